This design comes from an exercise in tuning for small area and a short achievable clock period on the open sky130 flow, not from production work. RTL that was checked went through simulation tests only; none was proved equivalent to the original. Order is by start time. A run may have started before the one above it ended, and the first run may already hold edits. The series may have gaps, and a smaller design here may also do less where the tests do not look. The RTL of run 1 was laid out without a check of its function.

==> design/flow/design.v <==
module flow_meter_counter #(
    parameter CLOCK_FREQ = 1000,
    parameter PULSES_PER_LITER = 450,
    parameter DEBOUNCE_CYCLES = 50,
    parameter RATE_SAMPLE_PERIOD_MS = 1000,
    parameter VOLUME_WIDTH = 32,
    parameter RATE_WIDTH = 16
)(
    input wire clk,
    input wire rst_n,
    input wire flow_pulse,
    input wire sensor_enable,
    input wire clear_volume,
    input wire clear_statistics,
    input wire start_measurement,
    input wire stop_measurement,
    input wire [15:0] calibration_factor,
    input wire use_custom_calibration,
    input wire [RATE_WIDTH-1:0] max_flow_rate,
    input wire [RATE_WIDTH-1:0] min_flow_rate,
    input wire enable_flow_monitoring,
    output reg [VOLUME_WIDTH-1:0] total_volume_ml,
    output reg [RATE_WIDTH-1:0] flow_rate_ml_per_sec,
    output reg [RATE_WIDTH-1:0] flow_rate_l_per_min,
    output reg [31:0] pulse_count,
    output reg measurement_active,
    output reg [RATE_WIDTH-1:0] min_flow_rate_measured,
    output reg [RATE_WIDTH-1:0] max_flow_rate_measured,
    output reg [RATE_WIDTH-1:0] avg_flow_rate,
    output reg flow_detected,
    output reg no_flow_timeout,
    output reg over_flow_detected,
    output reg under_flow_detected,
    output reg sensor_error,
    output reg [7:0] error_code
);
    localparam RATE_SAMPLE_CYCLES = (CLOCK_FREQ / 1000) * RATE_SAMPLE_PERIOD_MS;
    localparam NO_FLOW_TIMEOUT_CYCLES = CLOCK_FREQ * 5;
    localparam ML_PER_LITER = 1000;
    localparam SECONDS_PER_MINUTE = 60;
    reg [DEBOUNCE_CYCLES-1:0] pulse_filter;
    wire pulse_filtered;
    reg pulse_prev;
    wire pulse_rising_edge;
    reg [15:0] pulses_per_liter_active;
    reg [31:0] rate_timer;
    reg [31:0] pulses_in_period;
    reg [31:0] last_pulse_time;
    reg [63:0] volume_accumulator;
    reg [31:0] rate_sample_count;
    reg [47:0] flow_rate_sum;
    reg [31:0] no_flow_timer;
    always @(posedge clk or negedge rst_n) begin
        if (!rst_n) begin
            pulse_filter <= {DEBOUNCE_CYCLES{1'b0}};
        end else if (sensor_enable && measurement_active) begin
            pulse_filter <= {pulse_filter[DEBOUNCE_CYCLES-2:0], flow_pulse};
        end else begin
            pulse_filter <= {DEBOUNCE_CYCLES{1'b0}};
        end
    end
    assign pulse_filtered = (pulse_filter == {DEBOUNCE_CYCLES{1'b1}});
    always @(posedge clk or negedge rst_n) begin
        if (!rst_n) begin
            pulse_prev <= 1'b0;
        end else begin
            pulse_prev <= pulse_filtered;
        end
    end
    assign pulse_rising_edge = pulse_filtered & ~pulse_prev;
    always @(posedge clk or negedge rst_n) begin
        if (!rst_n) begin
            pulses_per_liter_active <= PULSES_PER_LITER;
        end else begin
            if (use_custom_calibration && (calibration_factor != 16'd0)) begin
                pulses_per_liter_active <= calibration_factor;
            end else begin
                pulses_per_liter_active <= PULSES_PER_LITER;
            end
        end
    end
    always @(posedge clk or negedge rst_n) begin
        if (!rst_n) begin
            measurement_active <= 1'b0;
        end else if (start_measurement) begin
            measurement_active <= 1'b1;
        end else if (stop_measurement) begin
            measurement_active <= 1'b0;
        end
    end
    always @(posedge clk or negedge rst_n) begin
        if (!rst_n) begin
            pulse_count <= 32'd0;
            last_pulse_time <= 32'd0;
            flow_detected <= 1'b0;
        end else if (clear_volume) begin
            pulse_count <= 32'd0;
        end else if (sensor_enable && measurement_active) begin
            if (pulse_rising_edge) begin
                pulse_count <= pulse_count + 1'b1;
                last_pulse_time <= rate_timer;
                flow_detected <= 1'b1;
            end
        end else begin
            flow_detected <= 1'b0;
        end
    end
    always @(posedge clk or negedge rst_n) begin
        if (!rst_n) begin
            pulses_in_period <= 32'd0;
        end else if (!clear_statistics && sensor_enable && measurement_active &&
                     rate_timer >= RATE_SAMPLE_CYCLES) begin
            pulses_in_period <= 32'd0;
        end else if (clear_volume) begin
            pulses_in_period <= 32'd0;
        end else if (sensor_enable && measurement_active && pulse_rising_edge) begin
            pulses_in_period <= pulses_in_period + 1'b1;
        end
    end
    always @(posedge clk or negedge rst_n) begin
        if (!rst_n) begin
            total_volume_ml <= {VOLUME_WIDTH{1'b0}};
            volume_accumulator <= 64'd0;
        end else if (clear_volume) begin
            total_volume_ml <= {VOLUME_WIDTH{1'b0}};
            volume_accumulator <= 64'd0;
        end else if (sensor_enable && measurement_active && pulse_rising_edge) begin
            volume_accumulator <= volume_accumulator + ML_PER_LITER;
            if (volume_accumulator >= pulses_per_liter_active) begin
                total_volume_ml <= total_volume_ml + (volume_accumulator / pulses_per_liter_active);
                volume_accumulator <= volume_accumulator % pulses_per_liter_active;
            end
        end
    end
    always @(posedge clk or negedge rst_n) begin
        if (!rst_n) begin
            rate_timer <= 32'd0;
            flow_rate_ml_per_sec <= {RATE_WIDTH{1'b0}};
            flow_rate_l_per_min <= {RATE_WIDTH{1'b0}};
        end else if (clear_statistics) begin
            rate_timer <= 32'd0;
            flow_rate_ml_per_sec <= {RATE_WIDTH{1'b0}};
            flow_rate_l_per_min <= {RATE_WIDTH{1'b0}};
        end else if (sensor_enable && measurement_active) begin
            if (rate_timer >= RATE_SAMPLE_CYCLES) begin
                if (pulses_in_period > 0) begin
                    flow_rate_ml_per_sec <= (pulses_in_period * ML_PER_LITER) / 
                                          (pulses_per_liter_active * (RATE_SAMPLE_PERIOD_MS / 1000));
                    flow_rate_l_per_min <= (flow_rate_ml_per_sec * SECONDS_PER_MINUTE) / ML_PER_LITER;
                end else begin
                    flow_rate_ml_per_sec <= {RATE_WIDTH{1'b0}};
                    flow_rate_l_per_min <= {RATE_WIDTH{1'b0}};
                end
                rate_timer <= 32'd0;
            end else begin
                rate_timer <= rate_timer + 1'b1;
            end
        end
    end
    always @(posedge clk or negedge rst_n) begin
        if (!rst_n) begin
            min_flow_rate_measured <= {RATE_WIDTH{1'b1}};
            max_flow_rate_measured <= {RATE_WIDTH{1'b0}};
            avg_flow_rate <= {RATE_WIDTH{1'b0}};
            rate_sample_count <= 32'd0;
            flow_rate_sum <= 48'd0;
        end else if (clear_statistics) begin
            min_flow_rate_measured <= {RATE_WIDTH{1'b1}};
            max_flow_rate_measured <= {RATE_WIDTH{1'b0}};
            avg_flow_rate <= {RATE_WIDTH{1'b0}};
            rate_sample_count <= 32'd0;
            flow_rate_sum <= 48'd0;
        end else if (sensor_enable && measurement_active && rate_timer == RATE_SAMPLE_CYCLES) begin
            if (flow_rate_ml_per_sec < min_flow_rate_measured && flow_rate_ml_per_sec > 0) begin
                min_flow_rate_measured <= flow_rate_ml_per_sec;
            end
            if (flow_rate_ml_per_sec > max_flow_rate_measured) begin
                max_flow_rate_measured <= flow_rate_ml_per_sec;
            end
            if (flow_rate_ml_per_sec > 0) begin
                rate_sample_count <= rate_sample_count + 1'b1;
                flow_rate_sum <= flow_rate_sum + flow_rate_ml_per_sec;
                if (rate_sample_count > 0) begin
                    avg_flow_rate <= flow_rate_sum / rate_sample_count;
                end
            end
        end
    end
    always @(posedge clk or negedge rst_n) begin
        if (!rst_n) begin
            no_flow_timer <= 32'd0;
            no_flow_timeout <= 1'b0;
            over_flow_detected <= 1'b0;
            under_flow_detected <= 1'b0;
            sensor_error <= 1'b0;
            error_code <= 8'd0;
        end else if (clear_statistics) begin
            no_flow_timer <= 32'd0;
            no_flow_timeout <= 1'b0;
            over_flow_detected <= 1'b0;
            under_flow_detected <= 1'b0;
            sensor_error <= 1'b0;
            error_code <= 8'd0;
        end else if (sensor_enable && measurement_active && enable_flow_monitoring) begin
            if (pulse_rising_edge) begin
                no_flow_timer <= 32'd0;
                no_flow_timeout <= 1'b0;
            end else if (no_flow_timer >= NO_FLOW_TIMEOUT_CYCLES) begin
                no_flow_timeout <= 1'b1;
                error_code <= 8'h01;
            end else begin
                no_flow_timer <= no_flow_timer + 1'b1;
            end
            if (flow_rate_ml_per_sec > max_flow_rate) begin
                over_flow_detected <= 1'b1;
                error_code <= 8'h02;
            end else begin
                over_flow_detected <= 1'b0;
            end
            if (flow_rate_ml_per_sec > 0 && flow_rate_ml_per_sec < min_flow_rate) begin
                under_flow_detected <= 1'b1;
                error_code <= 8'h03;
            end else begin
                under_flow_detected <= 1'b0;
            end
            sensor_error <= no_flow_timeout || over_flow_detected || under_flow_detected;
        end
    end
endmodule
==> design/flow/run.sh <==
#!/bin/bash
# synth_recipe.tcl (not shown) runs the flow's synth.tcl, then flattens the netlist and writes it again
# the make line also repeats each setting of config.mk as NAME=value (left out here)
make -C /OpenROAD-flow-scripts/flow DESIGN_CONFIG=/design/flow/config.mk WORK_HOME=/design/flow/orfs CLKGATE_MAP_FILE= SYNTH_SCRIPT=/design/flow/synth_recipe.tcl finish
==> design/flow/config.mk <==
export PLATFORM = sky130hd
export DESIGN_NAME = flow_meter_counter
export DESIGN_NICKNAME = flow_meter_counter
export VERILOG_FILES = /design/flow/design.v
export SDC_FILE = /design/flow/constraint.sdc
export NUM_CORES = 4
export LEC_CHECK = 0
export CAP_MARGIN = 20
export CORE_MARGIN = 2
export CORE_UTILIZATION = 40
export SLEW_MARGIN = 20
==> design/flow/constraint.sdc <==
create_clock -name core_clock -period 330.0 [get_ports {clk}]
set_input_delay 66.0000 -clock core_clock [delete_from_list [all_inputs] [get_ports {clk}]]
set_output_delay 66.0000 -clock core_clock [all_outputs]
set_load 0.01 [all_outputs]
==> run summary, run 1 <==
- The run finished with no timing, DRC or antenna violations.
- The wire length per cell after detailed routing is 20.0 µm.
- The max-slew violation total from the final report is 0.
- The die outline width is 677 µm.
- CTS placed an instance of sky130_fd_sc_hd__clkbuf_16 at the clock tree root.
- For this run, the leading register cell type out of synthesis is sky130_fd_sc_hd__dfrtp_1.
- The clock latency of the later-clocked register in the worst-skew pair is 0.86 ns.
- Synthesis instantiated 220 different standard cells from the library.
- The post-route clock skew is 0.109 ns.
- The kind of cell with the highest combined delay along the critical path is compound AO/OA/AOI/OAI gates.
- The max-cap check violation count is 0.
- Setup total negative slack on the finished layout was measured at 0 ns.
- The worst reg2reg path endpoint is total_volume_ml[31].
- After Yosys synthesis, XOR and XNOR cells account for 8.81% of the synthesized area.
- Before antenna repair, the detailed router went through 8 iterations.
- The beginning of the worst hold path is avg_flow_rate[6].
- The number of antenna violations at the first check in global routing came to 13.
- The number of vias per cell after detailed routing is 6.18.
- Setup repair after global routing left no endpoint under its margin.
- The instance count on the critical path is 723.
- The weighted congestion at the end of routability-driven global placement is 0.961.
- Summing the sequential cell areas from Yosys gives 6.30% of the chip area.
- The number of buffers added to fix hold violations after cts is 0.
- For this design the top-level I/O count stands at 216.
- The number of instances in the synthesized netlist is 24.8k.
- The number of fillers in the final layout is 46.6k.
- The register-to-register path setup slack is 28.31 ns.
- Setup violations remaining at the end of the flow were counted as 0.
- For this run the aggregate overflow at the end of global routing stands at 0.
- After floorplanning, the core was divided into 247 placement rows.
- The share of the synthesized area in compound gates (AO/OA/AOI/OAI) is 29.4%.
- The synthesized area per cell is 7.32 µm².
- Counting flops with a built-in enable in the synthesized netlist gives 0.
- The first global-routing pass estimated 968,000 µm of wire.
- The maximum achievable frequency is 0.00331 GHz.
- The combinational family with the most area after synthesis is compound AO/OA/AOI/OAI gates.
- The number of warnings reported in the yosys synthesis log is 1.
- Entering global routing, the biggest net connects 85 pins.
- The cell type of the slowest stage on the worst timing path is sky130_fd_sc_hd__a2111oi_0.
- The simple-gate area share of the yosys netlist is 29.0%.
- The number of sinks driven by the clock tree is 456.
- The placed wire-length estimate is 487,000 µm.
- The level count of the clock H-tree is 3.
- The total length of routed wires is 610,000 µm.
- The final-report hold violation count is 0.
- The region available for standard cell placement spans 452,000 µm².
- In this run the critical register-to-register path is launched from volume_accumulator[4].
- Counting along the longest clock path gives a buffer depth of 4.
- For this run, design rule violations remaining after detail routing come to 0.
- Headroom to the max-slew limit came out at 23.4%.
- For the worst setup path, the data required time is 330.70 ns.
- Counting both buffers and inverters, the worst setup path holds a total of 55.
- The critical path launch point type is a register.
- In the final layout, the share of cells above drive strength 1 is 8.78%.
- The path class of the tightest hold or removal check is register to register.
- In this run, synthesis produced a sequential element count of 456.
- The worst hold path terminates at avg_flow_rate[6].
- Detailed routing inserted a total of 188k vias.
- The via count of the first global-routing pass came to 176k.
- The number of nets in the layout is 27.2k.
- Measured along the y axis, the die boundary spans 677 µm.
- The starting utilization of the core area is 40.1%.
- Clock-pin slew was measured on the worst setup and hold paths at 0.05 ns.
- The shortest clock period the worst path allows after layout is 301.69 ns.
- The number of nets still failing antenna checks after routing is 0.
- Global routing used 25.3% of the available tracks across all layers.
- The number of CTS-inserted buffers is 74.
- The worst setup path is of the register to register kind.
- The final clock period utilization by the worst path is 91.4%.
- The area growth from synthesis to layout is 5.06%.
- For the worst flop-to-flop path, the logic depth is 1,454.
- The share of synthesized cell area in full adder, half adder and majority cells is 19.2%.
- The worst hold path depth is 2.
- The overall die area is 459,000 µm².
- For the pin with the worst max-slew slack, the measured transition is 1.12 ns.
- The share of synthesized area spent on multiplexers is 2.51%.
- Of all nets on the critical path, the largest fanout is 49.
- In the synthesized netlist the async set-or-reset flop fraction comes to 100%.
- The count of buffers added on input and output ports is 206.
- The delay of the slowest critical-path stage is 0.68 ns.
- The mapped netlist covers 181,000 µm².
- The critical path ends at total_volume_ml[31].
- TritonCTS built the clock tree.
- STA puts the critical path data arrival time at 302.39 ns.
- The worst setup path is captured at a register.
- The most critical setup path has its startpoint at volume_accumulator[4].
- The first routing iteration left 14.1k violations.
- The most repeated library cell on the critical path is sky130_fd_sc_hd__o21a_1.
[logic make-up (layout without fill, tap and decap cells)]
| group | Yosys count | in the layout |
|---|---|---|
| AO/OA/AOI/OAI | 7577 | 7577 |
| XOR/XNOR | 1756 | 1756 |
| AND/OR/NAND/NOR | 10100 | 10100 |
| multiplexers | 418 | 418 |
| adder cells (fa/ha/maj) | 2716 | 2716 |
| other | 1 | 10 |
| flip-flops | 456 | 456 |
| buffers and inverters | 1743 | 1440 |
[registers in the layout, summed over array words and instances (netlist names), 16 cells and up]
| register | flops |
|---|---|
| min_flow_rate_measured | 16 |
| pulses_per_liter_active | 16 |
| avg_flow_rate | 16 |
| max_flow_rate_measured | 16 |
| flow_rate_ml_per_sec | 16 |
| volume_accumulator | 64 |
| flow_rate_sum | 48 |
| total_volume_ml | 32 |
| no_flow_timer | 32 |
| rate_sample_count | 32 |
| pulses_in_period | 32 |
| rate_timer | 32 |
| pulse_filter | 50 |
| pulse_count | 32 |
[timing repair]
| item | CTS | global route |
|---|---|---|
| resized for setup | 0 | 12 |
| setup buffers | 0 | 0 |
| setup endpoints to repair | 0 | 16 |
[metrics by stage]
stage	instances	hold slack, ns	instance area (µm²)	setup WS, ns	utilization (%)
floorplan	24800	0.454	181000	45.35	-
global placement	30300	0.464	188000	38.03	41.6
detailed placement	30400	0.472	188000	30.64	41.6
CTS	30500	0.484	191000	29.01	42.1
global route	30500	0.515	191000	0.00270	42.2
finish	30500	0.476	191000	28.31	42.2
[routing by layer]
metal | vias up | track usage, % | wire length, µm
li1 | 93000 | - | -
met1 | 89100 | 33.5 | 276000
met2 | 5133 | 43.2 | 282000
met3 | 968 | 2.15 | 31200
met4 | 4 | 7.95 | 20900
met5 | - | 0 | 32
[cells in the final DEF, fill, tap and decap left out, types with 76 or more instances in the layout]
cell type and instances:
sky130_fd_sc_hd__nor4_1 266, sky130_fd_sc_hd__mux2_2 248, sky130_fd_sc_hd__mux2i_1 148, sky130_fd_sc_hd__xnor2_1 1007, sky130_fd_sc_hd__a21o_1 321, sky130_fd_sc_hd__inv_1 740
sky130_fd_sc_hd__dfrtp_1 435, sky130_fd_sc_hd__o31ai_1 1189, sky130_fd_sc_hd__clkdlybuf4s50_1 202, sky130_fd_sc_hd__nand2b_1 197, sky130_fd_sc_hd__and2_1 166, sky130_fd_sc_hd__nand3_1 471
sky130_fd_sc_hd__or2_2 306, sky130_fd_sc_hd__o21ai_0 755, sky130_fd_sc_hd__a311oi_1 76, sky130_fd_sc_hd__and3_1 246, sky130_fd_sc_hd__or4_1 102, sky130_fd_sc_hd__ha_1 2572
sky130_fd_sc_hd__a211oi_1 122, sky130_fd_sc_hd__nor3_1 2010, sky130_fd_sc_hd__a31oi_1 196, sky130_fd_sc_hd__o211ai_1 135, sky130_fd_sc_hd__o21a_1 1730, sky130_fd_sc_hd__nand2_1 2354
sky130_fd_sc_hd__nor2b_1 223, sky130_fd_sc_hd__nand4_1 394, sky130_fd_sc_hd__xor2_1 699, sky130_fd_sc_hd__clkbuf_16 76, sky130_fd_sc_hd__a21oi_1 1589, sky130_fd_sc_hd__o21ai_1 133
sky130_fd_sc_hd__or3_1 213, sky130_fd_sc_hd__buf_4 303, sky130_fd_sc_hd__o21bai_1 111, sky130_fd_sc_hd__o2111ai_1 80, sky130_fd_sc_hd__fa_1 124, sky130_fd_sc_hd__nor4b_1 83
sky130_fd_sc_hd__and4_1 77, sky130_fd_sc_hd__nor2_1 2100
[area by class of cell]
type                    count  area [µm²]  share of cell area [%]
multi-input cells       22600      162000                    84.8
flip-flops and latches    456       11400                    6.00
well taps                5976        7480                    3.92
repair buffers            508        4320                    2.27
inverters                 805        3110                    1.63
clock buffers              91        2060                    1.08
clock inverters            36         484                   0.254
diodes                      1        2.50                 0.00131
[cells in the mapped netlist, types with 306 or more instances]
cell	n	area share, %
sky130_fd_sc_hd__ha_1	2572	18
sky130_fd_sc_hd__nand2_1	2354	4.9
sky130_fd_sc_hd__nor2_1	2115	4.4
sky130_fd_sc_hd__nor3_1	2015	5.6
sky130_fd_sc_hd__o21a_1	1730	7.2
sky130_fd_sc_hd__a21oi_1	1595	4.4
sky130_fd_sc_hd__o31ai_1	1193	4.9
sky130_fd_sc_hd__xnor2_1	1007	4.9
sky130_fd_sc_hd__inv_1	775	1.6
sky130_fd_sc_hd__o21ai_0	763	2.1
sky130_fd_sc_hd__xor2_1	699	3.4
sky130_fd_sc_hd__clkbuf_1	514	1.1
sky130_fd_sc_hd__nand3_1	472	1.3
sky130_fd_sc_hd__dfrtp_1	436	6.0
sky130_fd_sc_hd__nand4_1	394	1.4
sky130_fd_sc_hd__a21o_1	321	1.3
sky130_fd_sc_hd__or2_2	306	1.1
Power of run 1 is not shown: the default activity estimate is doubtful for this run.
==> inputs of run 2 (changes only) <==
==> design/flow/design.v (replaced) <==
module flow_meter_counter #(
    parameter CLOCK_FREQ = 1000,
    parameter PULSES_PER_LITER = 450,
    parameter DEBOUNCE_CYCLES = 50,
    parameter RATE_SAMPLE_PERIOD_MS = 1000,
    parameter VOLUME_WIDTH = 32,
    parameter RATE_WIDTH = 16
)(
    input wire clk,
    input wire rst_n,
    input wire flow_pulse,
    input wire sensor_enable,
    input wire clear_volume,
    input wire clear_statistics,
    input wire start_measurement,
    input wire stop_measurement,
    input wire [15:0] calibration_factor,
    input wire use_custom_calibration,
    input wire [RATE_WIDTH-1:0] max_flow_rate,
    input wire [RATE_WIDTH-1:0] min_flow_rate,
    input wire enable_flow_monitoring,
    output reg [VOLUME_WIDTH-1:0] total_volume_ml,
    output reg [RATE_WIDTH-1:0] flow_rate_ml_per_sec,
    output wire [RATE_WIDTH-1:0] flow_rate_l_per_min,
    output reg [31:0] pulse_count,
    output reg measurement_active,
    output reg [RATE_WIDTH-1:0] min_flow_rate_measured,
    output reg [RATE_WIDTH-1:0] max_flow_rate_measured,
    output reg [RATE_WIDTH-1:0] avg_flow_rate,
    output reg flow_detected,
    output reg no_flow_timeout,
    output reg over_flow_detected,
    output reg under_flow_detected,
    output reg sensor_error,
    output wire [7:0] error_code
);
    integer i;
    wire en = sensor_enable & measurement_active;
    reg [5:0] db_cnt;
    reg pulse_prev;
    wire pulse_filtered = (db_cnt == 6'd50);
    wire edge_p = pulse_filtered & ~pulse_prev;
    wire pe = en & edge_p;
    always @(posedge clk or negedge rst_n) begin
        if (!rst_n) db_cnt <= 6'd0;
        else if (en & flow_pulse) db_cnt <= pulse_filtered ? db_cnt : db_cnt + 6'd1;
        else db_cnt <= 6'd0;
    end
    always @(posedge clk or negedge rst_n) begin
        if (!rst_n) pulse_prev <= 1'b0;
        else pulse_prev <= pulse_filtered;
    end
    reg [15:0] ppl;
    wire [15:0] ppl_n = (use_custom_calibration && (calibration_factor != 16'd0)) ?
                        calibration_factor : 16'd450;
    always @(posedge clk or negedge rst_n) begin
        if (!rst_n) ppl <= 16'd450;
        else ppl <= ppl_n;
    end
    always @(posedge clk or negedge rst_n) begin
        if (!rst_n) measurement_active <= 1'b0;
        else if (start_measurement) measurement_active <= 1'b1;
        else if (stop_measurement) measurement_active <= 1'b0;
    end
    always @(posedge clk or negedge rst_n) begin
        if (!rst_n) begin
            pulse_count <= 32'd0;
            flow_detected <= 1'b0;
        end else if (clear_volume) begin
            pulse_count <= 32'd0;
        end else if (en) begin
            if (edge_p) begin
                pulse_count <= pulse_count + 32'd1;
                flow_detected <= 1'b1;
            end
        end else begin
            flow_detected <= 1'b0;
        end
    end
    reg [9:0] rate_timer;
    wire win_end = rate_timer[9] & rate_timer[8] & rate_timer[7] & rate_timer[6] &
                   rate_timer[5] & rate_timer[3];    
    wire close = en & win_end;
    reg [28:0] win_e;
    reg win_nz;
    wire win_clr = (!clear_statistics && close) || clear_volume;
    wire [28:0] win_e_n = win_clr ? 29'd0 : pe ? win_e + 29'd125 : win_e;
    always @(posedge clk or negedge rst_n) begin
        if (!rst_n) begin
            win_e <= 29'd0;
            win_nz <= 1'b0;
        end else begin
            win_e <= win_e_n;
            if (win_clr) win_nz <= 1'b0;
            else if (pe) win_nz <= 1'b1;
        end
    end
    localparam RK = 13;
    wire [31:0] rn_n = {win_e_n, 3'b000};
    wire [31:0] rn = {win_e, 3'b000};
    reg [15:0] rr, rrem, rr_n;
    reg [16:0] rt;
    reg [17:0] rd;
    reg [15:0] rq, rq_hi, rq_hi_n;
    always @* begin
        rr_n = 16'd0;
        rq_hi_n = 16'd0;
        for (i = 31; i >= 32 - RK; i = i - 1) begin
            rt = {rr_n, rn_n[i]};
            rd = {1'b0, rt} - {2'b00, ppl_n};
            if (!rd[17]) begin
                rr_n = rd[15:0];
                if (i < 16) rq_hi_n[i] = 1'b1;
            end else begin
                rr_n = rt[15:0];
            end
        end
        rr = rrem;
        rq = rq_hi;
        for (i = 31 - RK; i >= 0; i = i - 1) begin
            rt = {rr, rn[i]};
            rd = {1'b0, rt} - {2'b00, ppl};
            if (!rd[17]) begin
                rr = rd[15:0];
                if (i < 16) rq[i] = 1'b1;
            end else begin
                rr = rt[15:0];
            end
        end
    end
    always @(posedge clk or negedge rst_n) begin
        if (!rst_n) begin
            rrem <= 16'd0;
            rq_hi <= 16'd0;
        end else begin
            rrem <= rr_n;
            rq_hi <= rq_hi_n;
        end
    end
    localparam VK = 8;
    reg [16:0] acc;
    wire [16:0] acc_n = clear_volume ? 17'd0 : acc;
    reg [15:0] vr, vrem, vr_n;
    reg [16:0] vt;
    reg [17:0] vd;
    reg [16:0] vq, vq_hi, vq_hi_n;
    always @* begin
        vr_n = 16'd0;
        vq_hi_n = 17'd0;
        for (i = 16; i >= 17 - VK; i = i - 1) begin
            vt = {vr_n, acc_n[i]};
            vd = {1'b0, vt} - {2'b00, ppl_n};
            if (!vd[17]) begin
                vr_n = vd[15:0];
                vq_hi_n[i] = 1'b1;
            end else begin
                vr_n = vt[15:0];
            end
        end
        vr = vrem;
        vq = vq_hi;
        for (i = 16 - VK; i >= 0; i = i - 1) begin
            vt = {vr, acc[i]};
            vd = {1'b0, vt} - {2'b00, ppl};
            if (!vd[17]) begin
                vr = vd[15:0];
                vq[i] = 1'b1;
            end else begin
                vr = vt[15:0];
            end
        end
    end
    always @(posedge clk or negedge rst_n) begin
        if (!rst_n) begin
            vrem <= 16'd0;
            vq_hi <= 17'd0;
        end else begin
            vrem <= vr_n;
            vq_hi <= vq_hi_n;
        end
    end
    always @(posedge clk or negedge rst_n) begin
        if (!rst_n) begin
            total_volume_ml <= 32'd0;
            acc <= 17'd0;
        end else if (clear_volume) begin
            total_volume_ml <= 32'd0;
            acc <= 17'd0;
        end else if (pe) begin
            total_volume_ml <= total_volume_ml + {15'd0, vq};
            acc <= (|vq) ? {1'b0, vr} : acc + 17'd1000;
        end
    end
    reg [11:0] lpm;
    wire [11:0] lpm_val;
    assign flow_rate_l_per_min = {4'd0, lpm};
    always @(posedge clk or negedge rst_n) begin
        if (!rst_n) begin
            rate_timer <= 10'd0;
            flow_rate_ml_per_sec <= 16'd0;
            lpm <= 12'd0;
        end else if (clear_statistics) begin
            rate_timer <= 10'd0;
            flow_rate_ml_per_sec <= 16'd0;
            lpm <= 12'd0;
        end else if (en) begin
            if (win_end) begin
                flow_rate_ml_per_sec <= win_nz ? rq : 16'd0;
                lpm <= win_nz ? lpm_val : 12'd0;
                rate_timer <= 10'd0;
            end else begin
                rate_timer <= rate_timer + 10'd1;
            end
        end
    end
    wire [31:0] fr60 = flow_rate_ml_per_sec * 32'd60;
    wire [31:0] lpm_full = fr60 / 32'd1000;
    assign lpm_val = lpm_full[11:0];
    reg [31:0] sample_cnt;
    reg [47:0] rate_sum;
    reg [31:0] arem;
    reg [15:0] aq;
    reg [5:0] astep;
    wire fr_nz = |flow_rate_ml_per_sec;
    wire [32:0] at = {arem, rate_sum[47]};
    wire [33:0] ad = {1'b0, at} - {2'b00, sample_cnt};
    wire abit = ~ad[33];
    always @(posedge clk or negedge rst_n) begin
        if (!rst_n) begin
            min_flow_rate_measured <= 16'hFFFF;
            max_flow_rate_measured <= 16'd0;
            avg_flow_rate <= 16'd0;
            sample_cnt <= 32'd0;
            rate_sum <= 48'd0;
            arem <= 32'd0;
            aq <= 16'd0;
            astep <= 6'd0;
        end else if (clear_statistics) begin
            min_flow_rate_measured <= 16'hFFFF;
            max_flow_rate_measured <= 16'd0;
            avg_flow_rate <= 16'd0;
            sample_cnt <= 32'd0;
            rate_sum <= 48'd0;
            arem <= 32'd0;
            aq <= 16'd0;
            astep <= 6'd0;
        end else if (close) begin
            if (flow_rate_ml_per_sec < min_flow_rate_measured && fr_nz)
                min_flow_rate_measured <= flow_rate_ml_per_sec;
            if (flow_rate_ml_per_sec > max_flow_rate_measured)
                max_flow_rate_measured <= flow_rate_ml_per_sec;
            if (fr_nz) begin
                sample_cnt <= sample_cnt + 32'd1;
                rate_sum <= rate_sum + {32'd0, flow_rate_ml_per_sec};
                if (sample_cnt != 32'd0) avg_flow_rate <= aq;
            end
            arem <= 32'd0;
            astep <= 6'd48;
        end else if (astep != 6'd0) begin
            arem <= abit ? ad[31:0] : at[31:0];
            aq <= {aq[14:0], abit};
            rate_sum <= {rate_sum[46:0], rate_sum[47]};
            astep <= astep - 6'd1;
        end
    end
    reg [12:0] nf_timer;
    reg [1:0] ec;
    assign error_code = {6'd0, ec};
    wire nf_end = nf_timer[12] & nf_timer[9] & nf_timer[8] & nf_timer[7] & nf_timer[3];
    wire over_c = flow_rate_ml_per_sec > max_flow_rate;
    wire under_c = fr_nz && (flow_rate_ml_per_sec < min_flow_rate);
    always @(posedge clk or negedge rst_n) begin
        if (!rst_n) begin
            nf_timer <= 13'd0;
            no_flow_timeout <= 1'b0;
            over_flow_detected <= 1'b0;
            under_flow_detected <= 1'b0;
            sensor_error <= 1'b0;
            ec <= 2'd0;
        end else if (clear_statistics) begin
            nf_timer <= 13'd0;
            no_flow_timeout <= 1'b0;
            over_flow_detected <= 1'b0;
            under_flow_detected <= 1'b0;
            sensor_error <= 1'b0;
            ec <= 2'd0;
        end else if (en && enable_flow_monitoring) begin
            if (edge_p) begin
                nf_timer <= 13'd0;
                no_flow_timeout <= 1'b0;
            end else if (nf_end) begin
                no_flow_timeout <= 1'b1;
            end else begin
                nf_timer <= nf_timer + 13'd1;
            end
            over_flow_detected <= over_c;
            under_flow_detected <= under_c;
            if (under_c) ec <= 2'd3;
            else if (over_c) ec <= 2'd2;
            else if (!edge_p && nf_end) ec <= 2'd1;
            sensor_error <= no_flow_timeout | over_flow_detected | under_flow_detected;
        end
    end
endmodule
==> run 2 against run 1 <==
  * Clock skew down 0.037 ns
  * Final area down 64%
  * Still clean on timing, DRC and antenna
  * First-iteration DRC count down 81%
  * Global-route usage down 4.9 points
  * Register-to-register slack better by 230 ns
==> run summary, run 2 <==
- The run finished with no timing, DRC or antenna violations.
- The count of flip-flops with a built-in enable after synthesis is 0.
- The sequential element share of the synthesized area is 16.7%.
- Row generation in the floorplan step produced 144 rows.
- Of the post-synthesis cell area, the dominant cell type holds 18.5%.
- The maximum achievable frequency is 0.00878 GHz.
- The tightest slew margin relative to the limit is 27.9%.
- Pin placement for this block handled 216 I/O pins.
- The number of antenna diodes in the final layout is 0.
- Gates resized during post-CTS repair numbered 0.
- The cell count after synthesis came out at 8,002.
- After clock tree synthesis, the setup repair step added 0 buffers.
- The total area inside the core boundary comes to 154,000 µm².
- Among all cell types in the netlist, the one instantiated most often is sky130_fd_sc_hd__ha_1.
- The number of buffers added to fix hold violations after cts is 0.
- The shortest clock period the worst path allows after layout is 113.93 ns.
- For this design, the sink count on the clock tree is 415.
- Synthesis inferred 415 register bits.
- The buffer cell driving the clock tree root is sky130_fd_sc_hd__clkbuf_16.
- The slew at the pin with the worst max-slew slack is 1.08 ns.
- The delay of the slowest critical-path stage is 0.58 ns.
- The die is 399 µm wide.
- The max-cap check violation count is 0.
- After detailed routing, the number of remaining DRC violations is 0.
- The total overflow reported by the global router is 0.
- Of all nets on the critical path, the largest fanout is 28.
- Data on the critical path is required at its endpoint by 330.50 ns.
- The number of warnings reported in the yosys synthesis log is 1.
- The max-slew violation total from the final report was 0.
- The commonest cells after synthesis are sky130_fd_sc_hd__ha_1, sky130_fd_sc_hd__nor2_1, sky130_fd_sc_hd__a21oi_1.
- Ranked by flip-flop count, first place goes to rate_sum.
- The cell type contributing the most total cell area after synthesis is sky130_fd_sc_hd__ha_1.
- The die height is 399 µm.
- The flip-flop count of the largest register after layout is 48.
- Leaving out fill and tap cells, the most frequent cell in the layout is sky130_fd_sc_hd__ha_1.
- The total global routing track utilization is 20.4%.
- The share of cells above drive strength 1 is 7.72%.
- The number of nets still failing antenna checks after routing is 0.
- Summing every instance area after synthesis gives 62,400 µm².
- The clock latency of the later-clocked register in the worst-skew pair is 0.68 ns.
- In the routed layout, each cell is associated on average with a via count of 5.45.
- The number of fillers in the final layout is 15.2k.
- In the layout the commonest cells are sky130_fd_sc_hd__ha_1, sky130_fd_sc_hd__a21oi_1, sky130_fd_sc_hd__nor2_1.
- A synthesized cell averages 7.79 µm².
- The final count of negative-setup-slack endpoints is 0.
- For this block, the via count after detailed routing is 56.0k.
- The total negative setup slack is 0 ns.
- Counting the buffers created by CTS gives 52.
- For the worst setup path, the data arrival time is 114.43 ns.
- Including well taps, the total number of placed cells is 10.2k.
- The worst setup path is launched from an input pin.
- The buffering stage count on the worst path with inverters included is 18.
- Summed over all layers, the routed wires come to 167,000 µm.
- The placed wire-length estimate is 125,000 µm.
- The kind of cell with the highest combined delay along the critical path is compound AO/OA/AOI/OAI gates.
- The wire length per cell after detailed routing is 16.3 µm.
- Entering global routing, the biggest net connects 140 pins.
- The die covers 159,000 µm².
- The number of antenna violations at the first check in global routing is 0.
- Relative to the synthesized area, the layout overhead comes to 10.6%.
- The min-delay analysis places its worst path in the category register to register.
- The number of nets in the layout is 9,231.
- The via count of the first global-routing pass is 53.7k.
- By area the synthesized netlist is led by sky130_fd_sc_hd__ha_1, sky130_fd_sc_hd__dfrtp_1, sky130_fd_sc_hd__a21oi_1.
- The global-route wire length before repair is 272,000 µm.
- The number of cells in the finished layout apart from fillers is 10.3k.
- The critical path is of the input pin to register type.
- The starting utilization of the core area is 40.4%.
- The longest clock path from root to sink contains 3 buffers.
- Yosys mapped the design onto 121 distinct sky130hd cell types.
- The largest individual stage delay along the critical path comes from the cell sky130_fd_sc_hd__nand3_1.
- The worst slack on hold paths is 0.476 ns.
- The worst path uses 34.5% of the clock period.
- Clock-pin slew was measured on the worst setup and hold paths at 0.06 ns.
- The most numerous cell type found on the critical path is sky130_fd_sc_hd__o21ai_0.
- On the final layout, the worst clock skew is 0.0719 ns.
- STA classifies the critical path endpoint as a register.
- The prevailing post-synth register cell is sky130_fd_sc_hd__dfrtp_1.
- Setup repair after global routing left no endpoint under its margin.
- Buffers placed on the I/O ports in this run total 205.
- At the end of routability-driven placement, the weighted congestion stood at 0.858.
- The final-report hold violation count is 0.
- The async set-reset flop share out of synthesis is 100%.
- The level count of the clock H-tree is 2.
- The clock tree from TritonCTS is built.
- After the first detailed-routing iteration, the DRC count stood at 2,702.
- The length of the first detailed-routing pass in iterations is 5.
==> run 2: through the flow <==
step	worst slack [ns]	instance area (µm²)	utilization [%]
after detailed placement	216.01	67100	43.4
after floorplan	220.29	62400	-
after global routing	210.34	69000	44.7
after global placement	216.74	67100	43.4
final	216.07	69000	44.7
after CTS	216.32	69000	44.7
==> run 2: final cells by class <==
type                    instances  area [µm²]  area share [%]
inverters                     680        2550            3.70
multi-input cells            6708       48700            70.5
repair buffers                317        2910            4.21
clock inverters                31         458           0.664
flip-flops and latches        415       10400            15.1
well taps                    2044        2560            3.71
clock buffers                  65        1440            2.09
==> run 2: worst reg2reg max path, delay by kind of cell (launching register included) <==
family                     cells  cell delay, ns
AOI/OAI and AO/OA            228           46.60
DFF                            1            0.65
buffers and inverters         30            4.88
muxes                          3            1.02
and+or+nand+nor               72            9.08
adders and majority gates     19            5.21
==> run 2: worst paths after layout <==
path | from | end | slack (ns) | cells past startpoint
worst min register to register | lpm[7] | lpm[7] | 0.48 | 2
worst max register to register | ppl[1] | flow_rate_ml_per_sec[0] | 262.40 | 352
worst min-delay path | lpm[7] | lpm[7] | 0.48 | 2
min in group asynchronous | rst_n | lpm[9] | 65.31 | 1
worst max-delay path | sensor_enable | rrem[1] | 216.07 | 243
max in group asynchronous | rst_n | avg_flow_rate[9] | 262.68 | 3
==> run 2: kinds of logic (layout without fill, tap and decap cells) <==
logic type                 Yosys count  after routing  share of synthesized area, %
xor gates and xnor gates           667            667                          9.39
muxes                              391            391                          6.84
buffers and inverters              902           1093                          5.55
adders and majority gates         1000           1000                          21.0
and+or+nand+nor                   2216           2216                          16.7
other                                1             24                       0.00601
DFF                                415            415                          16.7
AOI/OAI and AO/OA                 2410           2410                          23.9
==> run 2: metal layers <==
| layer | track usage, % | routed length [µm] | vias up |
|---|---|---|---|
| li1 | - | - | 28600 |
| met1 | 26.0 | 76300 | 26300 |
| met2 | 36.6 | 81400 | 786 |
| met3 | 1.71 | 4760 | 205 |
| met4 | 5.34 | 4260 | 0 |
| met5 | 0 | 0 | - |
Power of run 2 is not shown: default switching activity piles up to over one toggle a cycle in this logic, so the estimate is an artifact.
==> inputs of run 3 (changes only) <==
--- a/design/flow/design.v
+++ b/design/flow/design.v
@@ -96,5 +96,5 @@
         end
     end
-    localparam RK = 13;
+    localparam RK = 7;
     wire [31:0] rn_n = {win_e_n, 3'b000};
     wire [31:0] rn = {win_e, 3'b000};
@@ -129,36 +129,17 @@
         end
     end
-    always @(posedge clk or negedge rst_n) begin
-        if (!rst_n) begin
-            rrem <= 16'd0;
-            rq_hi <= 16'd0;
-        end else begin
-            rrem <= rr_n;
-            rq_hi <= rq_hi_n;
-        end
-    end
-    localparam VK = 8;
+    always @(posedge clk) begin
+        rrem <= rr_n;
+        rq_hi <= rq_hi_n;
+    end
     reg [16:0] acc;
-    wire [16:0] acc_n = clear_volume ? 17'd0 : acc;
-    reg [15:0] vr, vrem, vr_n;
+    reg [15:0] vr;
     reg [16:0] vt;
     reg [17:0] vd;
-    reg [16:0] vq, vq_hi, vq_hi_n;
+    reg [16:0] vq;
     always @* begin
-        vr_n = 16'd0;
-        vq_hi_n = 17'd0;
-        for (i = 16; i >= 17 - VK; i = i - 1) begin
-            vt = {vr_n, acc_n[i]};
-            vd = {1'b0, vt} - {2'b00, ppl_n};
-            if (!vd[17]) begin
-                vr_n = vd[15:0];
-                vq_hi_n[i] = 1'b1;
-            end else begin
-                vr_n = vt[15:0];
-            end
-        end
-        vr = vrem;
-        vq = vq_hi;
-        for (i = 16 - VK; i >= 0; i = i - 1) begin
+        vr = 16'd0;
+        vq = 17'd0;
+        for (i = 16; i >= 0; i = i - 1) begin
             vt = {vr, acc[i]};
             vd = {1'b0, vt} - {2'b00, ppl};
@@ -169,13 +150,4 @@
                 vr = vt[15:0];
             end
-        end
-    end
-    always @(posedge clk or negedge rst_n) begin
-        if (!rst_n) begin
-            vrem <= 16'd0;
-            vq_hi <= 17'd0;
-        end else begin
-            vrem <= vr_n;
-            vq_hi <= vq_hi_n;
         end
     end
@@ -214,7 +186,4 @@
         end
     end
-    wire [31:0] fr60 = flow_rate_ml_per_sec * 32'd60;
-    wire [31:0] lpm_full = fr60 / 32'd1000;
-    assign lpm_val = lpm_full[11:0];
     reg [31:0] sample_cnt;
     reg [47:0] rate_sum;
@@ -222,8 +191,40 @@
     reg [15:0] aq;
     reg [5:0] astep;
+    reg [10:0] lu;
+    reg [5:0] lr;
     wire fr_nz = |flow_rate_ml_per_sec;
     wire [32:0] at = {arem, rate_sum[47]};
     wire [33:0] ad = {1'b0, at} - {2'b00, sample_cnt};
     wire abit = ~ad[33];
+    wire lrun = (astep <= 6'd16) && (astep != 6'd0);
+    wire [5:0] lidx6 = astep - 6'd1;
+    wire [3:0] lidx = lidx6[3:0];
+    wire [6:0] lt = {lr, flow_rate_ml_per_sec[lidx]};
+    wire lbit = (lt >= 7'd50);
+    wire [1:0] lc = (lr >= 6'd34) ? 2'd2 : (lr >= 6'd17) ? 2'd1 : 2'd0;
+    assign lpm_val = {1'b0, lu} + {lu, 1'b0} + {10'd0, lc};
+    always @(posedge clk or negedge rst_n) begin
+        if (!rst_n) begin
+            astep <= 6'd48;
+        end else if (clear_statistics || close) begin
+            astep <= 6'd48;
+        end else if (astep != 6'd0) begin
+            astep <= astep - 6'd1;
+        end
+    end
+    always @(posedge clk) begin
+        if (clear_statistics || close) begin
+            arem <= 32'd0;
+        end else if (astep != 6'd0) begin
+            arem <= abit ? ad[31:0] : at[31:0];
+            aq <= {aq[14:0], abit};
+        end
+        if (astep == 6'd48) begin
+            lr <= 6'd0;
+        end else if (lrun) begin
+            lr <= lbit ? lt[5:0] - 6'd50 : lt[5:0];
+            lu <= {lu[9:0], lbit};
+        end
+    end
     always @(posedge clk or negedge rst_n) begin
         if (!rst_n) begin
@@ -233,7 +234,4 @@
             sample_cnt <= 32'd0;
             rate_sum <= 48'd0;
-            arem <= 32'd0;
-            aq <= 16'd0;
-            astep <= 6'd0;
         end else if (clear_statistics) begin
             min_flow_rate_measured <= 16'hFFFF;
@@ -242,7 +240,4 @@
             sample_cnt <= 32'd0;
             rate_sum <= 48'd0;
-            arem <= 32'd0;
-            aq <= 16'd0;
-            astep <= 6'd0;
         end else if (close) begin
             if (flow_rate_ml_per_sec < min_flow_rate_measured && fr_nz)
@@ -255,11 +250,6 @@
                 if (sample_cnt != 32'd0) avg_flow_rate <= aq;
             end
-            arem <= 32'd0;
-            astep <= 6'd48;
         end else if (astep != 6'd0) begin
-            arem <= abit ? ad[31:0] : at[31:0];
-            aq <= {aq[14:0], abit};
             rate_sum <= {rate_sum[46:0], rate_sum[47]};
-            astep <= astep - 6'd1;
         end
     end
==> run 3 against run 2 <==
  * Cell count decreased by 0.39%
  * Clock skew decreased by 0.039 ns
  * Global-route usage increased by 1.6 points
  * Worst setup slack improved by 21 ns
  * Register-to-register slack got worse by 25 ns
  * Critical path type unchanged
  * Largest cell class unchanged
==> run summary, run 3 <==
- The data arrival time of the critical path is 93.67 ns.
- The most repeated library cell on the critical path is sky130_fd_sc_hd__o21ai_0.
- The boundary pin count is 216.
- Derived from the worst setup path, the maximum achievable clock frequency is 0.0107 GHz.
- The overall die area is 159,000 µm².
- The number of gates resized after CTS was 0.
- The floorplan row count is 144.
- In this run the worst path has a maximum fanout of 31.
- The number of nets still failing antenna checks after routing is 0.
- STA puts the critical path data required time at 330.50 ns.
- The final count of negative-setup-slack endpoints is 0.
- The unique cell type count in the Yosys netlist is 117.
- The path type of the worst min-delay path is register to register.
- In the post-synthesis netlist, the cell with the most instances is sky130_fd_sc_hd__ha_1.
- Synthesis produced a netlist whose cell count is 7,947.
- By area the synthesized netlist is led by sky130_fd_sc_hd__ha_1, sky130_fd_sc_hd__dfrtp_1, sky130_fd_sc_hd__mux2_2.
- Counting instances in the post-synthesis netlist gives the leading cell types as sky130_fd_sc_hd__ha_1, sky130_fd_sc_hd__nor2_1, sky130_fd_sc_hd__nand2_1.
- The synthesized netlist occupies a cell area of 62,400 µm².
- The total length of routed wires is 180,000 µm.
- The register clock-pin slew on the reported worst setup and hold paths is 0.06 ns.
- The final-report hold violation count is 0.
- The tool flagged a number of max-cap violations equal to 0.
- The first global-routing pass estimated 292,000 µm of wire.
- The number of buffers added to fix hold violations after cts is 0.
- STA classifies the critical path startpoint as an input pin.
- On the critical path, the stage with the largest delay is an instance of sky130_fd_sc_hd__or4_1.
- The count of flip-flops with a built-in enable after synthesis is 27.
- For the worst-skew pair, the clock arrives at the later sink with an insertion delay of 0.63 ns.
- The first detailed-routing pass took 6 iterations.
- The share of cells above drive strength 1 is 7.93%.
- After detailed routing, the average wire length per cell comes to 17.6 µm.
- The via count of the first global-routing pass came to 55.7k.
- For this configuration, the core starts out at a cell density of 40.4%.
- The largest net degree at the start of global routing is 83.
- The number of warnings reported in the yosys synthesis log is 1.
- The prevailing post-synth register cell is sky130_fd_sc_hd__dfrtp_1.
- The tightest slew margin relative to the limit is 34.0%.
- sky130_fd_sc_hd__ha_1 takes more of the synthesized area than any other cell.
- The buffer cell driving the clock tree root is sky130_fd_sc_hd__clkbuf_16.
- The number of sinks driven by the clock tree is 408.
- The placed wire-length estimate is 139,000 µm.
- The area growth from synthesis to layout is 10.1%.
- In the global route stage, overall resource usage came out at 22.0%.
- The vias after detailed routing is 57.7k.
- The area fraction of the dominant cell type after synthesis is 18.3%.
- The max-slew violation total from the final report is 0.
- The final clock period utilization by the worst path is 28.2%.
- After global routing the overflow that remains totals 0.
- The largest buffer count on any clock path is 3.
- The standard cell core area is 155,000 µm².
- The first-iteration detailed-routing DRC count is 3,311.
- The flip-flop count of the largest register after layout is 48.
- More flip-flops sit in one register than any other, and that register is rate_sum.
- The number of fillers in the final layout is 15.5k.
- The worst setup path is captured at a register.
- The post-route clock skew is 0.0325 ns.
- For this run, the register share of the synthesized area comes to 16.2%.
- Leaving out fill and tap cells, the most frequent cell in the layout is sky130_fd_sc_hd__ha_1.
- In the routed layout, each cell is associated on average with a via count of 5.64.
- The worst path needs 93.17 ns of the cycle, external delays included.
- The post-CTS setup buffer count is 0.
- The floorplan step set the die width to 399 µm.
- The slew at the pin with the worst max-slew slack is 0.982 ns.
- In the layout the commonest cells are sky130_fd_sc_hd__ha_1, sky130_fd_sc_hd__nor2_1, sky130_fd_sc_hd__nand2_1.
- The flow ran to the end and the layout has no timing, DRC or antenna violations.
- Buffers placed on the I/O ports in this run total 205.
- After synthesis the netlist holds a flip-flop and latch count of 408.
- The level count of the clock H-tree is 2.
- In this run, CTS created clock tree buffers numbering 47.
- Counting flops with an async set or reset pin after synthesis yields a share of 80.1%.
- The die height is 399 µm.
- The DRC violation count after routing is 0.
- For the final routed database, the setup TNS stands at 0 ns.
- The type of the worst setup path is input pin to register.
- The number of antenna violations at the first check in global routing is 4.
- The delay of the slowest critical-path stage is 0.65 ns.
- Setup repair after global routing left no endpoint under its margin.
- TritonCTS built the clock tree.
- The weighted congestion at the end of routability-driven global placement is 0.880.
- Dividing the synthesized area by the synthesized cell count gives 7.86 µm².
- The number of nets in the layout is 9,158.
run 3: changes by cell type in the layout (fill, tap and decap cells not counted), sizes merged, moves of 65 or more:
cell   before  now
a21o      323  428
a21oi     792  549
dfrtp     395  305
inv       681  604
nand2     553  707
nor2      793  728
nor3       77  152
xnor2     434  322
xor2      233  304
run 3: area by class of cell:
type | count | area (µm²) | share of cell area [%]
Multi-Input combinational cell | 6766 | 49400 | 71.9
Sequential cell | 408 | 10100 | 14.7
Timing Repair Buffer | 310 | 2840 | 4.13
Tap cell | 2044 | 2560 | 3.72
Inverter | 603 | 2260 | 3.29
Clock buffer | 66 | 1320 | 1.92
Clock inverter | 22 | 226 | 0.330
Antenna cell | 1 | 2.50 | 0.00364
run 3: cell families after synthesis:
| logic type | after synthesis | synth area share (%) |
|---|---|---|
| other | 1 | 0.00601 |
| XOR/XNOR | 626 | 8.78 |
| multiplexers | 474 | 8.35 |
| AO/OA/AOI/OAI | 2350 | 24.6 |
| buffers and inverters | 796 | 4.98 |
| flip-flops | 408 | 16.2 |
| AND/OR/NAND/NOR | 2328 | 17.2 |
| adder cells (fa/ha/maj) | 964 | 19.9 |
run 3: metrics by stage:
stage	setup WS [ns]	hold WS [ns]	std cells	util (%)	area, µm²
after global placement	236.96	0.432	10100	43.4	67100
after global routing	229.94	0.460	10200	44.4	68700
after detailed placement	236.54	0.436	10100	43.4	67200
after CTS	237.03	0.458	10200	44.4	68700
after floorplan	239.97	0.426	7970	-	62500
final	236.83	0.451	10200	44.4	68700
run 3: path summary, 6_finish.rpt:
path / startpoint / end / slack (ns) / cells past startpoint
max in group asynchronous: rst_n / acc[10] / 262.39 / 3
setup / recovery: sensor_enable / rrem[1] / 236.83 / 144
hold / removal: aq[0] / aq[1] / 0.45 / 0
min in group asynchronous: rst_n / flow_rate_ml_per_sec[8] / 65.37 / 1
hold reg to reg: aq[0] / aq[1] / 0.45 / 0
setup reg to reg: ppl[1] / flow_rate_ml_per_sec[0] / 237.73 / 404
run 3: critical path, delay by kind of cell:
kind / cells / cell delay, ns
adder cells (fa/ha/maj): 8 / 2.24
XOR/XNOR: 1 / 0.14
multiplexers: 7 / 2.65
buffers and inverters: 12 / 2.49
AO/OA/AOI/OAI: 76 / 13.04
AND/OR/NAND/NOR: 40 / 7.00
run 3: layer usage:
metal  global-route usage, %  routed length [µm]
met2                    37.5               82800
met4                    3.98                3290
met1                    30.5               86700
met3                    1.75                7090
met5                       0                   0
Power of run 3 is left out for the same reason.
==> inputs of run 4 (changes only) <==
--- a/design/flow/design.v
+++ b/design/flow/design.v
@@ -96,5 +96,35 @@
         end
     end
-    localparam RK = 7;
+    function [16:0] dstep;
+        input [15:0] r;
+        input nb;
+        input [15:0] d;
+        reg [16:0] t, dd, g, p, G, P, Gn, Pn;
+        integer l, b, k;
+        begin
+            t = {r, nb};
+            dd = {1'b0, d};
+            g = ~t & dd;
+            p = ~(t ^ dd);
+            G = g;
+            P = p;
+            for (l = 0; l < 5; l = l + 1) begin
+                Gn = G;
+                Pn = P;
+                for (b = 0; b < 17; b = b + 1) begin
+                    if (b & (1 << l)) begin
+                        k = ((b >> l) << l) - 1;
+                        Gn[b] = G[b] | (P[b] & G[k]);
+                        Pn[b] = P[b] & P[k];
+                    end
+                end
+                G = Gn;
+                P = Pn;
+            end
+            dstep[16] = ~G[16];
+            dstep[15:0] = G[16] ? t[15:0] : (~p[15:0] ^ {G[14:0], 1'b0});
+        end
+    endfunction
+    localparam RK = 3;
     wire [31:0] rn_n = {win_e_n, 3'b000};
     wire [31:0] rn = {win_e, 3'b000};
@@ -103,28 +133,19 @@
     reg [17:0] rd;
     reg [15:0] rq, rq_hi, rq_hi_n;
+    reg [16:0] rs;
     always @* begin
         rr_n = 16'd0;
         rq_hi_n = 16'd0;
         for (i = 31; i >= 32 - RK; i = i - 1) begin
-            rt = {rr_n, rn_n[i]};
-            rd = {1'b0, rt} - {2'b00, ppl_n};
-            if (!rd[17]) begin
-                rr_n = rd[15:0];
-                if (i < 16) rq_hi_n[i] = 1'b1;
-            end else begin
-                rr_n = rt[15:0];
-            end
+            rs = dstep(rr_n, rn_n[i], ppl_n);
+            rr_n = rs[15:0];
+            if (i < 16) rq_hi_n[i] = rs[16];
         end
         rr = rrem;
         rq = rq_hi;
         for (i = 31 - RK; i >= 0; i = i - 1) begin
-            rt = {rr, rn[i]};
-            rd = {1'b0, rt} - {2'b00, ppl};
-            if (!rd[17]) begin
-                rr = rd[15:0];
-                if (i < 16) rq[i] = 1'b1;
-            end else begin
-                rr = rt[15:0];
-            end
+            rs = dstep(rr, rn[i], ppl);
+            rr = rs[15:0];
+            if (i < 16) rq[i] = rs[16];
         end
     end
@@ -135,19 +156,13 @@
     reg [16:0] acc;
     reg [15:0] vr;
-    reg [16:0] vt;
-    reg [17:0] vd;
     reg [16:0] vq;
+    reg [16:0] vs;
     always @* begin
         vr = 16'd0;
         vq = 17'd0;
         for (i = 16; i >= 0; i = i - 1) begin
-            vt = {vr, acc[i]};
-            vd = {1'b0, vt} - {2'b00, ppl};
-            if (!vd[17]) begin
-                vr = vd[15:0];
-                vq[i] = 1'b1;
-            end else begin
-                vr = vt[15:0];
-            end
+            vs = dstep(vr, acc[i], ppl);
+            vr = vs[15:0];
+            vq[i] = vs[16];
         end
     end
==> run 4 against run 3 <==
  * Still clean on timing, DRC and antenna
  * Sequential cell count stayed put
  * Global-route usage is 0.53 points higher
  * Wire length is 2.2% lower
  * Highest routed layer unchanged
==> run summary, run 4 <==
- The flow ran to the end and the layout has no timing, DRC or antenna violations.
- The first-iteration detailed-routing DRC count is 3,639.
- The min-delay analysis places its worst path in the category register to register.
- The area growth from synthesis to layout is 10.2%.
- Dividing the detail-routed wire length by the instance count gives 18.3 µm.
- The most flop-heavy register is rate_sum.
- The first global-routing pass estimated 284,000 µm of wire.
- The prevailing post-synth register cell is sky130_fd_sc_hd__dfrtp_1.
- The total length of routed wires is 176,000 µm.
- Counting instances, the worst hold path has a depth of 0.
- The cell type of the slowest stage on the worst timing path is sky130_fd_sc_hd__dfstp_2.
- After clock tree synthesis, the flow added hold-fix buffers numbering 0.
- The number of antenna violations at the first check in global routing was 4.
- Summing the sequential cell areas from Yosys gives 16.8% of the chip area.
- In the layout the commonest cells are sky130_fd_sc_hd__ha_1, sky130_fd_sc_hd__nor2_1, sky130_fd_sc_hd__nand2_1.
- The number of gates resized after CTS is 0.
- The standard cell core area is 150,000 µm².
- Before antenna repair, the detailed router went through 6 iterations.
- The number of vias per cell after detailed routing is 5.64.
- In this run the most critical hold path is launched from aq[0].
- The vias after detailed routing is 54.2k.
- The number of cells in the finished layout apart from fillers is 9,612.
- The shortest clock period the worst path allows after layout is 78.72 ns.
- The worst reg2reg path endpoint is flow_rate_ml_per_sec[0].
- The library cell used most frequently in the layout, excluding fill and tap cells, is sky130_fd_sc_hd__ha_1.
- In this run the remaining antenna-violating nets after routing total 0.
- The via count of the first global-routing pass is 52.8k.
- Setup repair after global routing left no endpoint under its margin.
- In this run the mean area of a mapped cell was 8.12 µm².
- The maximum achievable frequency is 0.0127 GHz.
- In this run the count of I/O pins placed on the die edge is 216.
- The critical path launch point type is a register.
- Data on the critical path is required at its endpoint by 330.60 ns.
- With fillers left out, the area of the finished cells amounts to 66,300 µm².
- Setup violations remaining at the end of the flow were counted as 0.
- The number of nets in the layout is 8,647.
- The number of fillers in the final layout is 14.9k.
- The largest fanout on the critical path is 30.
- The starting utilization of the core area is 40.2%.
- The share of cells above drive strength 1 is 8.90%.
- The async set-reset flop share out of synthesis is 80.1%.
- The number of CTS-inserted buffers is 54.
- The number of warnings reported in the yosys synthesis log is 1.
- The number of instances in the synthesized netlist is 7,399.
- The path with the worst hold slack has its endpoint at aq[1].
- The largest buffer count on any clock path is 3.
- The count of flip-flops with a built-in enable after synthesis is 27.
- The DRC violation count after routing is 0.
- The tightest slew margin relative to the limit is 29.7%.
- The post-CTS setup buffer count is 0.
- The clock latency of the later-clocked register in the worst-skew pair is 0.68 ns.
- The kind of cell adding the most delay to the critical path is compound AO/OA/AOI/OAI gates.
- The clock arrives with 0.0668 ns of skew.
- At the pin with the least slew margin, the transition time is 1.05 ns.
- The total overflow reported by the global router is 0.
- The register-to-register path setup slack is 251.28 ns.
- The cell type contributing the most total cell area after synthesis is sky130_fd_sc_hd__ha_1.
- The count of input and output buffers is 205.
- For this design, the sink count on the clock tree is 408.
- The final-report hold violation count is 0.
- At the worst endpoint, the arrival time is 79.32 ns.
- The flop and latch count out of synthesis is 408.
- The worst register-to-register path has a depth of 368.
- The most repeated library cell on the critical path is sky130_fd_sc_hd__a21oi_1.
- The die is 392 µm wide.
- The die covers 153,000 µm².
- The total global routing track utilization is 22.5%.
- The synthesized netlist occupies a cell area of 60,100 µm².
- The flip-flop count of the largest register after layout is 48.
- Adding up every negative setup slack in the final design gives 0 ns.
- The area fraction of the dominant cell type after synthesis is 18.7%.
- The level count of the clock H-tree is 2.
- The max-slew violation total from the final report is 0.
- After synthesis, the cell types taking the most area are sky130_fd_sc_hd__ha_1, sky130_fd_sc_hd__dfrtp_1, sky130_fd_sc_hd__a21oi_1.
- Together, buffers and inverters on the worst path number 18.
- By count the netlist is led by sky130_fd_sc_hd__ha_1, sky130_fd_sc_hd__nor2_1, sky130_fd_sc_hd__nand2_1.
- The largest net degree at the start of global routing is 95.
- The endpoint class of the critical path is a register.
- TritonCTS built the clock tree.
- The die height is 392 µm.
- The floorplan row count is 142.
- After clock tree synthesis, the clock-pin slew on the worst setup and hold paths is 0.06 ns.
- Yosys mapped the design onto 163 distinct sky130hd cell types.
- The post-detailed-placement cell area is 64,400 µm².
- The launch instance of the worst register-to-register path is ppl[1].
- Counting tap cells, the placed design contains a total of 9,509 instances.
- The weighted congestion at the end of routability-driven global placement is 0.894.
- Detailed placement finished with a half-perimeter wire length of 133,000 µm.
- The cell sitting at the root of the clock tree is a sky130_fd_sc_hd__clkbuf_16.
- The type of the worst setup path is register to register.
- The max-cap check violation count is 0.
- For this run, the slowest stage of the critical path takes 0.99 ns.
- The final clock period utilization by the worst path is 23.9%.
- The most common cell in the synthesized netlist is sky130_fd_sc_hd__ha_1.
## run 4: worst reg2reg max path: cells and delay by family (launching register included)
| family | cells | cell delay, ns |
|---|---|---|
| simple gates | 82 | 12.90 |
| flops | 1 | 0.99 |
| compound gates | 201 | 41.20 |
| fa+ha+maj | 40 | 13.00 |
| buf+inv | 18 | 3.34 |
| mux | 19 | 6.17 |
| xor+xnor | 8 | 1.06 |
## run 4: routing by layer
| layer | track usage, % | part of all wire [%] |
|---|---|---|
| met1 | 30.4 | 47 |
| met2 | 39.0 | 47 |
| met3 | 1.88 | 3.8 |
| met4 | 4.87 | 2.1 |
| met5 | 0 | 0 |
## run 4: worst max-delay path by stage
stage | startpoint | to | cells after the start
finish | ppl[1] | flow_rate_ml_per_sec[0] | 368
global placement | sensor_enable | rrem[14] | 54
global route | ppl[1] | flow_rate_ml_per_sec[0] | 369
detailed placement | ppl[1] | flow_rate_ml_per_sec[0] | 356
floorplan | sensor_enable | rrem[3] | 57
CTS | ppl[1] | flow_rate_ml_per_sec[0] | 356
## run 4: stage by stage
stage,utilization [%],hold WS [ns],setup WS (ns)
3_3_place_gp,43.0,0.429,251.63
5_1_grt,44.3,0.466,244.57
6_report,44.3,0.451,251.28
4_1_cts,44.3,0.456,251.17
3_5_place_dp,43.0,0.439,251.48
2_1_floorplan,-,0.427,253.57
## run 4: cells by family (layout without fill, tap and decap cells)
family | count (synthesis) | after routing | share of synthesized area [%]
multiplexers | 274 | 274 | 5.11
AND/OR/NAND/NOR | 2289 | 2289 | 18.4
AO/OA/AOI/OAI | 2143 | 2143 | 23.1
flip-flops | 408 | 408 | 16.8
other | 2 | 27 | 0.0125
adder cells (fa/ha/maj) | 1054 | 1054 | 23.7
buffers and inverters | 683 | 855 | 4.97
XOR/XNOR | 546 | 546 | 7.98
## run 4: cell type report
class,instances,area (µm²),share of cell area [%]
multi-input cells,6332,47200,71.3
flip-flops and latches,408,10100,15.3
repair buffers,309,2840,4.28
well taps,2016,2520,3.81
inverters,445,1670,2.52
clock buffers,65,1420,2.15
clock inverters,36,435,0.657
diodes,1,2.50,0.00378
Power of run 4 is left out for the same reason.
==> inputs of run 5 (changes only) <==
--- a/design/flow/design.v
+++ b/design/flow/design.v
@@ -126,5 +126,5 @@
         end
     endfunction
-    localparam RK = 3;
+    localparam RK = 0;
     wire [31:0] rn_n = {win_e_n, 3'b000};
     wire [31:0] rn = {win_e, 3'b000};
--- a/design/flow/config.mk
+++ b/design/flow/config.mk
@@ -6,4 +6,5 @@
 export NUM_CORES = 4
 export LEC_CHECK = 0
+export ABC_AREA = 1
 export CAP_MARGIN = 20
 export CORE_MARGIN = 2
==> run 5 against run 4 <==
  * First-iteration DRC count down 14%
  * Sequential share of layout area down 0.15 points
  * Via count up 1.4%
  * Die area down 1.2%
  * Clock skew down 0.038 ns
  * Critical path depth down 343
  * Cell count up 8.2%
==> run summary, run 5 <==
- Based on the critical path, the design can be clocked at up to 0.0142 GHz.
- The final-report hold violation count came to 0.
- Summing every instance area after synthesis gives 59,400 µm².
- The area growth from synthesis to layout is 9.14%.
- The post-route netlist has 9.11% of its cells at a drive strength greater than 1.
- The most frequently used cell type in the post-synthesis netlist is sky130_fd_sc_hd__nand2_1.
- The clock tree from TritonCTS is built.
- Once detail routing completed, the nets flagged for antenna violations numbered 0.
- The count of flip-flops with a built-in enable after synthesis is 27.
- The largest fanout on the critical path is 34.
- At the end of the flow the core is filled with cells to 43.9%.
- The slew at the pin with the worst max-slew slack is 1.07 ns.
- The number of buffers added to fix hold violations after cts is 0.
- In this run the tool buffered the top-level ports with 205 buffer cells.
- The max-slew violation total from the final report is 0.
- The library cell used most frequently in the layout, excluding fill and tap cells, is sky130_fd_sc_hd__nand2_1.
- The prevailing post-synth register cell is sky130_fd_sc_hd__dfrtp_1.
- The number of antenna violations at the first check in global routing is 2.
- The shortest clock period the worst path allows after layout is 70.26 ns.
- The worst setup path is launched from an input pin.
- The number of CTS-inserted buffers is 47.
- Once the clock tree was built, the setup fixing pass inserted 0 buffers.
- In this run the critical register-to-register path is launched from ppl[1].
- The number of gates resized after CTS was 0.
- Synthesis produced a netlist whose cell count is 8,288.
- After layout, the worst path uses 21.3% of the clock period.
- Entering global routing, the biggest net connects 151 pins.
- Across every metal layer, demand over resource in global routing totals 22.4%.
- The cell type of the slowest stage on the worst timing path is sky130_fd_sc_hd__nor4_1.
- The final count of negative-setup-slack endpoints is 0.
- The synthesized area per cell is 7.16 µm².
- The initial utilization of the core area, before any placement, comes to 40.3%.
- The register with the most flip-flops in the layout has 48 of them.
- The via count of the first global-routing pass was 53.9k.
- The die height is 389 µm.
- The total length of routed wires is 172,000 µm.
- The largest buffer count on any clock path is 3.
- The pre-antenna-repair detailed-routing pass consisted of 6 iterations.
- The max-cap check violation count is 0.
- At the worst endpoint, the arrival time is 70.72 ns.
- The post-route clock skew is 0.0289 ns.
- The placed wire-length estimate is 132,000 µm.
- The library cells used most frequently in the layout, excluding fill and tap cells, are sky130_fd_sc_hd__nand2_1, sky130_fd_sc_hd__inv_1, sky130_fd_sc_hd__ha_1.
- The routed layout has 55.0k vias.
- The number of warnings reported in the yosys synthesis log is 1.
- The cell type contributing the most total cell area after synthesis is sky130_fd_sc_hd__ha_1.
- CTS placed an instance of sky130_fd_sc_hd__clkbuf_16 at the clock tree root.
- At the later pin of the worst-skew pair, clock insertion delay measures 0.62 ns.
- The path type of the worst min-delay path is register to register.
- The number of sinks driven by the clock tree is 392.
- After synthesis, the cell types taking the most area are sky130_fd_sc_hd__ha_1, sky130_fd_sc_hd__dfrtp_1, sky130_fd_sc_hd__nand2_1.
- In this run the standard cell core region covers 147,000 µm².
- In this design, the stage delay of the slowest critical-path cell is 0.51 ns.
- Counting stages on the worst path, the most repeated cell is sky130_fd_sc_hd__nor2_1.
- The setup path with the least slack is of type input pin to register.
- The floorplan row count is 141.
- The beginning of the worst hold path is aq[7].
- Setup repair after global routing left no endpoint under its margin.
- Clock-pin slew was measured on the worst setup and hold paths at 0.06 ns.
- The flop and latch count out of synthesis is 392.
- After synthesis, the most frequently instantiated cells are sky130_fd_sc_hd__nand2_1, sky130_fd_sc_hd__inv_1, sky130_fd_sc_hd__ha_1.
- Routability-driven placement finished with a final weighted congestion of 0.899.
- The number of vias per cell after detailed routing is 5.29.
- The total overflow reported by the global router is 0.
- The first global-routing pass estimated 280,000 µm of wire.
- At the worst endpoint, the required time is 330.46 ns.
- The number of nets in the layout is 9,522.
- The register with the most flip-flops in the final layout is rate_sum.
- The wire length per cell after detailed routing is 16.5 µm.
- For this run, the register share of the synthesized area comes to 16.5%.
- Yosys mapped the design onto 87 distinct sky130hd cell types.
- In this run the biggest area consumer among cell types represents 18.9% of the synthesized area.
- The most critical setup path has its startpoint at clear_statistics.
- The overall die area is 152,000 µm².
- The DRC violation count after routing is 0.
- The clock tree synthesis step divided the H-tree into 2 levels.
- The die outline width is 389 µm.
- Headroom to the max-slew limit came out at 28.6%.
- The detailed router finished its first iteration with 3,141 violations.
- For the final routed database, the setup TNS stands at 0 ns.
- The boundary pin count is 216.
- The run finished with no timing, DRC or antenna violations.
- Counting flops with an async set or reset pin after synthesis yields a share of 83.4%.
- The endpoint class of the critical path is a register.
-- run 5: changes by cell type after synthesis, sizes merged, moves of 121 or more --
cell,delta
nand2b,-126
mux2,-135
nor2b,-153
o21ai,+342
nand3,+288
mux2i,-131
nand2,+1324
nor2,-121
inv,+609
-- run 5: path summary, 6_finish.rpt --
path | end | slack, ns | cells past startpoint
hold / removal | aq[8] | 0.45 | 0
setup reg to reg | flow_rate_ml_per_sec[0] | 260.26 | 351
setup / recovery | sample_cnt[30] | 259.74 | 25
min in group asynchronous | nf_timer[8] | 65.47 | 1
hold reg to reg | aq[8] | 0.45 | 0
max in group asynchronous | ppl[2] | 262.86 | 2
-- run 5: area by class of cell --
| class | count | area, µm² |
|---|---|---|
| sequential | 392 | 9810 |
| fill | 14900 | 82700 |
| clock buffer | 68 | 1350 |
| antenna | 2 | 5.00 |
| tap | 1930 | 2410 |
| timing repair buffer | 273 | 2610 |
| clock inverter | 19 | 215 |
| inverter | 1064 | 4040 |
| multi-input combinational | 6648 | 44400 |
-- run 5: metrics by stage --
step,hold WS (ns),worst slack (ns),instances,cell area [µm²]
detailed placement,0.432,259.08,10300,63200
CTS,0.448,259.69,10400,64800
finish,0.445,259.74,10400,64800
floorplan,0.427,260.59,8312,59500
global placement,0.434,258.56,10300,63200
global route,0.469,252.08,10400,64800
-- run 5: per-layer routing --
| layer | track usage, % | wire length, µm | up-vias |
|---|---|---|---|
| li1 | - | - | 28000 |
| met1 | 27.6 | 75400 | 25600 |
| met2 | 40.3 | 83700 | 1095 |
| met3 | 2.08 | 6290 | 315 |
| met4 | 8.03 | 6510 | 2 |
| met5 | 0 | 13 | - |
-- run 5: cells by family (layout without fill, tap and decap cells) --
kind of cell               count (synthesis)  count (layout)  share of synthesized area (%)
other                                      2              28                         0.0126
muxes                                      3               3                         0.0569
buffers and inverters                   1272            1424                           9.00
and+or+nand+nor                         3229            3229                           25.2
DFF                                      392             392                           16.5
adders and majority gates               1038            1038                           23.6
AOI/OAI and AO/OA                       1814            1814                           17.7
xor gates and xnor gates                 538             538                           7.94
-- run 5: critical path, delay by kind of cell --
kind | cells | cell delay (ns)
simple gates | 19 | 3.33
buf+inv | 5 | 1.11
compound gates | 1 | 0.27
Power of run 5 is left out for the same reason.
==> inputs of run 6 (changes only) <==
--- a/design/flow/design.v
+++ b/design/flow/design.v
@@ -126,32 +126,17 @@
         end
     endfunction
-    localparam RK = 0;
-    wire [31:0] rn_n = {win_e_n, 3'b000};
     wire [31:0] rn = {win_e, 3'b000};
-    reg [15:0] rr, rrem, rr_n;
-    reg [16:0] rt;
-    reg [17:0] rd;
-    reg [15:0] rq, rq_hi, rq_hi_n;
+    reg [15:0] rr;
     reg [16:0] rs;
+    reg [15:0] rq;
     always @* begin
-        rr_n = 16'd0;
-        rq_hi_n = 16'd0;
-        for (i = 31; i >= 32 - RK; i = i - 1) begin
-            rs = dstep(rr_n, rn_n[i], ppl_n);
-            rr_n = rs[15:0];
-            if (i < 16) rq_hi_n[i] = rs[16];
-        end
-        rr = rrem;
-        rq = rq_hi;
-        for (i = 31 - RK; i >= 0; i = i - 1) begin
+        rr = 16'd0;
+        rq = 16'd0;
+        for (i = 31; i >= 0; i = i - 1) begin
             rs = dstep(rr, rn[i], ppl);
-            rr = rs[15:0];
+            rr = (i >= 16) ? (rs[15:0] & ~(16'hFFFF << (32 - i))) : rs[15:0];
             if (i < 16) rq[i] = rs[16];
         end
     end
-    always @(posedge clk) begin
-        rrem <= rr_n;
-        rq_hi <= rq_hi_n;
-    end
     reg [16:0] acc;
     reg [15:0] vr;
@@ -163,5 +148,5 @@
         for (i = 16; i >= 0; i = i - 1) begin
             vs = dstep(vr, acc[i], ppl);
-            vr = vs[15:0];
+            vr = (i >= 1) ? (vs[15:0] & ~(16'hFFFF << (17 - i))) : vs[15:0];
             vq[i] = vs[16];
         end
==> run 6 against run 5 <==
  * Fmax is 0.11% lower
  * Worst hold slack better by 0.0028 ns
  * Cell count down 20%
  * Non-clock buffer count is 10 lower
  * Synthesized cell count shrank 21%
  * Worst setup slack lost 0.074 ns
  * Critical path type unchanged
  * Critical endpoint unchanged
  * Largest cell class unchanged
==> run summary, run 6 <==
- Synthesis produced 6,540 cells.
- The endpoint class of the critical path is a register.
- The buffer cell driving the clock tree root is sky130_fd_sc_hd__clkbuf_16.
- The type of the worst setup path is input pin to register.
- The library cell used most frequently in the layout, excluding fill and tap cells, is sky130_fd_sc_hd__nand2_1.
- In this run the count of I/O pins placed on the die edge is 216.
- The detailed router finished its first iteration with 2,235 violations.
- The number of buffers added to fix hold violations after cts is 0.
- The DRC violation count after routing is 0.
- The post-route clock skew is 0.0452 ns.
- The largest total area in the synthesized netlist belongs to sky130_fd_sc_hd__ha_1.
- After layout, the minimum clock period comes to 70.33 ns.
- Setup repair after global routing left no endpoint under its margin.
- Counting the fill cells in the layout gives 12.0k.
- The HPWL after detailed placement is 98,200 µm.
- After detailed routing, the total wire length is 129,000 µm.
- In the layout the commonest cells are sky130_fd_sc_hd__nand2_1, sky130_fd_sc_hd__inv_1, sky130_fd_sc_hd__o21ai_0.
- The tightest slew margin relative to the limit is 32.9%.
- Post-CTS repair changed the size of 0 cells.
- Counting instances in the post-synthesis netlist gives the leading cell types as sky130_fd_sc_hd__nand2_1, sky130_fd_sc_hd__inv_1, sky130_fd_sc_hd__o21ai_0.
- The via count of the first global-routing pass came to 41.6k.
- For the pin with the worst max-slew slack, the measured transition is 1.00 ns.
- The run finished with no timing, DRC or antenna violations.
- Row generation in the floorplan step produced 126 rows.
- The number of antenna violations at the first check in global routing came to 1.
- The number of warnings reported in the yosys synthesis log is 1.
- The most repeated library cell on the critical path is sky130_fd_sc_hd__nor2_1.
- The synthesized cell area is 47,800 µm².
- In the post-synthesis netlist, the cell with the most instances is sky130_fd_sc_hd__nand2_1.
- Entering global routing, the biggest net connects 163 pins.
- The repair_antennas step left the layout with diodes totalling 0.
- The critical path data required time is 330.48 ns.
- After synthesis, the largest area contributor takes up 17.5% of total cell area.
- The first global-routing pass estimated 214,000 µm of wire.
- Max-cap violations in this run came to 0.
- In the finished design, the share of the clock period the worst path needs comes to 21.3%.
- The count of flip-flops with a built-in enable after synthesis is 27.
- The level count of the clock H-tree is 2.
- The critical path launch point type is an input pin.
- The max-slew violation total from the final report was 0.
- On the worst path, the slowest cell contributes a delay of 0.45 ns.
- The slowest stage of the critical path belongs to the cell sky130_fd_sc_hd__clkdlybuf4s50_1.
- The area of all placed cells without fillers is 53,400 µm².
- The flip-flop count of the largest register after layout is 48.
- The total area inside the core boundary comes to 118,000 µm².
- The weighted congestion at the end of routability-driven global placement is 0.845.
- The number of nets in the layout is 7,565.
- The vias after detailed routing is 43.2k.
- The clock latency of the later-clocked register in the worst-skew pair is 0.66 ns.
- Using the TritonRoute via totals, the vias-per-cell ratio works out to 5.17.
- The share of cells above drive strength 1 is 7.84%.
- The prevailing post-synth register cell is sky130_fd_sc_hd__dfrtp_1.
- No sink is reached through more buffers than the 3 on the longest clock path.
- Counting flops with an async set or reset pin after synthesis yields a share of 83.4%.
- Compared with the post-synthesis result, the final layout area differs by 11.6%.
- The die is 350 µm tall.
- The count of nets left with antenna violations once routing finished came out at 0.
- The length of the first detailed-routing pass in iterations is 5.
- In the final layout, the multi-input gates occupy 33,900 µm².
- Summed over all failing endpoints, the final setup total negative slack is 0 ns.
- Based on the critical path, the design can be clocked at up to 0.0142 GHz.
- In this run, synthesis produced a sequential element count of 392.
- The die is 350 µm wide.
- The worst hold path belongs to the class register to register.
- The final-report hold violation count is 0.
- The post-CTS setup buffer count is 0.
- The total global routing track utilization is 21.1%.
- Once placement finished, the instance area stood at 51,600 µm².
- The largest fanout on the critical path is 22.
- The wire length per cell after detailed routing is 15.4 µm.
- For the worst setup path, the data arrival time is 70.81 ns.
- The storage element area is 9800 µm².
- The synthesized area per cell is 7.31 µm².
- Counting every sink on the clock net gives 392.
- The unique cell type count in the Yosys netlist is 87.
- The total overflow reported by the global router is 0.
- After synthesis, the cell types taking the most area are sky130_fd_sc_hd__ha_1, sky130_fd_sc_hd__dfrtp_1, sky130_fd_sc_hd__nand2_1.
- The floorplan step defined a die boundary enclosing 122,000 µm².
- Clock-pin slew was measured on the worst setup and hold paths at 0.06 ns.
- Setup violations remaining at the end of the flow were counted as 0.
- The number of CTS-inserted buffers is 49.
- Of the synthesized area, sequential elements account for 20.5%.
- Counting flops per register, the top entry is rate_sum.
- The count of buffers added on input and output ports is 205.
- The starting utilization of the core area is 40.4%.
- The clock tree from TritonCTS is built.
-- run 6: per-layer routing --
metal / vias to the layer above / part of all wire, % / GRT usage, %
li1: 22200 / - / -
met1: 20200 / 46 / 27.2
met2: 580 / 49 / 37.8
met3: 129 / 3.0 / 2.06
met4: 0 / 2.1 / 4.57
met5: - / 0 / 0
-- run 6: layout make-up --
cell class / count / area share (%)
inverters: 900 / 6.39
clock buffers: 62 / 2.58
multi-input cells: 5097 / 63.5
clock inverters: 30 / 0.766
repair buffers: 263 / 4.71
well taps: 1600 / 3.75
flip-flops and latches: 392 / 18.3
-- run 6: path summary, 6_finish.rpt --
path / startpoint / endpoint / slack (ns) / cells after the start
setup / recovery: sensor_enable / sample_cnt[30] / 259.67 / 32
hold / removal: aq[9] / aq[10] / 0.45 / 0
setup reg to reg: ppl[12] / flow_rate_ml_per_sec[0] / 262.30 / 341
hold reg to reg: aq[9] / aq[10] / 0.45 / 0
max in group asynchronous: rst_n / ppl[4] / 263.01 / 2
min in group asynchronous: rst_n / avg_flow_rate[15] / 65.44 / 1
-- run 6: metrics by stage --
| stage | hold slack, ns | worst slack, ns | utilization [%] | cells |
|---|---|---|---|---|
| global placement | 0.433 | 259.11 | 43.6 | 8251 |
| global route | 0.461 | 254.62 | 45.1 | 8344 |
| detailed placement | 0.434 | 259.02 | 43.6 | 8251 |
| CTS | 0.448 | 259.69 | 45.1 | 8343 |
| floorplan | 0.427 | 260.35 | - | 6549 |
| finish | 0.448 | 259.67 | 45.1 | 8344 |
-- run 6: kinds of logic after synthesis --
group | count (synthesis) | synth area share, %
adder cells (fa/ha/maj) | 804 | 23.2
AO/OA/AOI/OAI | 1517 | 17.8
XOR/XNOR | 360 | 6.59
AND/OR/NAND/NOR | 2399 | 22.9
other | 1 | 0.00784
flip-flops | 392 | 20.5
multiplexers | 7 | 0.154
buffers and inverters | 1060 | 8.89
-- run 6: worst max-delay path: cells and delay by family --
kind / cells / cell delay [ns]
buf+inv: 7 / 1.18
simple gates: 24 / 3.47
compound gates: 1 / 0.09
Power of run 6 is left out for the same reason.
==> inputs of run 7 (changes only) <==
--- a/design/flow/config.mk
+++ b/design/flow/config.mk
@@ -10,3 +10,5 @@
 export CORE_MARGIN = 2
 export CORE_UTILIZATION = 40
+export CTS_BUF_LIST = sky130_fd_sc_hd__clkbuf_4 sky130_fd_sc_hd__clkbuf_8
+export GPL_TIMING_DRIVEN = 0
 export SLEW_MARGIN = 20
==> run 7 against run 6 <==
  * Count of clock-buffer cells in the layout rose by 55
  * Cell count is 2.1% higher
  * Final area rose by 1.4%
  * Sequential cell count stayed put
  * Largest cell class unchanged
==> run summary, run 7 <==
- The run finished with no timing, DRC or antenna violations.
- Once layout is done, the placed cells without fillers occupy 54,100 µm².
- The cell that appears most often on the critical path is sky130_fd_sc_hd__nand2_1.
- Each instance of the synthesized netlist takes up on average 7.31 µm².
- Once routing completed, OpenROAD measured the worst setup slack at 257.46 ns.
- The critical path data required time is 330.69 ns.
- The buffering stage count on the worst path with inverters included is 83.
- The shortest clock period the worst path allows after layout is 72.54 ns.
- Of the available clock period, the critical path in the final layout requires 22.0%.
- Counting the buffers created by CTS gives 78.
- The die outline width is 350 µm.
- 216 I/O pins were placed.
- The largest buffer count on any clock path is 3.
- The weighted congestion at the end of routability-driven global placement is 0.881.
- Setup violations remaining at the end of the flow were counted as 0.
- The beginning of the worst hold path is aq[6].
- In this run the critical register-to-register path is launched from ppl[6].
- Among all flip-flop cells after synthesis, the most frequent one is sky130_fd_sc_hd__dfrtp_1.
- The tree built by TritonCTS fans out to 392 sinks.
- The delay of the slowest critical-path stage is 1.06 ns.
- The number of instances in the synthesized netlist is 6,540.
- The DRC violation count after routing is 0.
- The async set-reset flop share out of synthesis is 83.4%.
- The largest fanout on the critical path is 38.
- The floorplan step defined a core boundary enclosing 118,000 µm².
- The tool flagged a number of max-cap violations equal to 0.
- The floorplan has 126 rows.
- The mapped netlist covers 47,800 µm².
- The commonest non-fill, non-tap cell in the layout is sky130_fd_sc_hd__nand2_1.
- The flop and latch count out of synthesis is 392.
- The post-placement cell count is 8,373.
- The area growth from synthesis to layout is 13.2%.
- The endpoint identified for the worst register-to-register timing path is flow_rate_ml_per_sec[0].
- Dividing the detail-routed via count by the number of cells gives 5.18.
- The maximum achievable frequency is 0.0138 GHz.
- The critical path runs through a total of 391 cells.
- The total overflow left after global routing is 0.
- The placed wire-length estimate is 107,000 µm.
- In this run, the number of DRC markers left after iteration 0 of detailed routing was 2,258.
- The register-to-register path setup slack is 257.46 ns.
- The die is 350 µm tall.
- The die covers 122,000 µm².
- The path type of the worst min-delay path is register to register.
- Leaving out fill and tap cells, the most frequent cells in the layout are sky130_fd_sc_hd__nand2_1, sky130_fd_sc_hd__inv_1, sky130_fd_sc_hd__o21ai_0.
- Summed over all instances, the cell type with the most area after synthesis is sky130_fd_sc_hd__ha_1.
- Once placement finished, the instance area stood at 52,400 µm².
- The critical path starts at ppl[6].
- The share of cells above drive strength 1 is 8.17%.
- Ranked by instance count, the synthesized netlist is headed by sky130_fd_sc_hd__nand2_1, sky130_fd_sc_hd__inv_1, sky130_fd_sc_hd__o21ai_0.
- The area fraction of the dominant cell type after synthesis is 17.5%.
- The tightest slew margin relative to the limit is 31.1%.
- The via count of the first global-routing pass came to 42.2k.
- The max-slew violation total from the final report is 0.
- In the post-synthesis netlist, the cell with the most instances is sky130_fd_sc_hd__nand2_1.
- By area the synthesized netlist is led by sky130_fd_sc_hd__ha_1, sky130_fd_sc_hd__dfrtp_1, sky130_fd_sc_hd__nand2_1.
- The clock tree from TritonCTS is built.
- Setup repair after global routing left no endpoint under its margin.
- The cell type of the slowest stage on the worst timing path is sky130_fd_sc_hd__dfstp_4.
- The starting utilization of the core area is 40.4%.
- The final-report hold violation count was 0.
- The H-tree generated during clock tree synthesis spans 3 levels.
- The number of warnings reported in the yosys synthesis log is 1.
- Global routing consumed, over all layers together, 22.1% of the routing resources.
- Gates resized during post-CTS repair numbered 0.
- For this block, the via count after detailed routing is 44.1k.
- The critical path launch point type is a register.
- In this run the clock root is driven by a sky130_fd_sc_hd__clkbuf_8.
- Summed over all layers, the routed wires come to 135,000 µm.
- Before CTS, the worst setup slack after placement is 257.52 ns.
- After clock tree synthesis, the clock-pin slew on the worst setup and hold paths is 0.06 ns.
- Entering global routing, the biggest net connects 88 pins.
- The endpoint with the worst hold slack is aq[7].
- The global-route wire length before repair is 220,000 µm.
- The slew at the pin with the worst max-slew slack is 1.03 ns.
- The type of the worst setup path is register to register.
- The share of the Yosys chip area taken by registers is 20.5%.
- The count of input and output buffers is 203.
- Between clock sinks in the finished design, the worst skew comes to 0.0650 ns.
- The number of antenna violations at the first check in global routing is 3.
- The data arrival time of the critical path is 73.23 ns.
- The length of the first detailed-routing pass in iterations is 6.
- Hold repair after CTS inserted 0 buffers.
- The register with the most flip-flops in the layout has 48 of them.
- The cell depth of the worst flop-to-flop path is 391.
- The most flop-heavy register is rate_sum.
- Yosys mapped a number of flops with a built-in enable equal to 27.
- The total negative setup slack is 0 ns.
- The worst hold path depth is 0.
- The unique cell type count in the Yosys netlist is 87.
- The clock latency of the later-clocked register in the worst-skew pair is 0.78 ns.
- The number of nets in the layout is 7,715.
- The count of nets left with antenna violations once routing finished came out at 0.
- The number of cells in the finished layout apart from fillers is 8,520.
- The post-CTS setup buffer count is 0.
- The wire length per cell after detailed routing is 15.9 µm.
- The endpoint class of the critical path is a register.
- On the critical path the largest part of the delay comes from compound AO/OA/AOI/OAI gates.
==> run 7: cell counts after synthesis <==
Identical to the previous run, type by type.
==> run 7: cell type report <==
class	count	area, µm²
clock inverters	25	263
plain buffers	160	841
diodes	5	12.5
repair buffers	224	2470
multi-input cells	5097	33800
well taps	1600	2000
fillers	12000	64300
inverters	900	3410
flip-flops and latches	392	9820
clock buffers	117	1470
==> run 7: worst max path at each step <==
stage	slack (ns)	endpoint
floorplan	260.35	sample_cnt[30]
detailed placement	257.52	flow_rate_ml_per_sec[0]
global placement	246.95	total_volume_ml[6]
CTS	257.34	flow_rate_ml_per_sec[0]
global route	249.71	flow_rate_ml_per_sec[0]
finish	257.46	flow_rate_ml_per_sec[0]
==> run 7: through the flow <==
step,hold slack (ns),util [%]
final,0.449,45.7
after global routing,0.464,45.7
after CTS,0.456,45.7
after detailed placement,0.442,44.2
after global placement,0.435,43.8
after floorplan,0.427,-
==> run 7: cells by family after synthesis <==
family | Yosys count | synth area share, %
DFF | 392 | 20.5
and+or+nand+nor | 2399 | 22.9
AOI/OAI and AO/OA | 1517 | 17.8
xor gates and xnor gates | 360 | 6.59
buffers and inverters | 1060 | 8.89
adders and majority gates | 804 | 23.2
other | 1 | 0.00784
muxes | 7 | 0.154
==> run 7: routing by layer <==
metal	global-route usage [%]	share of wire, %	up-vias
met1	28.6	46	20600
met2	38.1	47	734
li1	-	-	22500
met5	0	0	-
met4	7.10	3.3	0
met3	2.64	3.6	206
Power of run 7 is left out for the same reason.
==> inputs of run 8 (changes only) <==
--- a/design/flow/design.v
+++ b/design/flow/design.v
@@ -54,8 +54,5 @@
     wire [15:0] ppl_n = (use_custom_calibration && (calibration_factor != 16'd0)) ?
                         calibration_factor : 16'd450;
-    always @(posedge clk or negedge rst_n) begin
-        if (!rst_n) ppl <= 16'd450;
-        else ppl <= ppl_n;
-    end
+    always @(posedge clk) ppl <= ppl_n;
     always @(posedge clk or negedge rst_n) begin
         if (!rst_n) measurement_active <= 1'b0;
@@ -204,21 +201,25 @@
     wire [1:0] lc = (lr >= 6'd34) ? 2'd2 : (lr >= 6'd17) ? 2'd1 : 2'd0;
     assign lpm_val = {1'b0, lu} + {lu, 1'b0} + {10'd0, lc};
-    always @(posedge clk or negedge rst_n) begin
-        if (!rst_n) begin
-            astep <= 6'd48;
+    reg cnt_inc;
+    wire astart = (astep == 6'd49);
+    always @(posedge clk or negedge rst_n) begin
+        if (!rst_n) begin
+            astep <= 6'd49;
         end else if (clear_statistics || close) begin
-            astep <= 6'd48;
+            astep <= 6'd49;
         end else if (astep != 6'd0) begin
             astep <= astep - 6'd1;
         end
     end
+    always @(posedge clk or negedge rst_n) begin
+        if (!rst_n) sample_cnt <= 32'd0;
+        else if (clear_statistics) sample_cnt <= 32'd0;
+        else if (cnt_inc) sample_cnt <= sample_cnt + 32'd1;
+    end
     always @(posedge clk) begin
-        if (clear_statistics || close) begin
-            arem <= 32'd0;
-        end else if (astep != 6'd0) begin
-            arem <= abit ? ad[31:0] : at[31:0];
-            aq <= {aq[14:0], abit};
-        end
-        if (astep == 6'd48) begin
+        if (astart) arem <= 32'd0;
+        else arem <= abit ? ad[31:0] : at[31:0];
+        if (astep != 6'd0 && !astart) aq <= {aq[14:0], abit};
+        if (astart) begin
             lr <= 6'd0;
         end else if (lrun) begin
@@ -232,12 +233,12 @@
             max_flow_rate_measured <= 16'd0;
             avg_flow_rate <= 16'd0;
-            sample_cnt <= 32'd0;
             rate_sum <= 48'd0;
+            cnt_inc <= 1'b0;
         end else if (clear_statistics) begin
             min_flow_rate_measured <= 16'hFFFF;
             max_flow_rate_measured <= 16'd0;
             avg_flow_rate <= 16'd0;
-            sample_cnt <= 32'd0;
             rate_sum <= 48'd0;
+            cnt_inc <= 1'b0;
         end else if (close) begin
             if (flow_rate_ml_per_sec < min_flow_rate_measured && fr_nz)
@@ -246,10 +247,11 @@
                 max_flow_rate_measured <= flow_rate_ml_per_sec;
             if (fr_nz) begin
-                sample_cnt <= sample_cnt + 32'd1;
                 rate_sum <= rate_sum + {32'd0, flow_rate_ml_per_sec};
                 if (sample_cnt != 32'd0) avg_flow_rate <= aq;
             end
-        end else if (astep != 6'd0) begin
-            rate_sum <= {rate_sum[46:0], rate_sum[47]};
+            cnt_inc <= fr_nz;
+        end else begin
+            cnt_inc <= 1'b0;
+            if (astep != 6'd0 && !astart) rate_sum <= {rate_sum[46:0], rate_sum[47]};
         end
     end
--- a/design/flow/config.mk
+++ b/design/flow/config.mk
@@ -10,5 +10,3 @@
 export CORE_MARGIN = 2
 export CORE_UTILIZATION = 40
-export CTS_BUF_LIST = sky130_fd_sc_hd__clkbuf_4 sky130_fd_sc_hd__clkbuf_8
-export GPL_TIMING_DRIVEN = 0
 export SLEW_MARGIN = 20
==> run 8 against run 7 <==
  * Largest cell class unchanged
  * Area after synthesis decreased by 1.9%
  * Highest routed layer unchanged
  * Critical endpoint is now pulse_count[31]
  * Critical path type is now input pin to register
  * Clock skew is 0.043 ns lower
  * Utilization down 0.69 points
  * Still clean
  * Cell count shrank 4.2%
==> run summary, run 8 <==
- The flow ran to the end and the layout has no timing, DRC or antenna violations.
- The cell type of the slowest stage on the worst timing path is sky130_fd_sc_hd__inv_1.
- The unique cell type count in the Yosys netlist is 79.
- In the final layout, the share of cells above drive strength 1 is 6.10%.
- The slew at the pin with the worst max-slew slack is 1.03 ns.
- The data arrival time of the critical path is 71.09 ns.
- The tightest slew margin relative to the limit is 31.5%.
- The overall die area is 120,000 µm².
- The placed wire-length estimate is 98,100 µm.
- The buffer cell driving the clock tree root is sky130_fd_sc_hd__clkbuf_16.
- Across the run, the number of max-cap violations was 0.
- The post-route clock skew is 0.0221 ns.
- The delay of the slowest critical-path stage is 0.59 ns.
- The commonest non-fill, non-tap cell in the layout is sky130_fd_sc_hd__nand2_1.
- The final-report hold violation count is 0.
- The count of flip-flops with a built-in enable after synthesis is 27.
- The total negative setup slack is 0 ns.
- After detailed routing, the total wire length is 128,000 µm.
- CTS built an H-tree with a depth of 2.
- The clock drives 393 sinks.
- The async set-reset flop share out of synthesis is 79.4%.
- The first global-routing pass estimated 213,000 µm of wire.
- The first-iteration detailed-routing DRC count is 2,479.
- Measured on the finished design, the core utilization comes to 45.0%.
- The cell type contributing the most total cell area after synthesis is sky130_fd_sc_hd__ha_1.
- The count of input and output buffers is 205.
- Of all nets on the critical path, the largest fanout is 23.
- Data on the critical path is required at its endpoint by 330.49 ns.
- The number of diodes is 0.
- After detailed routing, the number of vias per cell comes to 5.24.
- The final count of negative-setup-slack endpoints is 0.
- Dividing the synthesized area by the synthesized cell count gives 7.28 µm².
- At the later pin of the worst-skew pair, clock insertion delay measures 0.60 ns.
- The boundary pin count is 216.
- The most flop-heavy register is rate_sum.
- Entering global routing, the biggest net connects 130 pins.
- Timing would allow up to 0.0142 GHz.
- The final clock period utilization by the worst path is 21.4%.
- The length of the first detailed-routing pass in iterations is 6.
- The die height is 346 µm.
- After detailed routing, the average wire length per cell comes to 15.7 µm.
- The via count of the first global-routing pass is 41.4k.
- The worst path in the final design needs a cycle of 70.61 ns, including I/O delays and setup.
- Clock tree synthesis inserted a total of 47 buffers.
- The number of buffers added to fix hold violations after cts is 0.
- The cell that appears most often on the critical path is sky130_fd_sc_hd__nor2_1.
- In the layout the commonest cells are sky130_fd_sc_hd__nand2_1, sky130_fd_sc_hd__inv_1, sky130_fd_sc_hd__o21ai_0.
- The critical path launch point type is an input pin.
- Measured along the x axis, the die boundary spans 346 µm.
- For this run the aggregate overflow at the end of global routing stands at 0.
- The worst hold path belongs to the class register to register.
- The number of antenna violations at the first check in global routing was 0.
- Synthesis inferred 393 register bits.
- The area fraction of the dominant cell type after synthesis is 17.8%.
- Of the synthesized area, sequential elements account for 20.7%.
- Routability-driven placement finished with a final weighted congestion of 0.855.
- After detailed routing, the number of remaining DRC violations is 0.
- The mapped netlist covers 46,900 µm².
- The post-detailed-placement cell area is 50,700 µm².
- Buffers added to address setup during post-CTS repair amount to 0.
- The clock passes through at most 3 buffers.
- The initialized floorplan defines 125 standard-cell rows.
- Yosys attributes the largest share of cell area to sky130_fd_sc_hd__ha_1, sky130_fd_sc_hd__dfrtp_1, sky130_fd_sc_hd__nand2_1.
- The worst setup path is captured at a register.
- The vias after detailed routing is 42.8k.
- The detail route stage leaves a number of antenna-violating nets equal to 0.
- The total global routing track utilization is 21.2%.
- The number of instances in the synthesized netlist is 6,440.
- Among all cell types in the netlist, the one instantiated most often is sky130_fd_sc_hd__nand2_1.
- The number of nets in the layout is 7,466.
- For this run, the number of Yosys warnings is 1.
- By startpoint and endpoint, the worst setup path is classified as input pin to register.
- Counting instances in the post-synthesis netlist gives the leading cell types as sky130_fd_sc_hd__nand2_1, sky130_fd_sc_hd__inv_1, sky130_fd_sc_hd__o21ai_0.
- The clock tree from TritonCTS is built.
- Setup repair after global routing left no endpoint under its margin.
- Once the clock tree was built, the resizer swapped 0 gates to a different size.
- For this run, the leading register cell type out of synthesis is sky130_fd_sc_hd__dfrtp_1.
- The area growth from synthesis to layout is 11.6%.
- The register with the most flip-flops in the layout has 48 of them.
- The register clock-pin slew on the reported worst setup and hold paths is 0.06 ns.
- The standard cell core area is 116,000 µm².
- The starting utilization of the core area is 40.4%.
- The max-slew violation total from the final report is 0.
- The area of all placed cells without fillers is 52,300 µm².
## run 8: metrics by stage
stage,std cells,worst slack (ns),hold WS (ns)
6_report,8165,259.39,0.447
5_1_grt,8165,253.37,0.466
4_1_cts,8165,259.53,0.451
3_5_place_dp,8078,258.93,0.433
3_3_place_gp,8077,258.97,0.436
2_1_floorplan,6449,260.92,0.427
## run 8: worst paths after layout
| path | start | to | slack [ns] | cells after the start |
|---|---|---|---|---|
| setup / recovery | sensor_enable | pulse_count[31] | 259.39 | 30 |
| max in group asynchronous | rst_n | rate_sum[1] | 263.02 | 2 |
| min in group asynchronous | rst_n | avg_flow_rate[11] | 65.42 | 1 |
| setup reg to reg | ppl[13] | flow_rate_ml_per_sec[0] | 261.69 | 356 |
| hold / removal | aq[1] | aq[2] | 0.45 | 0 |
| hold reg to reg | aq[1] | aq[2] | 0.45 | 0 |
## run 8: area by class of cell
cell class	count	area, µm²
inverter	876	3300
fill	11800	63900
clock inverter	26	364
tap	1524	1910
timing repair buffer	267	2550
multi-input combinational	5018	33200
sequential	393	9740
clock buffer	61	1320
## run 8: per-layer routing
| metal | track usage, % | up-vias | part of all wire, % |
|---|---|---|---|
| li1 | - | 22000 | - |
| met1 | 28.3 | 20000 | 47 |
| met5 | 0 | - | 0 |
| met2 | 37.1 | 697 | 48 |
| met4 | 4.65 | 0 | 2.1 |
| met3 | 1.74 | 133 | 3.5 |
## run 8: cells by family (layout without fill, tap and decap cells)
kind of cell / after synthesis / after routing / synth area share [%]
simple gates: 2313 / 2313 / 21.7
fa+ha+maj: 805 / 805 / 23.7
other cells: 1 / 10 / 0.00799
compound gates: 1508 / 1508 / 18.0
flops: 393 / 393 / 20.7
mux: 7 / 7 / 0.157
xor+xnor: 375 / 375 / 7.02
buf+inv: 1038 / 1230 / 8.70
## run 8: worst max-delay path, delay by kind of cell
kind,cells,cell delay [ns]
buf+inv,5,1.40
simple gates,25,3.69
Power of run 8 is left out for the same reason.
==> inputs of run 9 (changes only) <==
--- a/design/flow/config.mk
+++ b/design/flow/config.mk
@@ -9,4 +9,5 @@
 export CAP_MARGIN = 20
 export CORE_MARGIN = 2
-export CORE_UTILIZATION = 40
+export CORE_UTILIZATION = 65
+export PLACE_DENSITY = 0.72
 export SLEW_MARGIN = 20
==> run 9 against run 8 <==
  * Still clean
  * Via count is 1.9% higher
  * First-iteration DRC count is 28% higher
  * Wire length is 4.6% lower
  * Synthesized cell count stayed put
  * Count of clock-buffer cells in the layout is 3 lower
  * Area after synthesis stayed put
==> run summary, run 9 <==
- For the worst-skew pair, the clock arrives at the later sink with an insertion delay of 0.59 ns.
- The count of flip-flops with a built-in enable after synthesis is 27.
- In the synthesized netlist, the cells that appear most often are sky130_fd_sc_hd__nand2_1, sky130_fd_sc_hd__inv_1, sky130_fd_sc_hd__o21ai_0.
- The wire length per cell after detailed routing is 16.1 µm.
- The starting utilization of the core area is 65.6%.
- Of the synthesized area, sequential elements account for 20.7%.
- The worst hold path belongs to the class register to register.
- In this run the remaining antenna-violating nets after routing total 0.
- Derived from the worst setup path, the maximum achievable clock frequency is 0.0142 GHz.
- TritonCTS built the clock tree.
- The endpoint class of the critical path is a register.
- The beginning of the worst hold path is aq[7].
- By instance count, the cell type seen most on the critical path is sky130_fd_sc_hd__nor2_1.
- The die height is 273 µm.
- The overall die area is 74,300 µm².
- The first TritonRoute pass finished after 6 iterations.
- The root buffer cell chosen for the clock tree is sky130_fd_sc_hd__clkbuf_16.
- Summed over all nets, wire length on met3 after detailed routing comes to 5160 µm.
- The standard cell core area is 71,500 µm².
- The tightest slew margin relative to the limit is 30.9%.
- Once the clock tree was built, the resizer swapped 0 gates to a different size.
- The slew at the pin with the worst max-slew slack is 1.03 ns.
- The async set-reset flop share out of synthesis is 79.4%.
- The boundary pin count is 216.
- The number of antenna violations at the first check in global routing is 1.
- The data arrival time of the critical path is 71.11 ns.
- By area the synthesized netlist is led by sky130_fd_sc_hd__ha_1, sky130_fd_sc_hd__dfrtp_1, sky130_fd_sc_hd__nand2_1.
- On the worst path, the slowest cell contributes a delay of 0.58 ns.
- The commonest non-fill, non-tap cell in the layout is sky130_fd_sc_hd__nand2_1.
- Summed over all nets, wire length on met2 after detailed routing comes to 58,500 µm.
- The number of placed instances, taps included, is 7,485.
- The launch instance of the worst register-to-register path is ppl[12].
- The area fraction of the dominant cell type after synthesis is 17.8%.
- Counting the buffers created by CTS gives 45.
- In the synthesized netlist, the number of instances is 6,440.
- Across the routed clock network, the largest skew measured is 0.0208 ns.
- The number of nets in the layout is 7,446.
- The DRC violation count after routing is 0.
- The total overflow reported by the global router is 0.
- The area growth from synthesis to layout is 9.51%.
- The total length of routed wires is 122,000 µm.
- The kind of cell adding the most delay to the critical path is simple AND/OR/NAND/NOR gates.
- The type of the worst setup path is input pin to register.
- After layout, the minimum clock period comes to 70.65 ns.
- Once detailed placement completed, the half-perimeter wirelength came to 92,500 µm.
- The highest layer used for signal routing is met5.
- The final count of negative-setup-slack endpoints is 0.
- The worst-case setup margin in the final layout is 259.35 ns.
- The synthesized design spends more area on one cell type than any other, namely sky130_fd_sc_hd__ha_1.
- The critical path launch point is sensor_enable.
- The max-cap check violation count is 0.
- The first global-routing pass estimated 204,000 µm of wire.
- 0 antenna diodes ended up in the layout.
- The die is 273 µm wide.
- Counting flops per register, the top entry is rate_sum.
- Among all stages on the critical path, the largest delay is contributed by sky130_fd_sc_hd__inv_1.
- The vias after detailed routing is 43.7k.
- The final-report hold violation count is 0.
- The unique cell type count in the Yosys netlist is 79.
- Setup repair after global routing left no endpoint under its margin.
- The largest net degree at the start of global routing is 141.
- The count of buffers added on input and output ports is 205.
- The congestion estimate from routability-driven global placement came to 0.920.
- The multi-input gate area in the final layout is 33,100 µm².
- Timing analysis after detailed placement gives a worst setup slack of 258.52 ns.
- Synthesis inferred 393 register bits.
- Summing every instance area after synthesis gives 46,900 µm².
- The clock tree synthesis step divided the H-tree into 2 levels.
- The floorplan row count is 98.
- The post-CTS setup buffer count is 0.
- The prevailing post-synth register cell is sky130_fd_sc_hd__dfrtp_1.
- The flip-flop count of the largest register after layout is 48.
- The detailed router finished its first iteration with 3,171 violations.
- After clock tree synthesis, the clock-pin slew on the worst setup and hold paths is 0.06 ns.
- CTS saw 393 sinks.
- The number of vias per cell after detailed routing is 5.77.
- Across the whole layout, storage elements account for 9740 µm².
- The total negative setup slack is 0 ns.
- The max-slew violation total from the final report came to 0.
- The share of cells above drive strength 1 is 5.76%.
- The clock passes through at most 3 buffers.
- For this run, the number of Yosys warnings is 1.
- The critical path launch point type is an input pin.
- The run finished with no timing, DRC or antenna violations.
- The final clock period utilization by the worst path is 21.4%.
- The largest fanout on the critical path is 23.
- In the final routing, the length of wire on met1 measures 54,000 µm.
- STA puts the critical path data required time at 330.46 ns.
- Fill cells in the final layout number 6,046.
- Across every metal layer, demand over resource in global routing totals 32.8%.
- The synthesized area per cell is 7.28 µm².
- In the layout the commonest cells are sky130_fd_sc_hd__nand2_1, sky130_fd_sc_hd__inv_1, sky130_fd_sc_hd__o21ai_0.
- The finished layout holds 7,570 standard cells, fillers aside.
- After clock tree synthesis, the flow added hold-fix buffers numbering 0.
- The via count of the first global-routing pass is 41.9k.
- The buffering stage count on the worst path with inverters included is 5.
- The most frequently used cell type in the post-synthesis netlist is sky130_fd_sc_hd__nand2_1.
run 9: worst reg2reg max path: cells and delay by family, from the launching register on:
family,cells,cell delay [ns]
AOI/OAI and AO/OA,116,26.01
xor gates and xnor gates,1,0.15
adders and majority gates,31,9.67
buffers and inverters,49,10.06
DFF,1,0.30
muxes,3,1.20
and+or+nand+nor,155,20.70
run 9: worst paths after layout:
| check | endpoint | slack, ns | cells past startpoint |
|---|---|---|---|
| worst min-delay path | aq[8] | 0.45 | 0 |
| worst min register to register | aq[8] | 0.45 | 0 |
| max in group asynchronous | acc[4] | 262.61 | 3 |
| worst max-delay path | pulse_count[31] | 259.35 | 30 |
| worst max register to register | flow_rate_ml_per_sec[0] | 261.74 | 355 |
| min in group asynchronous | sample_cnt[24] | 65.44 | 1 |
run 9: cell type report:
| class | instances | area share (%) |
|---|---|---|
| multi-input cells | 5018 | 64.5 |
| clock inverters | 26 | 0.580 |
| inverters | 876 | 6.42 |
| repair buffers | 249 | 4.72 |
| flip-flops and latches | 393 | 19.0 |
| well taps | 950 | 2.31 |
| clock buffers | 58 | 2.47 |
run 9: through the flow:
stage / instance area (µm²) / hold slack (ns) / util [%]
global route: 51400 / 0.452 / 71.9
finish: 51400 / 0.446 / 71.9
floorplan: 46900 / 0.427 / -
global placement: 49800 / 0.432 / 69.6
detailed placement: 49800 / 0.436 / 69.6
CTS: 51300 / 0.450 / 71.8
run 9: cells by family (layout without fill, tap and decap cells):
| logic type | Yosys count | in the layout | share of synthesized area, % |
|---|---|---|---|
| and+or+nand+nor | 2313 | 2313 | 21.7 |
| AOI/OAI and AO/OA | 1508 | 1508 | 18.0 |
| buffers and inverters | 1038 | 1209 | 8.70 |
| adders and majority gates | 805 | 805 | 23.7 |
| DFF | 393 | 393 | 20.7 |
| xor gates and xnor gates | 375 | 375 | 7.02 |
| muxes | 7 | 7 | 0.157 |
| other | 1 | 10 | 0.00799 |
run 9: layer usage:
layer,vias to the layer above,GRT usage (%)
met4,2,11.5
met1,20500,42.3
li1,21900,-
met2,991,57.5
met5,-,0
met3,210,2.67
Power of run 9 is left out for the same reason.
==> inputs of run 10 (changes only) <==
--- a/design/flow/design.v
+++ b/design/flow/design.v
@@ -123,4 +123,20 @@
         end
     endfunction
+    function [16:0] dstep_r;
+        input [15:0] r;
+        input nb;
+        input [15:0] d;
+        reg [16:0] t, dd, B;
+        integer b;
+        begin
+            t = {r, nb};
+            dd = {1'b0, d};
+            B[0] = (~t[0] & dd[0]);
+            for (b = 1; b < 17; b = b + 1)
+                B[b] = (~t[b] & dd[b]) | (~(t[b] ^ dd[b]) & B[b-1]);
+            dstep_r[16] = ~B[16];
+            dstep_r[15:0] = B[16] ? t[15:0] : (t[15:0] ^ dd[15:0] ^ {B[14:0], 1'b0});
+        end
+    endfunction
     wire [31:0] rn = {win_e, 3'b000};
     reg [15:0] rr;
@@ -131,5 +147,5 @@
         rq = 16'd0;
         for (i = 31; i >= 0; i = i - 1) begin
-            rs = dstep(rr, rn[i], ppl);
+            rs = (32 - i <= 0) ? dstep_r(rr, rn[i], ppl) : dstep(rr, rn[i], ppl);
             rr = (i >= 16) ? (rs[15:0] & ~(16'hFFFF << (32 - i))) : rs[15:0];
             if (i < 16) rq[i] = rs[16];
@@ -144,5 +160,5 @@
         vq = 17'd0;
         for (i = 16; i >= 0; i = i - 1) begin
-            vs = dstep(vr, acc[i], ppl);
+            vs = (17 - i <= 10) ? dstep_r(vr, acc[i], ppl) : dstep(vr, acc[i], ppl);
             vr = (i >= 1) ? (vs[15:0] & ~(16'hFFFF << (17 - i))) : vs[15:0];
             vq[i] = vs[16];
--- a/design/flow/config.mk
+++ b/design/flow/config.mk
@@ -9,5 +9,4 @@
 export CAP_MARGIN = 20
 export CORE_MARGIN = 2
-export CORE_UTILIZATION = 65
-export PLACE_DENSITY = 0.72
+export CORE_UTILIZATION = 40
 export SLEW_MARGIN = 20
==> run 10 against run 9 <==
  * First-iteration DRC count down 24%
  * Synthesized cell count rose by 0.53%
  * Critical path depth decreased by 16
  * Sequential share of layout area shrank 0.42 points
  * Utilization is 27 points lower
  * Non-clock buffer count rose by 18
  * Area after synthesis grew 0.87%
  * Count of clock-buffer cells in the layout grew 12
  * Cell count up 8.5%
  * Fmax rose by 1.1%
  * Via count is 1.4% lower
  * Wire length is 5.6% higher
  * Critical path type unchanged
  * Critical endpoint is now rate_sum[15]
  * Highest routed layer is now met4
==> run summary, run 10 <==
- Averaged over all synthesized cells, the footprint is 7.31 µm².
- In the final routed layout, each cell accounts on average for 15.7 µm.
- The maximum achievable frequency is 0.0143 GHz.
- The die outline width is 348 µm.
- The sequential element share of the synthesized area is 20.6%.
- In this run, synthesis inferred 27 flip-flops with an integrated enable.
- sky130_fd_sc_hd__ha_1 takes more of the synthesized area than any other cell.
- The flop and latch count out of synthesis is 393.
- The most frequently used cell type in the post-synthesis netlist is sky130_fd_sc_hd__nand2_1.
- The area growth from synthesis to layout is 11.1%.
- The largest net degree at the start of global routing is 115.
- STA puts the critical path data arrival time at 70.41 ns.
- Counting stages on the worst path, the most repeated cell is sky130_fd_sc_hd__o21ai_0.
- The delay of the slowest critical-path stage is 0.69 ns.
- The overall die area is 121,000 µm².
- The floorplan row count is 126.
- The total overflow reported by the global router is 0.
- Detailed placement finished with a half-perimeter wire length of 99,500 µm.
- TritonCTS built the clock tree.
- The count of nets left with antenna violations once routing finished came out at 0.
- Data on the critical path is required at its endpoint by 330.52 ns.
- Counting every instance in the synthesized netlist gives 6,474.
- The slew at the pin with the worst max-slew slack is 1.15 ns.
- The number of buffers and inverters on the critical path is 5.
- The most flop-heavy register is rate_sum.
- The async set-reset flop share out of synthesis is 79.4%.
- By area the synthesized netlist is led by sky130_fd_sc_hd__ha_1, sky130_fd_sc_hd__dfrtp_1, sky130_fd_sc_hd__nand2_1.
- In the synthesized netlist, the cells that appear most often are sky130_fd_sc_hd__nand2_1, sky130_fd_sc_hd__inv_1, sky130_fd_sc_hd__ha_1.
- Headroom to the max-slew limit came out at 22.9%.
- The worst setup path is launched from an input pin.
- The starting utilization of the core area is 40.2%.
- The total global routing track utilization is 21.2%.
- The first detailed-routing pass took 5 iterations.
- The register clock-pin slew on the reported worst setup and hold paths is 0.06 ns.
- The repair_antennas step left the layout with diodes totalling 0.
- The path type of the worst min-delay path is register to register.
- The largest buffer count on any clock path is 3.
- The number of vias per cell after detailed routing is 5.24.
- The die height is 348 µm.
- The endpoint class of the critical path is a register.
- Once the clock tree was built, the resizer swapped 0 gates to a different size.
- The cell type of the slowest stage on the worst timing path is sky130_fd_sc_hd__nand2_2.
- The number of warnings reported in the yosys synthesis log is 1.
- Counting the buffers created by CTS gives 47.
- Setup repair after global routing left no endpoint under its margin.
- The final clock period utilization by the worst path is 21.2%.
- Leaving out fill and tap cells, the most frequent cell in the layout is sky130_fd_sc_hd__nand2_1.
- 216 I/O pins were placed.
- The run finished with no timing, DRC or antenna violations.
- The number of nets in the layout is 7,492.
- The kind of cell adding the most delay to the critical path is simple AND/OR/NAND/NOR gates.
- The core region is 118,000 µm².
- Setup violations remaining at the end of the flow were counted as 0.
- The vias after detailed routing is 43.0k.
- The via count of the first global-routing pass is 41.4k.
- The final-report hold violation count is 0.
- The flip-flop count of the largest register after layout is 48.
- The type of the worst setup path is input pin to register.
- For this run, design rule violations remaining after detail routing come to 0.
- The top cell types in the final layout, fill and taps aside, are sky130_fd_sc_hd__nand2_1, sky130_fd_sc_hd__inv_1, sky130_fd_sc_hd__ha_1.
- The level count of the clock H-tree is 2.
- In this run the post-CTS setup repair buffer count came out at 0.
- For this design, the CTS-stage hold fixing added 0 buffers.
- The share of cells above drive strength 1 is 7.11%.
- The global-route wire length before repair is 214,000 µm.
- Of the post-synthesis cell area, the dominant cell type holds 16.7%.
- The number of antenna violations at the first check in global routing is 0.
- The max-slew violation total from the final report is 0.
- The number of sinks driven by the clock tree is 393.
- For the worst-skew pair, the clock arrives at the later sink with an insertion delay of 0.63 ns.
- The count of input and output buffers is 205.
- The signal on the critical path passes through clkdlybuf4s50_1 > nand2_1 > nor2_1 > buf_4 > clkinv_1 > nand2_2 > clkinv_1 > o21ai_0 > nand2_1 > nor2_1 > inv_1 > a21oi_1 > o21ai_0 > o21ai_0.
- The shortest clock period the worst path allows after layout is 69.90 ns.
- The total negative setup slack is 0 ns.
- CTS placed an instance of sky130_fd_sc_hd__clkbuf_16 at the clock tree root.
- After synthesis the cells add up to 47,300 µm².
- Synthesis instantiated 84 different standard cells from the library.
- Max-cap violations in this run came to 0.
- The total length of routed wires is 129,000 µm.
- The prevailing post-synth register cell is sky130_fd_sc_hd__dfrtp_1.
- The largest fanout on the critical path is 27.
- The weighted congestion at the end of routability-driven global placement is 0.857.
- The post-route clock skew is 0.0324 ns.
- The first-iteration detailed-routing DRC count is 2,407.
[run 10: worst paths after layout]
path	from	slack, ns	cells past startpoint	to
worst max-delay path	sensor_enable	260.10	14	rate_sum[15]
worst min-delay path	aq[2]	0.45	0	aq[3]
worst max register to register	ppl[14]	261.38	340	flow_rate_ml_per_sec[0]
worst min register to register	aq[2]	0.45	0	aq[3]
max in group asynchronous	rst_n	261.31	4	acc[10]
min in group asynchronous	rst_n	65.42	1	nf_timer[11]
[run 10: per-layer routing]
metal	GRT usage, %	wire length (µm)	part of all wire [%]
met3	1.69	3940	3.1
met1	28.1	59900	47
met5	0	0	0
met2	37.6	62400	48
met4	4.27	2500	1.9
[run 10: metrics by stage]
stage	instance area [µm²]	std cells	setup WS, ns	utilization (%)	hold WS (ns)
after floorplan	47300	6483	261.60	-	0.427
after global placement	51000	8129	259.55	43.3	0.436
after detailed placement	51000	8129	259.45	43.3	0.438
after CTS	52500	8216	260.12	44.6	0.454
after global routing	52500	8216	253.47	44.6	0.469
final	52500	8216	260.10	44.6	0.451
[run 10: cell type report]
cell class / count / area, µm²
Clock buffer: 70 / 1340
Clock inverter: 17 / 195
Fill cell: 11900 / 65200
Inverter: 898 / 3400
Multi-Input combinational cell: 5035 / 33400
Sequential cell: 393 / 9750
Tap cell: 1536 / 1920
Timing Repair Buffer: 267 / 2520
[run 10: cells by family (layout without fill, tap and decap cells)]
kind of cell	Yosys count	in the layout	synth area share [%]
AO/OA/AOI/OAI	1438	1438	17.3
XOR/XNOR	346	346	6.40
adder cells (fa/ha/maj)	792	792	23.5
buffers and inverters	1055	1252	8.96
flip-flops	393	393	20.6
multiplexers	13	13	0.280
other	1	10	0.00793
AND/OR/NAND/NOR	2436	2436	23.0
Power of run 10 is left out for the same reason.
==> inputs of run 11 (changes only) <==
--- a/design/flow/design.v
+++ b/design/flow/design.v
@@ -160,5 +160,5 @@
         vq = 17'd0;
         for (i = 16; i >= 0; i = i - 1) begin
-            vs = (17 - i <= 10) ? dstep_r(vr, acc[i], ppl) : dstep(vr, acc[i], ppl);
+            vs = (17 - i <= 17) ? dstep_r(vr, acc[i], ppl) : dstep(vr, acc[i], ppl);
             vr = (i >= 1) ? (vs[15:0] & ~(16'hFFFF << (17 - i))) : vs[15:0];
             vq[i] = vs[16];
==> run 11 against run 10 <==
  * Utilization increased by 0.50 points
  * Sequential share of layout area increased by 0.37 points
  * Cell count decreased by 5.4%
  * First-iteration DRC count increased by 12%
  * Fmax decreased by 11%
  * Count of clock-buffer cells in the layout decreased by 2
  * Clock skew increased by 0.032 ns
  * Register-to-register slack got worse by 9.9 ns
  * Worst setup slack got worse by 8.7 ns
  * Critical path type is now register to register
  * Highest routed layer unchanged
==> run summary, run 11 <==
- Clock skew on the completed layout was measured at 0.0640 ns.
- The level count of the clock H-tree is 2.
- The buffering stage count on the worst path with inverters included is 62.
- The first global-routing pass estimated 214,000 µm of wire.
- In this run the core area contains 124 standard-cell rows.
- The die outline width is 343 µm.
- The total area inside the core boundary comes to 114,000 µm².
- Entering global routing, the biggest net connects 154 pins.
- In this run, placement finished with an instance count of 7,676.
- The max-cap check violation count is 0.
- The number of antenna violations at the first check in global routing is 3.
- The smallest clock period supported by the final layout is computed as 78.56 ns.
- The largest fanout on the critical path is 30.
- For this design, the sink count on the clock tree is 393.
- Counting flops with a built-in enable in the synthesized netlist gives 27.
- The number of different library cells used by synthesis comes to 85.
- In this run the vertical extent of the chip is 343 µm.
- Yosys instantiated no cell more often than sky130_fd_sc_hd__nand2_1.
- The type of the worst setup path is register to register.
- Of all flip-flops after synthesis, the portion carrying an async set or reset was 79.4%.
- The starting utilization of the core area is 40.3%.
- The most repeated library cell on the critical path is sky130_fd_sc_hd__nand2_1.
- The repair_antennas step left the layout with diodes totalling 0.
- The slew at the pin with the worst max-slew slack is 1.09 ns.
- For this block, the via count after detailed routing is 40.8k.
- The buffer cell driving the clock tree root is sky130_fd_sc_hd__clkbuf_16.
- The endpoint with the worst hold slack is aq[7].
- The path type of the worst min-delay path is register to register.
- Setup repair after global routing left no endpoint under its margin.
- The max-slew violation total from the final report was 0.
- After synthesis the cells add up to 46,000 µm².
- The worst setup path is captured at a register.
- The area fraction of the dominant cell type after synthesis is 15.9%.
- The placed wire-length estimate is 99,400 µm.
- The wire length per cell after detailed routing is 16.8 µm.
- The register clock-pin slew on the reported worst setup and hold paths is 0.06 ns.
- The number of gates resized after CTS is 0.
- The multi-input gate area in the final layout is 32,200 µm².
- The number of nets still failing antenna checks after routing is 0.
- The first detailed-routing pass took 5 iterations.
- Leaving out fill and tap cells, the most frequent cells in the layout are sky130_fd_sc_hd__nand2_1, sky130_fd_sc_hd__inv_1, sky130_fd_sc_hd__ha_1.
- The post-CTS setup buffer count is 0.
- The tightest slew margin relative to the limit is 26.7%.
- Counting flops and latches in the post-synthesis netlist gives 393.
- The cell family contributing the most delay on the critical path is compound AO/OA/AOI/OAI gates.
- The number of fillers in the final layout is 11.4k.
- For this run, the leading register cell type out of synthesis is sky130_fd_sc_hd__dfrtp_1.
- The final count of negative-setup-slack endpoints is 0.
- The most flop-heavy register is rate_sum.
- The run finished with no timing, DRC or antenna violations.
- The critical path starts at ppl[10].
- The clock reaches the later pin of the worst-skew pair after 0.66 ns.
- The via count of the first global-routing pass is 40.3k.
- The beginning of the worst hold path is aq[6].
- The number of instances in the synthesized netlist is 6,037.
- For this run, the top clock speed supported by timing is 0.0127 GHz.
- The detailed router finished its first iteration with 2,697 violations.
- The register-to-register path setup slack is 251.44 ns.
- The total overflow reported by the global router is 0.
- The storage element area is 9740 µm².
- Setup total negative slack on the finished layout was measured at 0 ns.
- The total length of routed wires is 131,000 µm.
- The critical path data required time is 330.49 ns.
- The worst hold path depth is 0.
- The sequential element share of the synthesized area is 21.1%.
- For this run, the number of Yosys warnings is 1.
- The total global routing track utilization is 22.4%.
- The number of buffers added to fix hold violations after cts is 0.
- The floorplan step defined a die boundary enclosing 118,000 µm².
- The weighted congestion at the end of routability-driven global placement is 0.894.
- The clock passes through at most 3 buffers.
- The number of vias per cell after detailed routing is 5.25.
- The cell depth of the worst flop-to-flop path is 468.
- The worst register-to-register path begins at ppl[10].
- The worst reg2reg path endpoint is flow_rate_ml_per_sec[0].
- The number of clock buffers added by TritonCTS is 50.
- Compared with the post-synthesis result, the final layout area differs by 11.9%.
- The cell type contributing the most total cell area after synthesis is sky130_fd_sc_hd__dfrtp_1.
- The synthesized area per cell is 7.63 µm².
- The delay of the slowest critical-path stage is 0.56 ns.
- The number of cells in the finished layout apart from fillers is 7,770.
- The clock tree from TritonCTS is built.
- By count the netlist is led by sky130_fd_sc_hd__nand2_1, sky130_fd_sc_hd__inv_1, sky130_fd_sc_hd__ha_1.
- The number of nets in the layout is 7,058.
- The count of buffers added on input and output ports is 205.
- The final clock period utilization by the worst path is 23.8%.
- The flip-flop count of the largest register after layout is 48.
- The critical path launch point type is a register.
- By area the synthesized netlist is led by sky130_fd_sc_hd__dfrtp_1, sky130_fd_sc_hd__ha_1, sky130_fd_sc_hd__fa_1.
- Leaving out fill and tap cells, the most frequent cell in the layout is sky130_fd_sc_hd__nand2_1.
- In the final layout, the share of cells above drive strength 1 is 7.67%.
- On the critical path, the stage with the largest delay is an instance of sky130_fd_sc_hd__o21ai_0.
- During I/O placement, the number of pins put on the boundary was 216.
- The DRC violation count after routing is 0.
- The final-report hold violation count is 0.
- The data arrival time of the critical path is 79.04 ns.
run 11: cell type report:
class | instances | share of cell area, %
clock inverters | 26 | 0.699
repair buffers | 269 | 4.95
flip-flops and latches | 393 | 18.9
clock buffers | 68 | 2.85
multi-input cells | 4622 | 62.5
well taps | 1512 | 3.67
inverters | 880 | 6.44
run 11: cells by family (layout without fill, tap and decap cells):
| logic type | after synthesis | in the layout | synth area share [%] |
|---|---|---|---|
| buffers and inverters | 1031 | 1243 | 9.12 |
| flip-flops | 393 | 393 | 21.1 |
| other | 1 | 10 | 0.00814 |
| adder cells (fa/ha/maj) | 784 | 784 | 25.3 |
| AND/OR/NAND/NOR | 2320 | 2320 | 22.9 |
| XOR/XNOR | 296 | 296 | 5.63 |
| multiplexers | 26 | 26 | 0.565 |
| AO/OA/AOI/OAI | 1186 | 1186 | 15.3 |
run 11: worst register-to-register path, delay by kind of cell, from the launching register on:
| family | cells | cell delay, ns |
|---|---|---|
| adders and majority gates | 32 | 11.08 |
| muxes | 2 | 0.85 |
| buffers and inverters | 62 | 7.25 |
| AOI/OAI and AO/OA | 207 | 40.73 |
| DFF | 1 | 0.30 |
| and+or+nand+nor | 165 | 18.22 |
run 11: worst max path at each step:
stage	cells after the start	to	slack [ns]
6_report	468	flow_rate_ml_per_sec[0]	251.44
5_1_grt	459	flow_rate_ml_per_sec[0]	242.33
4_1_cts	462	flow_rate_ml_per_sec[0]	251.51
3_5_place_dp	462	flow_rate_ml_per_sec[0]	251.82
3_3_place_gp	453	flow_rate_ml_per_sec[0]	253.91
2_1_floorplan	501	flow_rate_ml_per_sec[0]	257.50
run 11: per-stage QoR:
stage | instance area [µm²] | hold WS [ns] | utilization, % | setup slack (ns)
CTS | 51500 | 0.451 | 45.1 | 251.51
finish | 51500 | 0.452 | 45.1 | 251.44
floorplan | 46100 | 0.427 | - | 257.50
global placement | 49700 | 0.437 | 43.5 | 253.91
detailed placement | 49700 | 0.436 | 43.5 | 251.82
global route | 51500 | 0.466 | 45.1 | 242.33
run 11: layer usage:
metal,global-route usage [%],part of all wire (%),vias up
met2,37.8,47,903
met3,2.62,5.0,223
li1,-,-,20400
met4,7.18,3.2,0
met5,0,0,-
met1,29.9,45,19300
Power of run 11 is left out for the same reason.

-- afterwards: timing with drivers on the ports --
No port has a modelled driver above. Below, the same layouts with a new extraction and two added sets of constraints. Step 1 sets driving cells, clkbuf_16 on the clock port and buf_2 on the other inputs (assumed; they add their load-dependent delay and slew). Step 2 adds t to the input delays and takes it off the output delays; t is the mean of the earliest and latest rising clock arrival at the registers after step 1. Input paths then give back, and output paths get back, about the clock's delay inside the block. a / b / c = ideal / step 1 / step 2; a / b = the first two.
run	shift t [ns]	setup WS [ns]	worst setup path at the end	clock arrival spread, ns	slew at the worst register clock pin (ns)
run 1	0.899	28.314 / 28.314 / 28.314	register to register	0.109 / 0.109	0.08 / 0.08
run 2	0.720	216.070 / 216.099 / 215.379	input to register	0.072 / 0.072	0.07 / 0.07
run 3	0.693	236.829 / 236.873 / 236.180	input to register	0.033 / 0.033	0.08 / 0.08
run 4	0.723	251.277 / 251.277 / 251.277	register to register	0.068 / 0.068	0.07 / 0.07
run 5	0.684	259.739 / 259.787 / 259.103	input to register	0.030 / 0.030	0.07 / 0.07
run 6	0.701	259.665 / 259.710 / 259.009	input to register	0.046 / 0.046	0.07 / 0.07
run 7	0.815	257.459 / 257.459 / 257.459	register to register	0.071 / 0.071	0.08 / 0.08
run 8	0.662	259.394 / 259.436 / 258.774	input to register	0.026 / 0.026	0.07 / 0.07
run 9	0.648	259.351 / 259.398 / 258.750	input to register	0.021 / 0.022	0.07 / 0.07
run 10	0.684	260.102 / 260.146 / 259.462	input to register	0.034 / 0.034	0.07 / 0.07
run 11	0.700	251.443 / 251.443 / 251.443	register to register	0.071 / 0.070	0.07 / 0.07
After both steps every run listed still meets setup and hold. The setup slack of run 2, which loses most, moves by +0.029 ns with the drivers and by -0.691 ns with both steps.
